This design comes from an exercise in tuning for small area on the open sky130 flow, not from production work.
Where RTL was checked, it was by simulation tests only, not by an equivalence proof against the original.
Runs are listed by start time; runs that overlapped did not see each other's results, and the first one shown may already differ from the original design.
The series may have gaps, and a smaller design here may also do less where the tests do not look.
Only the layout flow was run in run 15; the RTL was not checked for function there.
The clock cells of runs 5 to 16 come from the design's own scripts or RTL, not from TritonCTS.
The flow treats the clock pin as an ideal source. Dropping or thinning the clock tree relies on that and would not hold on a real chip.

--- design.v ---
`timescale 1ns / 1ps
module UART(
    input clk,
    input rst,
    input start,
    input [7:0] tx_in,
    input rx,
    output reg tx,
    output [7:0] rx_output,
    output rx_done,
    output tx_done
);
    parameter baud_rate = 9600;  
    reg bit_done;  
    integer count;
    parameter clk_value = 100_000;  
    parameter wait_count = clk_value / (baud_rate);
    parameter idle = 2'b00;  
    parameter send = 2'b01;  
    parameter check = 2'b11;  
    reg [1:0] state;
    always @(posedge clk) begin
        if (rst) begin
            count <= 0;
            bit_done <= 1'b0;
        end else if (state == idle) begin
            count <= 0;
        end else begin
            if (count >= wait_count) begin
                bit_done <= 1'b1;
                count <= 0;
            end else begin
                count <= count + 1;
                bit_done <= 1'b0;
            end
        end
    end
    reg [9:0] tx_data;
    integer bit_index;
    reg [9:0] tx_shift;
    always @(posedge clk) begin
        if (rst) begin
            tx <= 1'b1;
            tx_data <= 0;
            bit_index <= 0;
            tx_shift <= 0;
            state <= idle;
        end else
        case (state)
            idle: begin
                tx <= 1'b1;
                bit_index <= 0;
                tx_shift <= 0;
                if (start) begin
                    tx_data <= {1'b1, tx_in, 1'b0};
                    state <= send;
                end else begin
                    tx_data <= 0;
                    state <= idle;
                end
            end
            send: begin
                tx <= (bit_index <= 9) ? tx_data[bit_index] : 1'b1;
                state <= check;
                tx_shift <= {(bit_index <= 9) ? tx_data[bit_index] : 1'b1, tx_shift[9:1]};
            end
            check: begin
                if (bit_index <= 9) begin
                    if (bit_done == 1'b1) begin
                        bit_index <= bit_index + 1;
                        state <= send;
                    end
                end else begin
                    state <= idle;
                    bit_index <= 0;
                end
            end
            default: state <= idle;
        endcase
    end
    assign tx_done = (bit_index == 9 && bit_done == 1) ? 1'b1 : 1'b0;
    integer rcount;
    integer rindex;
    parameter ridle = 2'b00, rcheck = 2'b01, recv = 2'b10, rwait = 2'b11;
    reg [1:0] rstate;
    reg [9:0] rxdata;
    reg rbit_done;
    integer rtick;
    always @(posedge clk) begin
        if (rst) begin
            rtick <= 0;
            rbit_done <= 1'b0;
        end else if (rstate == ridle) begin
            rtick <= 0;
        end else begin
            if (rtick >= wait_count) begin
                rbit_done <= 1'b1;
                rtick <= 0;
            end else begin
                rtick <= rtick + 1;
                rbit_done <= 1'b0;
            end
        end
    end
    always @(posedge clk) begin
        if (rst) begin
            rxdata <= 0;
            rindex <= 0;
            rcount <= 0;
            rstate <= ridle;
        end else
        case (rstate)
            ridle: begin
                rxdata <= 0;
                rindex <= 0;
                rcount <= 0;
                if (rx == 1'b0) begin
                    rstate <= rwait;
                end else begin
                    rstate <= ridle;
                end
            end
            rwait: begin
                if (rcount < wait_count / 2) begin
                    rcount <= rcount + 1;
                    rstate <= rwait;
                end else begin
                    rcount <= 0;
                    rstate <= recv;
                    rxdata <= {rx, rxdata[9:1]};
                end
            end
            recv: begin
                if (rindex <= 9) begin
                    if (rbit_done == 1'b1) begin
                        rindex <= rindex + 1;
                        rstate <= rwait;
                    end
                end else begin
                    rstate <= ridle;
                    rindex <= 0;
                end
            end
            default: rstate <= ridle;
        endcase
    end
assign rx_output = rxdata[8:1];
assign rx_done = (rindex == 9 && rbit_done == 1) ? 1'b1 : 1'b0;
endmodule
--- run.sh ---
#!/bin/bash
# synth_recipe.tcl (not shown) runs the flow's synth.tcl, then flattens the netlist and writes it again
# the make line also repeats each setting of config.mk as NAME=value (left out here)
make -C /OpenROAD-flow-scripts/flow DESIGN_CONFIG=/design/flow/config.mk WORK_HOME=/design/flow/orfs CLKGATE_MAP_FILE= SYNTH_SCRIPT=/design/flow/synth_recipe.tcl finish
--- config.mk ---
export PLATFORM = sky130hd
export DESIGN_NAME = UART
export DESIGN_NICKNAME = UART
export VERILOG_FILES = /design/flow/design.v
export SDC_FILE = /design/flow/constraint.sdc
export NUM_CORES = 4
export LEC_CHECK = 0
export CAP_MARGIN = 20
export CORE_MARGIN = 2
export CORE_UTILIZATION = 40
export SLEW_MARGIN = 20
--- constraint.sdc ---
create_clock -name core_clock -period 10.0 [get_ports {clk}]
set_input_delay 2.0000 -clock core_clock [delete_from_list [all_inputs] [get_ports {clk}]]
set_output_delay 2.0000 -clock core_clock [all_outputs]
set_load 0.01 [all_outputs]
==> metrics.yaml, run 1 <==
drt:
  route.vias.total: 7264
  first_pass_iters: 4
  drc: 0
  postRouteWirelength_mm: 19.3
  via_per_inst: 5.33
  drt-wirelength-per-cell_um: 14.1
  antenna_left: 0
  drt_iter0_markers: 413
place:
  placed_area_um2: 9380
  io_buffers: 22
  dp_slack_ps: 5760
  place.gp.congestion: 0.796
  hpwl_mm: 13.1
clock_network:
  worstSkewPairLatency_ps: 440
  cts_tree: "done"
  max-clock-path-buffers: 2
  cts_hold_buf: 0
  post_cts_buffers: 0
  cts.sinks: 185
  numCtsBuffers: 17
  h-tree-depth: 4
  cts-root-buf: "clkbuf_16"
  ctsResizeCount: 0
  path_clk_slew_ps: 70
worst_setup_path:
  crit_buf_inv: 1
  cp-startpoint: "bit_index[7]$_SDFFE_PP0P_"
  critPathTopFamily: "simple AND/OR/NAND/NOR gates"
  worst_setup_path_end_kind: "output pin"
  path_class: "reg2out"
  cpMaxStageDelayCell: "clkdlybuf4s50_1"
  slowest_delay_ps: 620
  startpoint_type: "flop"
  cp_max_fo: 4
  critical_path_depth: 4
  r2r-start: "rstate[0]$_SDFFE_PP0P_"
  required_ps: 8000
  worstPathArrival_ps: 2250
  path_cells: "nor4_1 > nand4_1 > nor3_1 > clkdlybuf4s50_1"
  r2r_cells: 8
synth:
  avgSynthCellArea_um2: 8.37
  syn-cell-area_um2: 9010
  synth_area_leaders: "dfxtp_1 (41%), nor2_1 (7.1%), xnor2_1 (7.0%)"
  synth.most_common_cell: "dfxtp_1"
  synthCells: 1077
  synth_fp_nets: 1105
  synth-main-ff-cell: "dfxtp_1"
  synth_top_cells_by_count: "dfxtp_1 (185), nor2_1 (171), nand2_1 (83)"
  ys_seq_area_share_pct: 41.1
  synth_area_leader_cell: "dfxtp_1"
  synth_edf_count: 0
  ys_ff_latch: 185
  async_flop_share_pct: 0
  ys_warn_count: 1
  synth_cell_types: 58
  synth_top_area_share_pct: 41.1
sta:
  finalClockSkew_ps: 8.43
  rsz0062_at_grt: "false"
  setup_slack_ps: 5750
  min_period_over_period_pct: 42.5
  finalSetupViolations: 0
  finalMaxSlewViolations: 0
  timing.fmax_mhz: 235
  slew-limit-headroom_pct: 31.6
  worst_pin_slew_ps: 1030
  tns_ps: 0
  final.min_clock_period_ps: 4250
  hold_slack_ps: 452
  finalHoldViolCount: 0
grt:
  antenna_found_initial: 0
  first_global_vias: 6803
  grt_first_pass_wirelength_mm: 33.0
  grt_overflow: 0
  grt_max_degree: 33
  grt.total_usage_pct: 16.8
die:
  boundaryPins: 23
  die_h_um: 154
  core-area_um2: 22000
  die_area_um2: 23800
  fp.dieW_um: 154
  fp-row-count: 54
  start_util_pct: 41.1
job:
  cap_viol_max_count: 0
cells_and_area:
  syn2layout_area_growth_pct: 10.9
  num_antenna_cells: 0
  nets: 1101
  drive_gt1_share_pct: 6.37
  fin_area_um2: 10000
worst_hold_path:
  hp-class: "reg2reg"
  min_path_cells: 2
  min_from: "tx_data[8]$_SDFFE_PP0P_"
status:
  status: "no timing/DRC/antenna violations"
-- state kept, by name, indices dropped and copies added, names as in the netlist --
signal	cells
count	32
bit_done	1
state	2
rtick	32
tx_data	9
rindex	32
rbit_done	1
rxdata	9
bit_index	32
rstate	2
rcount	32
tx	1
-- worst register-to-register path, delay by kind of cell, from the launching register on --
kind / cells / cell delay (ps)
AOI/OAI and AO/OA: 1 / 700
adders and majority gates: 1 / 280
buffers and inverters: 2 / 240
DFF: 1 / 360
muxes: 2 / 320
and+or+nand+nor: 2 / 1370
-- layout make-up --
class                           count  area, um2
Clock inverter                     10        166
Fill cell                        2171      12000
Tap cell                          280        350
Inverter                           31        116
Multi-Input combinational cell    809       4930
Clock buffer                       20        457
Sequential cell                   185       3700
Timing Repair Buffer               29        273
-- cells by family (layout without fill, tap and decap cells) --
logic type	after synthesis	in the layout	synth area share, %
xor gates and xnor gates	131	131	12.7
and+or+nand+nor	546	546	30.5
AOI/OAI and AO/OA	103	103	7.74
muxes	13	13	1.47
DFF	185	185	41.1
adders and majority gates	16	16	2.22
buffers and inverters	83	90	4.22
-- placed cells by master (no fill, tap or decap), drive strengths merged, types with 18 or more instances in the layout --
cell	synthesis	layout
clkdlybuf4s50	0	22
nand2	83	83
nor2	171	171
dfxtp	185	185
and3	25	25
inv	31	33
a21oi	43	43
o21ai	22	22
xor2	59	59
xnor2	72	72
clkbuf	30	20
nor4	42	42
nand3	71	71
nand4	61	61
or3	18	18
nor3	27	27
-- worst paths after layout --
kind,to,slack [ps]
worst max-delay path,tx_done,5750
worst min-delay path,tx_data[8]$_SDFFE_PP0P_,450
worst max register to register,rindex[16]$_SDFFE_PP0P_,6670
worst min register to register,tx_data[8]$_SDFFE_PP0P_,450
-- metal layers --
layer | part of all wire, % | vias up | track usage (%)
met4 | 0.86 | 0 | 4.01
met1 | 52 | 3415 | 23.4
met3 | 2.7 | 15 | 3.80
met2 | 45 | 79 | 26.4
li1 | - | 3755 | -
met5 | 0 | - | 0
-- stage by stage --
step | cells | utilization [%]
after floorplan | 1077 | -
after global placement | 1334 | 42.7
after detailed placement | 1334 | 42.7
after CTS | 1364 | 45.5
after global routing | 1364 | 45.5
final | 1364 | 45.5
Power of run 1 is not shown: the default activity estimate is doubtful for this run.
==> inputs of run 2 (changes only) <==
==> design.v (replaced) <==
`timescale 1ns / 1ps
module UART(
    input clk,
    input rst,
    input start,
    input [7:0] tx_in,
    input rx,
    output tx,
    output [7:0] rx_output,
    output rx_done,
    output tx_done
);
    reg [3:0] q;
    reg [3:0] j;
    reg [7:0] tdata;
    wire t_idle = j[3] & j[2] & ~j[0] & ~q[1] & ~q[0];
    wire t_end  = j[3] & ~j[2] & j[0];
    wire t_load = rst | t_end | (t_idle & ~start);
    wire q_wrap = q[3] & q[1];
    always @(posedge clk) begin
        if (t_load) begin
            q <= 4'd8;
            j <= 4'd14;
        end else begin
            q <= q_wrap ? 4'd0 : q + 4'd1;
            if (q_wrap) j <= j + 4'd1;
        end
        if (t_idle) tdata <= tx_in;
    end
    assign tx = (~j[3] & tdata[j[2:0]]) | (j[3] & ~j[2]) | (j[3] & ~j[0] & ~q[1]);
    assign tx_done = j[3] & ~j[2] & ~j[0] & q[3] & q[0];
    reg [3:0] p;
    reg [3:0] i;
    reg [7:0] rdata;
    wire r_idle = (i == 4'd0) & ~p[2] & p[1] & p[0];
    wire r_end  = i[3] & i[1] & i[0];
    wire r_load = rst | r_end | (r_idle & rx);
    wire p_wrap = p[3] & p[1];
    always @(posedge clk) begin
        if (r_load) begin
            p <= 4'd3;
            i <= 4'd0;
        end else begin
            p <= p_wrap ? 4'd0 : p + 4'd1;
            if (p_wrap) i <= i + 4'd1;
        end
        if (p_wrap & ~(i == 4'd9)) rdata <= {rx, rdata[7:1]};
    end
    assign rx_output = rdata;
    assign rx_done = (i == 4'd10) & ~p[3] & p[2] & ~p[1] & ~p[0];
endmodule
==> metrics.yaml, run 2 <==
cells_and_area:
  final_common_cell: "clkdlybuf4s50_1"
  mostFrequentLayoutCells: "clkdlybuf4s50_1 (22), dfxtp_1 (16), edfxtp_1 (16)"
  multiInputGateArea_um2: 553
  top_regs: "rdata: 8 flops, tdata: 8 flops"
  fin_util_pct: 51.2
  nets: 155
  num_antenna_cells: 0
  seqCellArea_um2: 801
  drive_gt1_share_pct: 12.4
  nFillCells: 301
  stdcell_count: 183
  fin_area_um2: 1710
  syn2layout_area_growth_pct: 23.1
synth:
  synth_area_leader_cell: "edfxtp_1"
  synth_area_leaders: "edfxtp_1 (35%), dfxtp_1 (23%), ha_1 (6.3%)"
  synthCells: 109
  async_flop_share_pct: 0
  synth_top_area_share_pct: 34.6
  synth_adder_area_share_pct: 6.31
  synth_top_family_by_area: "simple AND/OR/NAND/NOR gates"
  ys_ff_latch: 32
  synth-main-ff-cell: "edfxtp_1"
  synth_top_cells_by_count: "dfxtp_1 (16), edfxtp_1 (16), nand2_1 (9)"
  muxShareOfSynthArea_pct: 3.88
  avgSynthCellArea_um2: 12.7
  ys_warn_count: 1
  synth_fp_nets: 128
  synth_edf_count: 16
  ys_seq_area_share_pct: 57.7
  synth_xor_area_share_pct: 3.16
  syn-cell-area_um2: 1390
  synth_compound_area_share_pct: 7.30
  yosys.area_share.simple_pct: 19.2
  synth_cell_types: 38
die:
  start_util_pct: 41.6
  die_area_um2: 3960
  fp.dieW_um: 62.9
  fp-row-count: 21
  die_h_um: 62.9
  core-area_um2: 3340
  boundaryPins: 23
clock_network:
  cts_tree: "done"
  max-clock-path-buffers: 2
  post_cts_buffers: 0
  h-tree-depth: 2
  cts.sinks: 32
  cts-root-buf: "clkbuf_4"
  ctsResizeCount: 0
  cts_hold_buf: 0
  path_clk_slew_ps: 110
  numCtsBuffers: 5
  worstSkewPairLatency_ps: 340
sta:
  timing.fmax_mhz: 244
  min_period_over_period_pct: 41.0
  finalSetupViolations: 0
  slew-limit-headroom_pct: 43.6
  finalHoldViolCount: 0
  worst_pin_slew_ps: 841
  finalMaxSlewViolations: 0
  rsz0062_at_grt: "false"
  tns_ps: 0
  final.min_clock_period_ps: 4100
  finalClockSkew_ps: 14.8
drt:
  first_pass_iters: 4
  postRouteWirelength_mm: 2.48
  via_per_inst: 4.99
  drc: 0
  drt_iter0_markers: 39
  drt-wirelength-per-cell_um: 13.5
  route.vias.total: 914
  antenna_left: 0
place:
  placed_area_um2: 1650
  hpwl_mm: 1.68
  dp.cells: 175
  place.gp.congestion: 0.832
  io_buffers: 22
worst_setup_path:
  cpMaxStageDelayCell: "mux4_2"
  worstPathArrival_ps: 2100
  path_class: "reg2out"
  crit_buf_inv: 1
  worst_setup_path_end_kind: "output pin"
  critPathTopFamily: "multiplexers"
  slowest_delay_ps: 540
  path_cells: "mux4_2 > nor3_1 > a31oi_1 > clkdlybuf4s50_1"
  cp_max_fo: 9
  startpoint_type: "flop"
  required_ps: 8000
grt:
  first_global_vias: 830
  grt.total_usage_pct: 13.8
  grt_max_degree: 11
  grt_first_pass_wirelength_mm: 4.11
  antenna_found_initial: 0
  grt_overflow: 0
job:
  cap_viol_max_count: 0
status:
  status: "no timing/DRC/antenna violations"
worst_hold_path:
  hp-class: "reg2reg"
## run 2: cell types whose count changed after synthesis, sizes merged, moves of 56 or more
cell / previous run / this run
nor2: 171 / 1
dfxtp: 185 / 16
nand2: 83 / 10
xnor2: 72 / 2
nand3: 71 / 7
nand4: 61 / 0
xor2: 59 / 3
## run 2: worst paths after layout
kind	startpoint	endpoint	slack, ps	cells past startpoint
setup / recovery	j[0]$_SDFFE_PP0P_	tx	5900	4
hold / removal	rdata[2]$_DFFE_PP_	rdata[1]$_DFFE_PP_	460	0
setup reg to reg	i[1]$_SDFFE_PP0P_	rdata[5]$_DFFE_PP_	8220	3
hold reg to reg	rdata[2]$_DFFE_PP_	rdata[1]$_DFFE_PP_	460	0
## run 2: kinds of logic after synthesis
| logic type | after synthesis |
|---|---|
| DFF | 32 |
| buffers and inverters | 6 |
| adders and majority gates | 7 |
| and+or+nand+nor | 42 |
| xor gates and xnor gates | 5 |
| muxes | 4 |
| AOI/OAI and AO/OA | 13 |
## run 2: metal layers
metal,vias to the layer above,share of wire (%),global-route usage (%)
li1,458,-,-
met1,428,53,19.0
met2,23,40,17.8
met3,5,5.6,7.03
met4,0,1.4,5.83
met5,-,0,0
## run 2: through the flow
stage                     worst slack, ps  hold slack, ps
after floorplan                      6860             454
after global placement               6270             437
after detailed placement             6270             431
after CTS                            5880             464
after global routing                 5730             474
final                                5900             460
## run 2: worst register-to-register path, delay by kind of cell (launching register included)
family / cells / cell delay [ps]
AO/OA/AOI/OAI: 1 / 650
flip-flops: 1 / 450
adder cells (fa/ha/maj): 1 / 190
buffers and inverters: 1 / 100
## run 2: final cells by class
class                      count  share of cell area [%]
clock buffer                   6                    3.00
clock inverter                 2                   0.586
inverter                       4                   0.879
multi-input combinational     71                    32.4
sequential                    32                    46.9
tap                           46                    3.37
timing repair buffer          22                    12.9
Power of run 2 is not shown: the default activity estimate is doubtful for this run.
==> inputs of run 3 (changes only) <==
==> design.v (replaced) <==
`timescale 1ns / 1ps
module UART(
    input clk,
    input rst,
    input start,
    input [7:0] tx_in,
    input rx,
    output tx,
    output [7:0] rx_output,
    output rx_done,
    output tx_done
);
    reg [3:0] q;
    reg [3:0] j;
    reg [7:0] tdata;
    wire t_idle = j[3] & j[2] & ~j[0] & ~q[1] & ~q[0];
    wire t_end  = j[3] & ~j[2] & j[0];
    wire t_load = rst | t_end | (t_idle & ~start);
    wire q_wrap = q[3] & q[1];
    wire [3:0] q_inc = {(q[3] & ~q[1]) | (q[2] & q[1] & q[0]),
                        q[2] ^ (q[1] & q[0]),
                        ~q_wrap & (q[1] ^ q[0]),
                        ~q_wrap & ~q[0]};
    wire [3:0] j_inc = {j[3] ^ (q_wrap & j[2] & j[1] & j[0]),
                        j[2] ^ (q_wrap & j[1] & j[0]),
                        j[1] ^ (q_wrap & j[0]),
                        j[0] ^ q_wrap};
    always @(posedge clk) begin
        q <= t_load ? 4'd8 : q_inc;
        j <= t_load ? 4'd14 : j_inc;
        if (t_idle) tdata <= tx_in;
    end
    assign tx = (~j[3] & tdata[j[2:0]]) | (j[3] & ~j[2]) | (j[3] & ~j[0] & ~q[1]);
    assign tx_done = j[3] & ~j[2] & ~j[0] & q[3] & q[0];
    reg [3:0] p;
    reg [3:0] i;
    reg [7:0] rdata;
    wire r_idle = ~i[3] & ~i[2] & ~i[1] & ~i[0] & ~p[2] & p[1] & p[0];
    wire r_end  = i[3] & i[1] & i[0];
    wire r_load = rst | r_end | (r_idle & rx);
    wire p_wrap = p[3] & p[1];
    wire [3:0] p_inc = {(p[3] & ~p[1]) | (p[2] & p[1] & p[0]),
                        p[2] ^ (p[1] & p[0]),
                        ~p_wrap & (p[1] ^ p[0]),
                        ~p_wrap & ~p[0]};
    wire [3:0] i_inc = {i[3] ^ (p_wrap & i[2] & i[1] & i[0]),
                        i[2] ^ (p_wrap & i[1] & i[0]),
                        i[1] ^ (p_wrap & i[0]),
                        i[0] ^ p_wrap};
    always @(posedge clk) begin
        p <= r_load ? 4'd3 : p_inc;
        i <= r_load ? 4'd0 : i_inc;
        if (p_wrap & ~(i[3] & i[0])) rdata <= {rx, rdata[7:1]};
    end
    assign rx_output = rdata;
    assign rx_done = i[3] & i[1] & ~i[0] & p[2] & ~p[1] & ~p[0];
endmodule
==> metrics.yaml, run 3 <==
status:
  status: "no timing/DRC/antenna violations"
cells_and_area:
  nets: 139
  nFillCells: 280
  num_antenna_cells: 0
  final_common_cell: "clkdlybuf4s50_1"
  syn2layout_area_growth_pct: 26.9
  top_regs: "rdata: 8 flops, tdata: 8 flops"
  mostFrequentLayoutCells: "clkdlybuf4s50_1 (22), dfxtp_1 (16), edfxtp_1 (16)"
  drive_gt1_share_pct: 10.5
grt:
  first_global_vias: 805
  grt_first_pass_wirelength_mm: 3.46
  antenna_found_initial: 0
  grt_max_degree: 10
  grt_overflow: 0
  grt.total_usage_pct: 13.4
clock_network:
  ctsResizeCount: 0
  cts_tree: "done"
  max-clock-path-buffers: 2
  cts.sinks: 32
  h-tree-depth: 2
  numCtsBuffers: 5
  cts-root-buf: "clkbuf_4"
  post_cts_buffers: 0
  path_clk_slew_ps: 90
  worstSkewPairLatency_ps: 320
  cts_hold_buf: 0
sta:
  setup_slack_ps: 5950
  min_period_over_period_pct: 40.5
  tns_ps: 0
  finalMaxSlewViolations: 0
  timing.fmax_mhz: 247
  worst_pin_slew_ps: 797
  rsz0062_at_grt: "false"
  slew-limit-headroom_pct: 46.9
  finalSetupViolations: 0
  final.min_clock_period_ps: 4050
  finalHoldViolCount: 0
  finalClockSkew_ps: 10.2
worst_setup_path:
  critPathTopFamily: "multiplexers"
  reg2reg_to: "tdata[1]$_DFFE_PP_"
  cpMaxStageDelayCell: "mux4_2"
  critical_path_depth: 4
  r2r-start: "j[3]$_SDFF_PP1_"
  r2r_slack_ps: 8270
  cp_max_fo: 8
  crit_buf_inv: 1
  required_ps: 8000
  slowest_delay_ps: 550
  path_cells: "mux4_2 > nor3_1 > a31oi_1 > clkdlybuf4s50_1"
  r2r_cells: 2
  cp-startpoint: "j[0]$_SDFF_PP0_"
  worstSetupEndpoint: "tx"
  worstPathArrival_ps: 2050
  path_class: "reg2out"
  startpoint_type: "flop"
  worst_setup_path_end_kind: "output pin"
place:
  place.gp.congestion: 0.744
  dp_slack_ps: 6290
  hpwl_mm: 1.53
  io_buffers: 22
die:
  die_area_um2: 3610
  fp.dieW_um: 60.1
  fp-row-count: 20
  core-area_um2: 3030
  die_h_um: 60.1
  boundaryPins: 23
  start_util_pct: 41.6
drt:
  drc: 0
  postRouteWirelength_mm: 2.11
  via_per_inst: 4.93
  drt_iter0_markers: 20
  route.vias.total: 828
  drt-wirelength-per-cell_um: 12.6
  first_pass_iters: 4
  antenna_left: 0
worst_hold_path:
  hp-class: "reg2reg"
  min_path_cells: 0
  min_from: "rdata[2]$_DFFE_PP_"
synth:
  async_flop_share_pct: 0
  synth_fp_nets: 110
  synth_top_area_share_pct: 38.2
  synth_area_leaders: "edfxtp_1 (38%), dfxtp_1 (25%), ha_1 (4.0%)"
  synth_edf_count: 16
  avgSynthCellArea_um2: 13.4
  synth-main-ff-cell: "edfxtp_1"
  synth_top_cells_by_count: "dfxtp_1 (16), edfxtp_1 (16), nand2_1 (5), nor2_1 (5)"
  synth_area_leader_cell: "edfxtp_1"
  synthCells: 94
  syn-cell-area_um2: 1260
  ys_ff_latch: 32
  ys_warn_count: 1
  synth_cell_types: 31
  ys_seq_area_share_pct: 63.6
job:
  cap_viol_max_count: 0
[run 3: cell types whose count changed in the layout (fill, tap and decap cells not counted), moves of 2 or more]
cell      delta
nand4_1      +2
clkinv_2     -2
and3_1       -4
nor2_1       +4
xnor2_1      +2
clkbuf_1     +2
nor3b_1      +3
nand2_1      -4
nand3_1      -4
ha_1         -3
[run 3: stage by stage]
stage	utilization [%]	hold WS, ps	cell area (um2)	cells
after floorplan	-	458	1260	94
after global placement	50.7	433	1530	160
after detailed placement	50.7	440	1530	160
after CTS	52.6	469	1590	168
after global routing	52.8	478	1600	168
final	52.8	462	1600	168
[run 3: layer usage]
layer	part of all wire, %	global-route usage (%)	up-vias
li1	-	-	409
met5	0	0	-
met3	4.1	4.55	6
met4	1.8	7.62	0
met1	47	15.8	397
met2	47	21.1	16
[run 3: worst min path at each step]
stage / slack, ps / to
after floorplan: 460 / p[3]$_SDFF_PP0_
after global placement: 430 / rdata[6]$_DFFE_PP_
after detailed placement: 440 / rdata[4]$_DFFE_PP_
after CTS: 470 / rdata[3]$_DFFE_PP_
after global routing: 480 / rdata[3]$_DFFE_PP_
final: 460 / rdata[1]$_DFFE_PP_
[run 3: logic make-up after synthesis]
family	Yosys count	synth area share [%]
adder cells (fa/ha/maj)	4	3.98
flip-flops	32	63.6
XOR/XNOR	6	4.17
buffers and inverters	4	1.19
AO/OA/AOI/OAI	11	7.46
AND/OR/NAND/NOR	34	16.1
multiplexers	3	3.48
[run 3: area by class of cell]
class / instances / area [um2] / share of cell area (%)
Clock buffer: 8 / 58.8 / 3.68
Inverter: 4 / 15.0 / 0.940
Multi-Input combinational cell: 58 / 448 / 28.0
Tap cell: 44 / 55.1 / 3.45
Sequential cell: 32 / 801 / 50.1
Timing Repair Buffer: 22 / 220 / 13.8
Power of run 3 is not shown: the default activity estimate is doubtful for this run.
==> inputs of run 4 (changes only) <==
==> flow/run.sh (new file) <==
#!/bin/bash
# Own flow: the standard layout (standard.sh) with two changes:
#  - synthesis maps the logic with an area-oriented abc script (flow/area.abc);
#  - port buffers are sky130_fd_sc_hd__buf_1 instead of the default choice.
set -euo pipefail
export MY_WORK="$PWD"
export MY_ABC_SCRIPT="$PWD/flow/area.abc"
bash standard.sh SYNTH_SCRIPT="$PWD/flow/my_synth.tcl" \
  BUFFER_PORTS_ARGS="-buffer_cell sky130_fd_sc_hd__buf_1" finish > flow_make.log 2>&1
==> flow/area.abc (new file) <==
strash
&get -n
&st
&syn2
&dch -f
&nf -a -p -R 1000
&put
strash
&get -n
&dch -f
&nf -a -p -R 1000
&put
topo
==> flow/my_synth.tcl (new file) <==
# The standard synthesis (synth_recipe.tcl), with the final abc mapping run
# from an area-oriented script instead of ORFS's delay-oriented one.
proc abc {args} {
  set i [lsearch -exact $args -script]
  if { $i >= 0 } { set args [lreplace $args $i [expr {$i + 1}] -script $::env(MY_ABC_SCRIPT)] }
  yosys abc {*}$args
}
source $::env(MY_WORK)/synth_recipe.tcl
==> standard.sh (new file) <==
#!/bin/bash
# synth_recipe.tcl (not shown) runs the flow's synth.tcl, then flattens the netlist and writes it again
# the make line also repeats each setting of config.mk as NAME=value (left out here)
make -C /OpenROAD-flow-scripts/flow DESIGN_CONFIG=/design/flow/config.mk WORK_HOME=/design/flow/orfs CLKGATE_MAP_FILE= SYNTH_SCRIPT=/design/flow/synth_recipe.tcl "${@:-finish}"
--- a/config.mk
+++ b/config.mk
@@ -10,2 +10,5 @@
 export CORE_UTILIZATION = 40
+export CTS_BUF_LIST = sky130_fd_sc_hd__clkbuf_8
+export CTS_CLUSTER_DIAMETER = 200
+export CTS_CLUSTER_SIZE = 40
 export SLEW_MARGIN = 20
removed: run.sh
==> metrics.yaml, run 4 <==
status:
  status: "no timing/DRC/antenna violations"
drt:
  postRouteWirelength_mm: 1.81
  drc: 0
  drt-wirelength-per-cell_um: 11.6
  via_per_inst: 5.11
  first_pass_iters: 15
  route.vias.total: 797
  antenna_left: 0
  drt_iter0_markers: 22
synth:
  avgSynthCellArea_um2: 12.8
  ys_seq_area_share_pct: 66.3
  synth_area_leader_cell: "edfxtp_1"
  synth_area_leaders: "edfxtp_1 (40%), dfxtp_1 (27%), ha_1 (4.1%)"
  synth_top_cells_by_count: "dfxtp_1 (16), edfxtp_1 (16), nand2_1 (12)"
  async_flop_share_pct: 0
  synth_cell_types: 27
  synth-main-ff-cell: "edfxtp_1"
  synth_edf_count: 16
  synth_top_area_share_pct: 39.8
  ys_warn_count: 1
  ys_ff_latch: 32
  synth_fp_nets: 110
  synthCells: 94
  syn-cell-area_um2: 1210
die:
  core-area_um2: 2810
  die_area_um2: 3470
  fp-row-count: 19
  fp.dieW_um: 58.9
  die_h_um: 58.9
  start_util_pct: 43.0
  boundaryPins: 23
job:
  cap_viol_max_count: 0
sta:
  final.min_clock_period_ps: 3690
  finalHoldViolCount: 0
  slew-limit-headroom_pct: 41.0
  min_period_over_period_pct: 36.9
  worst_pin_slew_ps: 878
  rsz0062_at_grt: "false"
  timing.fmax_mhz: 271
  finalMaxSlewViolations: 0
  setup_slack_ps: 6310
  finalSetupViolations: 0
  finalClockSkew_ps: 5.07
  tns_ps: 0
grt:
  grt.total_usage_pct: 12.8
  grt_first_pass_wirelength_mm: 3.16
  grt_max_degree: 11
  antenna_found_initial: 0
  first_global_vias: 740
  grt_overflow: 0
worst_setup_path:
  path_class: "reg2out"
  required_ps: 8000
  cp_max_fo: 7
  startpoint_type: "flop"
  worstPathArrival_ps: 1690
  reg2reg_to: "q[1]$_SDFF_PP0_"
  r2r_cells: 6
  worstSetupEndpoint: "tx"
  cp-startpoint: "j[0]$_SDFF_PP0_"
  r2r-start: "j[0]$_SDFF_PP0_"
  worst_setup_path_end_kind: "output pin"
  r2r_slack_ps: 8030
cells_and_area:
  drive_gt1_share_pct: 7.20
  fin_util_pct: 50.6
  top_regs: "rdata: 8 flops, tdata: 8 flops"
  nets: 140
  stdcell_count: 156
  mostFrequentLayoutCells: "buf_1 (22), dfxtp_1 (16), edfxtp_1 (16)"
  nFillCells: 259
  final_common_cell: "buf_1"
  syn2layout_area_growth_pct: 17.6
  num_antenna_cells: 0
place:
  dp_slack_ps: 6600
  hpwl_mm: 1.30
  place.gp.congestion: 0.768
  dp.cells: 148
  io_buffers: 22
clock_network:
  max-clock-path-buffers: 2
  numCtsBuffers: 5
  cts_hold_buf: 0
  post_cts_buffers: 0
  h-tree-depth: 2
  cts.sinks: 32
  worstSkewPairLatency_ps: 280
  ctsResizeCount: 0
  cts-root-buf: "clkbuf_8"
  cts_tree: "done"
  path_clk_slew_ps: 60
worst_hold_path:
  hp-class: "reg2reg"
[run 4: changes by cell type after synthesis, moves of 2 or more]
cell / previous run / this run
inv_1: 4 / 0
nor2_1: 5 / 7
and3b_1: 2 / 0
nor2b_1: 0 / 3
nand2_1: 5 / 12
nor3_1: 3 / 5
nor3b_1: 4 / 0
clkinv_1: 0 / 2
and2_1: 3 / 0
[run 4: per-layer routing]
metal	track usage [%]	vias to the layer above	wire [um]
li1	-	403	-
met1	15.6	369	859
met2	18.3	21	813
met3	6.59	4	102
met4	6.82	0	29
met5	0	-	0
[run 4: cell type report]
cell class                 instances  area [um2]  area share (%)
sequential                        32         801            56.4
clock inverter                     3        15.0            1.06
timing repair buffer              23        90.1            6.34
clock buffer                       5        68.8            4.85
tap                               31        38.8            2.73
multi-input combinational         60         399            28.1
inverter                           2        7.51           0.529
[run 4: kinds of logic after synthesis]
kind of cell	count (synthesis)	share of synthesized area [%]
compound gates	11	6.11
xor+xnor	5	3.63
simple gates	38	15.4
flops	32	66.3
mux	2	3.73
buf+inv	2	0.622
fa+ha+maj	4	4.15
[run 4: worst max-delay path: stages (launching register included)]
cell and delay, ps:
dfxtp_1 470, mux4_2 530, o32a_1 290, buf_1 130
[run 4: metrics by stage]
step	cell area, um2	hold WS, ps
after global routing	1420	466
after CTS	1420	458
after floorplan	1210	441
after detailed placement	1340	441
after global placement	1340	429
final	1420	454
[run 4: worst min path at each step]
stage / start / endpoint / slack (ps) / depth (start not counted)
global route: rdata[1]$_DFFE_PP_ / rdata[0]$_DFFE_PP_ / 470 / 0
finish: rdata[1]$_DFFE_PP_ / rdata[0]$_DFFE_PP_ / 450 / 0
floorplan: q[0]$_SDFF_PP0_ / q[0]$_SDFF_PP0_ / 440 / 1
global placement: rdata[7]$_DFFE_PP_ / rdata[6]$_DFFE_PP_ / 430 / 0
detailed placement: rdata[7]$_DFFE_PP_ / rdata[6]$_DFFE_PP_ / 440 / 0
CTS: rdata[7]$_DFFE_PP_ / rdata[6]$_DFFE_PP_ / 460 / 0
Power of run 4 is not shown: the default activity estimate is doubtful for this run.
==> inputs of run 5 (changes only) <==
==> flow/run.sh (replaced) <==
#!/bin/bash
# Own flow: the standard layout (standard.sh), with three changes:
#  - synthesis maps the logic with an area-oriented abc script (flow/area.abc);
#  - port buffers are sky130_fd_sc_hd__buf_1 instead of the default choice;
#  - the clock is buffered by flow/my_cts.tcl (a few clock buffers, each
#    driving one cluster of flip-flops) in place of TritonCTS.
# Each tool's output goes to a log file of its own in this folder.
set -euo pipefail
export MY_WORK="$PWD"
export MY_ABC_SCRIPT="$PWD/flow/area.abc"
ARGS=(SYNTH_SCRIPT="$PWD/flow/my_synth.tcl" BUFFER_PORTS_ARGS="-buffer_cell sky130_fd_sc_hd__buf_1")
bash standard.sh "${ARGS[@]}" place > flow_place.log 2>&1
RES="$PWD/orfs/results/sky130hd/UART/base"
MY_RESULTS="$RES" PLATFORM_DIR="$FLOW_HOME/platforms/sky130hd" CLK_K=2 CLK_BUF=sky130_fd_sc_hd__clkbuf_8 \
  openroad -no_init -exit flow/my_cts.tcl > flow_cts.log 2>&1
bash standard.sh "${ARGS[@]}" finish > flow_finish.log 2>&1
==> flow/my_cts.tcl (new file) <==
# Clock buffering in place of TritonCTS: the clock port drives CLK_K buffers
# (CLK_BUF cells), each driving one cluster of the flip-flops (k-means on
# their placed locations). Then legalise, and write the CTS step's results.
set P $::env(PLATFORM_DIR)
read_lef $P/lef/sky130_fd_sc_hd.tlef
read_lef $P/lef/sky130_fd_sc_hd_merged.lef
read_liberty $P/lib/sky130_fd_sc_hd__tt_025C_1v80.lib
read_db $::env(MY_RESULTS)/3_place.odb
read_sdc $::env(MY_RESULTS)/3_place.sdc
source $P/setRC.tcl

set block [ord::get_db_block]
set db [ord::get_db]
set K $::env(CLK_K)
set master [$db findMaster $::env(CLK_BUF)]
set clkport [$block findBTerm clk]
set clknet [$clkport getNet]
set sinks {}
foreach it [$clknet getITerms] { lappend sinks $it }
puts "clock sinks: [llength $sinks]"

# k-means on sink locations
set pts {}
foreach it $sinks {
  set b [[$it getInst] getBBox]
  lappend pts [list [expr {([$b xMin] + [$b xMax]) / 2.0}] [expr {([$b yMin] + [$b yMax]) / 2.0}]]
}
set n [llength $pts]
set sorted [lsort -real -index 0 $pts]
set cents {}
for {set k 0} {$k < $K} {incr k} {
  lappend cents [lindex $sorted [expr {int(($k + 0.5) * $n / $K)}]]
}
for {set iter 0} {$iter < 50} {incr iter} {
  set assign {}
  foreach p $pts {
    set best 0; set bd 1e30
    for {set k 0} {$k < $K} {incr k} {
      set c [lindex $cents $k]
      set d [expr {abs([lindex $p 0] - [lindex $c 0]) + abs([lindex $p 1] - [lindex $c 1])}]
      if {$d < $bd} { set bd $d; set best $k }
    }
    lappend assign $best
  }
  set new {}
  for {set k 0} {$k < $K} {incr k} {
    set sx 0.0; set sy 0.0; set c 0
    foreach p $pts a $assign { if {$a == $k} { set sx [expr {$sx + [lindex $p 0]}]; set sy [expr {$sy + [lindex $p 1]}]; incr c } }
    if {$c > 0} { lappend new [list [expr {$sx / $c}] [expr {$sy / $c}]] } else { lappend new [lindex $cents $k] }
  }
  set cents $new
}
for {set k 0} {$k < $K} {incr k} {
  set inst [odb::dbInst_create $block $master clkbuf_my_$k]
  set net [odb::dbNet_create $block clknet_my_$k]
  $net setSigType CLOCK
  [$inst findITerm A] connect $clknet
  [$inst findITerm X] connect $net
  set c [lindex $cents $k]
  $inst setLocation [expr {int([lindex $c 0])}] [expr {int([lindex $c 1])}]
  $inst setPlacementStatus PLACED
  set cnt 0
  foreach it $sinks a $assign { if {$a == $k} { $it disconnect; $it connect $net; incr cnt } }
  puts "buffer $k at $c drives $cnt sinks"
}
set_placement_padding -global -left 0 -right 0
detailed_placement
check_placement -verbose
set_propagated_clock [all_clocks]
estimate_parasitics -placement
set sl {}
foreach p [get_pins -hierarchical */CLK] { lappend sl [get_property $p slew_max] }
puts "max clock pin slew (placement estimate): [lindex [lsort -real $sl] end]"
report_clock_skew
report_worst_slack -min
report_worst_slack -max
write_db $::env(MY_RESULTS)/4_1_cts.odb
write_sdc $::env(MY_RESULTS)/4_cts.sdc
==> config.mk (replaced) <==
export PLATFORM = sky130hd
export DESIGN_NAME = UART
export DESIGN_NICKNAME = UART
export VERILOG_FILES = /design/flow/design.v
export SDC_FILE = /design/flow/constraint.sdc
export NUM_CORES = 4
export LEC_CHECK = 0
export CAP_MARGIN = 20
export CORE_AREA = 3 3 63 63
export DIE_AREA = 0 0 66 66
export SLEW_MARGIN = 20
==> metrics.yaml, run 5 <==
cells_and_area:
  nets: 137
  drive_gt1_share_pct: 4.20
  num_antenna_cells: 0
  mostFrequentLayoutCells: "buf_1 (22), dfxtp_1 (16), edfxtp_1 (16)"
  syn2layout_area_growth_pct: 14.5
  fin_area_um2: 1380
  top_regs: "rdata: 8 flops, tdata: 8 flops"
  final_common_cell: "buf_1"
sta:
  setup_slack_ps: 6390
  finalSetupViolations: 0
  finalClockSkew_ps: 2.83
  slew-limit-headroom_pct: 37.0
  finalHoldViolCount: 0
  worst_pin_slew_ps: 936
  hold_slack_ps: 459
  final.min_clock_period_ps: 3610
  tns_ps: 0
  rsz0062_at_grt: "false"
  min_period_over_period_pct: 36.1
  finalMaxSlewViolations: 0
  timing.fmax_mhz: 277
worst_setup_path:
  worst_setup_path_end_kind: "output pin"
  path_class: "reg2out"
  cpMaxStageDelayCell: "mux4_2"
  crit_buf_inv: 1
  critical_path_depth: 3
  startpoint_type: "flop"
  path_cells: "mux4_2 > o32a_1 > buf_1"
  required_ps: 8000
  cp-startpoint: "j[0]$_SDFF_PP0_"
  r2r-start: "j[0]$_SDFF_PP0_"
  cp_max_fo: 7
  r2r_cells: 6
  slowest_delay_ps: 550
  worstPathArrival_ps: 1610
  critPathTopFamily: "multiplexers"
synth:
  synth_area_leaders: "edfxtp_1 (40%), dfxtp_1 (27%), ha_1 (4.1%)"
  synth_top_area_share_pct: 39.8
  ys_warn_count: 1
  synth_top_cells_by_count: "dfxtp_1 (16), edfxtp_1 (16), nand2_1 (12)"
  async_flop_share_pct: 0
  synth_cell_types: 27
  ys_ff_latch: 32
  synth-main-ff-cell: "edfxtp_1"
  synth_edf_count: 16
  synth_fp_nets: 110
  synth_area_leader_cell: "edfxtp_1"
  avgSynthCellArea_um2: 12.8
  synthCells: 94
  ys_seq_area_share_pct: 66.3
  syn-cell-area_um2: 1210
grt:
  grt_first_pass_wirelength_mm: 3.18
  grt_overflow: 0
  antenna_found_initial: 0
  first_global_vias: 754
  grt_max_degree: 17
  grt.total_usage_pct: 8.71
die:
  boundaryPins: 23
  core-area_um2: 3390
  die_h_um: 66
  start_util_pct: 35.6
  fp-row-count: 21
  die_area_um2: 4360
  fp.dieW_um: 66
place:
  place.gp.congestion: 0.804
  dp_slack_ps: 6570
  hpwl_mm: 1.46
  placed_area_um2: 1360
  io_buffers: 22
worst_hold_path:
  min_path_cells: 0
  hp-class: "reg2reg"
  min_from: "rdata[6]$_DFFE_PP_"
drt:
  drc: 0
  first_pass_iters: 4
  postRouteWirelength_mm: 1.92
  via_per_inst: 4.73
  route.vias.total: 781
  drt-wirelength-per-cell_um: 11.6
  drt_iter0_markers: 28
  antenna_left: 0
clock_network:
  worstSkewPairLatency_ps: 150
  path_clk_slew_ps: 90
status:
  status: "no timing/DRC/antenna violations"
job:
  cap_viol_max_count: 0
==> run 5: layer usage <==
metal	up-vias	part of all wire, %	GRT usage [%]
li1	395	-	-
met1	364	44	10.2
met2	20	50	17.0
met3	2	4.5	0.850
met4	0	1.5	1.52
met5	-	0	0
==> run 5: worst reg2reg max path, delay by kind of cell (launching register included) <==
| kind | cells | cell delay (ps) |
|---|---|---|
| AND/OR/NAND/NOR | 5 | 1230 |
| flip-flops | 1 | 490 |
| buffers and inverters | 1 | 180 |
==> run 5: layout make-up <==
cell class / count / area [um2]
multi-input cells: 60 / 399
well taps: 46 / 57.6
plain buffers: 2 / 27.5
flip-flops and latches: 32 / 801
fillers: 318 / 2010
repair buffers: 23 / 90.1
inverters: 2 / 7.51
==> run 5: through the flow <==
step | util [%] | std cells
final | 40.8 | 165
after global routing | 40.8 | 165
after detailed placement | 40.0 | 163
after global placement | 40.0 | 163
after floorplan | - | 94
==> run 5: path summary, 6_finish.rpt <==
kind | slack (ps) | to
setup reg to reg | 8060 | q[1]$_SDFF_PP0_
setup / recovery | 6390 | tx
hold reg to reg | 460 | rdata[5]$_DFFE_PP_
hold / removal | 460 | rdata[5]$_DFFE_PP_
==> run 5: cell families (layout without fill, tap and decap cells) <==
group	count (synthesis)	count (layout)	share of synthesized area [%]
AO/OA/AOI/OAI	11	11	6.11
XOR/XNOR	5	5	3.63
adder cells (fa/ha/maj)	4	4	4.15
buffers and inverters	2	27	0.622
flip-flops	32	32	66.3
multiplexers	2	2	3.73
AND/OR/NAND/NOR	38	38	15.4
Power of run 5 is not shown: the default activity estimate is doubtful for this run.
==> inputs of run 6 (changes only) <==
==> design.v (replaced) <==
`timescale 1ns / 1ps
module UART(
    input clk,
    input rst,
    input start,
    input [7:0] tx_in,
    input rx,
    output tx,
    output [7:0] rx_output,
    output rx_done,
    output tx_done
);
    reg [3:0] q;
    reg [3:0] j;
    reg [7:0] tdata;
    reg tmux;
    wire t_idle = (q[3] & ~j[1] & ~j[2] & ~j[3]);
    wire t_end = (j[2] & j[3]);
    wire t_load = rst | t_end | (t_idle & ~start);
    wire q_wrap = (q[1] & q[2]);
    wire [3:0] q_nx = {((q[2])), ((q[1])), ((q[0])), ((q[0] & q[3]) | (~q[0] & ~q[2] & ~q[3]) | (~q[0] & ~q[1] & ~q[3]))};
    wire [3:0] j_tg = {((j[0] & j[1] & j[2])), ((j[0] & j[1])), ((j[0])), (1'b1)};
    always @(*) begin
        case ({j[2], j[1], j[0]})
            3'd0: tmux = tdata[5];
            3'd1: tmux = tdata[6];
            3'd2: tmux = tdata[7];
            3'd3: tmux = tdata[0];
            3'd4: tmux = tdata[1];
            3'd5: tmux = tdata[2];
            3'd6: tmux = tdata[3];
            3'd7: tmux = tdata[4];
            default: tmux = 1'b1;
        endcase
    end
    always @(posedge clk) begin
        q <= t_load ? 4'd9 : q_nx;
        j <= t_load ? 4'd1 : (j ^ ({4{q_wrap}} & j_tg));
        if (t_idle) tdata <= tx_in;
    end
    assign tx = (((j[0] & j[1]) | (j[3]) | (j[2])) & tmux) | (j[0] & j[1] & j[3]) | (j[2] & j[3]) | (q[0] & ~j[1] & ~j[2] & ~j[3]);
    assign tx_done = (q[0] & q[1] & j[0] & j[1] & j[3]);
    reg [3:0] p;
    reg [3:0] i;
    reg [7:0] rdata;
    wire r_idle = (p[2] & p[3] & ~i[0] & ~i[1] & ~i[2] & ~i[3]);
    wire r_end = (i[0] & i[1] & i[3]);
    wire r_load = rst | r_end | (r_idle & rx);
    wire p_wrap = (~p[0] & ~p[1] & ~p[2] & ~p[3]);
    wire [3:0] p_nx = {((p[2])), ((p[1])), ((p[0])), ((~p[1] & ~p[2] & ~p[3]) | (~p[0] & ~p[2] & ~p[3]) | (p[2] & p[3]))};
    wire [3:0] i_tg = {((i[0] & i[1] & i[2])), ((i[0] & i[1])), ((i[0])), (1'b1)};
    always @(posedge clk) begin
        p <= r_load ? 4'd12 : p_nx;
        i <= r_load ? 4'd0 : (i ^ ({4{p_wrap}} & i_tg));
        if (p_wrap & ((~i[3]) | (~i[0]))) rdata <= {rx, rdata[7:1]};
    end
    assign rx_output = rdata;
    assign rx_done = (p[0] & p[3] & i[1] & i[3]);
endmodule
==> metrics.yaml, run 6 <==
place:
  dp.cells: 156
  io_buffers: 22
  place.gp.congestion: 0.759
  hpwl_mm: 1.38
worst_setup_path:
  required_ps: 8000
  path_cells: "mux4_2 > nor2_1 > a21oi_1 > buf_1"
  path_class: "reg2out"
  worstPathArrival_ps: 1470
  slowest_delay_ps: 540
  r2r_slack_ps: 7970
  startpoint_type: "flop"
  worst_setup_path_end_kind: "output pin"
  cpMaxStageDelayCell: "mux4_2"
  cp_max_fo: 7
synth:
  async_flop_share_pct: 0
  synth_area_leader_cell: "edfxtp_1"
  ys_seq_area_share_pct: 69.3
  muxShareOfSynthArea_pct: 2.82
  synth_cell_types: 28
  yosys.area_share.simple_pct: 15.9
  synth_xor_area_share_pct: 1.52
  synth_top_family_by_area: "simple AND/OR/NAND/NOR gates"
  ys_ff_latch: 32
  synth_top_cells_by_count: "dfxtp_1 (16), edfxtp_1 (16), nor2_1 (13)"
  synth_edf_count: 16
  synth_adder_area_share_pct: 2.17
  synth_top_area_share_pct: 41.6
  synth_compound_area_share_pct: 7.91
  synth_area_leaders: "edfxtp_1 (42%), dfxtp_1 (28%), nor2_1 (4.2%)"
  synth-main-ff-cell: "edfxtp_1"
  synth_fp_nets: 101
  avgSynthCellArea_um2: 13.3
  ys_warn_count: 1
  syn-cell-area_um2: 1150
  synthCells: 87
grt:
  grt_max_degree: 18
  antenna_found_initial: 0
  grt_first_pass_wirelength_mm: 3.23
  first_global_vias: 699
  grt.total_usage_pct: 8.96
  grt_overflow: 0
drt:
  postRouteWirelength_mm: 1.87
  via_per_inst: 4.80
  first_pass_iters: 4
  drt_iter0_markers: 14
  antenna_left: 0
  drc: 0
  drt-wirelength-per-cell_um: 11.9
  route.vias.total: 759
sta:
  min_period_over_period_pct: 34.7
  timing.fmax_mhz: 288
  finalMaxSlewViolations: 0
  finalHoldViolCount: 0
  tns_ps: 0
  finalSetupViolations: 0
  rsz0062_at_grt: "false"
  slew-limit-headroom_pct: 51.0
  final.min_clock_period_ps: 3470
  worst_pin_slew_ps: 734
  finalClockSkew_ps: 5.31
die:
  start_util_pct: 34.1
  fp.dieW_um: 66
  boundaryPins: 23
  die_h_um: 66
  die_area_um2: 4360
  fp-row-count: 21
  core-area_um2: 3390
worst_hold_path:
  hp-class: "reg2reg"
cells_and_area:
  stdcell_count: 158
  multiInputGateArea_um2: 350
  syn2layout_area_growth_pct: 15.2
  mostFrequentLayoutCells: "buf_1 (22), dfxtp_1 (16), edfxtp_1 (16)"
  nets: 128
  seqCellArea_um2: 801
  num_antenna_cells: 0
  fin_util_pct: 39.2
  top_regs: "rdata: 8 flops, tdata: 8 flops"
  drive_gt1_share_pct: 3.57
  final_common_cell: "buf_1"
  nFillCells: 339
clock_network:
  worstSkewPairLatency_ps: 160
  path_clk_slew_ps: 100
status:
  status: "no timing/DRC/antenna violations"
job:
  cap_viol_max_count: 0
## run 6: changes by cell type in the layout (fill, tap and decap cells not counted), sizes merged, moves of 2 or more
| cell | delta |
|---|---|
| nor2 | +6 |
| nand4 | -2 |
| and4 | +2 |
| ha | -2 |
| and2 | +2 |
| or2 | +2 |
| nor3 | -2 |
| xnor2 | -2 |
| nand2 | -9 |
## run 6: routing by layer
layer	share of wire [%]	vias to the layer above	GRT usage (%)	wire length, um
met2	47	20	14.5	875
met1	47	357	13.3	874
li1	-	378	-	-
met5	0	-	0	0
met4	1.1	0	1.02	21
met3	5.4	4	1.02	101
## run 6: through the flow
stage / worst slack (ps) / instance area [um2] / hold slack, ps
after global routing: 6330 / 1330 / 475
final: 6530 / 1330 / 458
after global placement: 6750 / 1300 / 428
after detailed placement: 6710 / 1300 / 440
after floorplan: 6880 / 1150 / 411
## run 6: path summary, 6_finish.rpt
kind / startpoint / to / cells after the start
worst max-delay path: j[0]$_SDFF_PP1_ / tx / 4
worst min-delay path: q[2]$_SDFF_PP0_ / q[3]$_SDFF_PP1_ / 1
worst max register to register: p[3]$_SDFF_PP1_ / rdata[1]$_DFFE_PP_ / 2
worst min register to register: q[2]$_SDFF_PP0_ / q[3]$_SDFF_PP1_ / 1
## run 6: cell families (layout without fill, tap and decap cells)
group	after synthesis	count (layout)
AOI/OAI and AO/OA	13	13
muxes	2	2
DFF	32	32
adders and majority gates	2	2
and+or+nand+nor	35	35
buffers and inverters	1	26
xor gates and xnor gates	2	2
## run 6: critical path, delay by kind of cell, from the launching register on
kind	cells	cell delay, ps
buffers and inverters	1	130
and+or+nand+nor	1	100
muxes	1	540
AOI/OAI and AO/OA	1	70
DFF	1	490
## run 6: cell type report
cell class              instances  area share (%)
flip-flops and latches         32            60.2
multi-input cells              54            26.3
repair buffers                 23            6.77
well taps                      46            4.33
plain buffers                   2            2.07
inverters                       1           0.282
Power of run 6 is not shown: the default activity estimate is doubtful for this run.
==> inputs of run 7 (changes only) <==
--- a/config.mk
+++ b/config.mk
@@ -10,2 +10,3 @@
 export DIE_AREA = 0 0 66 66
+export GPL_TIMING_DRIVEN = 0
 export SLEW_MARGIN = 20
==> metrics.yaml, run 7 <==
status:
  status: "no timing/DRC/antenna violations"
worst_setup_path:
  slowest_delay_ps: 530
  worstPathArrival_ps: 1470
  cp_max_fo: 7
  path_cells: "mux4_2 > nor2_1 > a21oi_1 > buf_1"
  crit_buf_inv: 1
  required_ps: 8000
  cpMaxStageDelayCell: "mux4_2"
  path_class: "reg2out"
  startpoint_type: "flop"
  critPathTopFamily: "multiplexers"
  worst_setup_path_end_kind: "output pin"
synth:
  synthCells: 87
  muxShareOfSynthArea_pct: 2.82
  ys_ff_latch: 32
  ys_warn_count: 1
  synth_top_area_share_pct: 41.6
  synth_fp_nets: 101
  synth-main-ff-cell: "edfxtp_1"
  synth_top_cells_by_count: "dfxtp_1 (16), edfxtp_1 (16), nor2_1 (13)"
  synth_area_leader_cell: "edfxtp_1"
  yosys.area_share.simple_pct: 15.9
  syn-cell-area_um2: 1150
  synth_adder_area_share_pct: 2.17
  avgSynthCellArea_um2: 13.3
  ys_seq_area_share_pct: 69.3
  synth_cell_types: 28
  synth_area_leaders: "edfxtp_1 (42%), dfxtp_1 (28%), nor2_1 (4.2%)"
  synth_compound_area_share_pct: 7.91
  synth_xor_area_share_pct: 1.52
  async_flop_share_pct: 0
  synth_edf_count: 16
  synth_top_family_by_area: "simple AND/OR/NAND/NOR gates"
drt:
  routedLengthMet1_um: 835
  first_pass_iters: 4
  wl_met3_um: 118
  route.vias.total: 743
  drt-wirelength-per-cell_um: 12.1
  top_layer: "met4"
  via_per_inst: 4.70
  antenna_left: 0
  drt_iter0_markers: 21
  met2_length_um: 928
  postRouteWirelength_mm: 1.92
  drc: 0
die:
  die_area_um2: 4360
  fp-row-count: 21
  boundaryPins: 23
  die_h_um: 66
  fp.dieW_um: 66
  start_util_pct: 34.1
  core-area_um2: 3390
place:
  place.gp.congestion: 0.778
  io_buffers: 22
  hpwl_mm: 1.46
sta:
  slew-limit-headroom_pct: 51.6
  finalSetupViolations: 0
  finalClockSkew_ps: 6.85
  finalMaxSlewViolations: 0
  min_period_over_period_pct: 34.7
  timing.fmax_mhz: 288
  final.min_clock_period_ps: 3470
  rsz0062_at_grt: "false"
  worst_pin_slew_ps: 725
  finalHoldViolCount: 0
  tns_ps: 0
cells_and_area:
  top_regs: "rdata: 8 flops, tdata: 8 flops"
  nets: 128
  drive_gt1_share_pct: 4.46
  syn2layout_area_growth_pct: 15.5
  nFillCells: 342
  num_antenna_cells: 0
  final_common_cell: "buf_1"
  mostFrequentLayoutCells: "buf_1 (22), dfxtp_1 (16), edfxtp_1 (16)"
grt:
  first_global_vias: 731
  grt.total_usage_pct: 9.34
  grt_first_pass_wirelength_mm: 3.34
  antenna_found_initial: 0
  grt_overflow: 0
  grt_max_degree: 18
worst_hold_path:
  hp-class: "reg2reg"
job:
  cap_viol_max_count: 0
clock_network:
  path_clk_slew_ps: 90
  worstSkewPairLatency_ps: 150
[run 7: changes by cell type in the layout (fill, tap and decap cells not counted)]
| cell | change |
|---|---|
| nor4b_1 | -1 |
| nor4b_2 | +1 |
| buf_4 | -1 |
| buf_2 | +1 |
[run 7: logic make-up after synthesis]
family          Yosys count
fa+ha+maj                 2
xor+xnor                  2
mux                       2
flops                    32
buf+inv                   1
compound gates           13
simple gates             35
[run 7: cell type report]
class / instances / area [um2] / area share (%)
sequential: 32 / 801 / 60.0
inverter: 1 / 3.75 / 0.281
timing repair buffer: 23 / 87.6 / 6.57
multi-input combinational: 54 / 357 / 26.7
buffer: 2 / 27.5 / 2.06
tap: 46 / 57.6 / 4.32
[run 7: metal layers]
metal  vias up  GRT usage, %
met5         -             0
met4         0          1.52
met3         4          1.19
met2        25          16.0
met1       339          12.8
li1        375             -
[run 7: per-stage QoR]
stage	area, um2	hold WS, ps	worst slack [ps]	instances	util, %
finish	1330	454	6530	158	39.4
global placement	1290	426	6710	155	38.2
floorplan	1150	411	6880	87	-
detailed placement	1310	435	6690	156	38.5
global route	1330	475	6330	158	39.4
[run 7: worst paths after layout]
check | start | endpoint | slack, ps | cells after the start
worst max-delay path | j[0]$_SDFF_PP1_ | tx | 6530 | 4
worst max register to register | p[3]$_SDFF_PP1_ | rdata[1]$_DFFE_PP_ | 8010 | 2
worst min-delay path | rdata[4]$_DFFE_PP_ | rdata[3]$_DFFE_PP_ | 450 | 0
worst min register to register | rdata[4]$_DFFE_PP_ | rdata[3]$_DFFE_PP_ | 450 | 0
[run 7: worst reg2reg max path: cells and delay by family, from the launching register on]
| family | cells | cell delay [ps] |
|---|---|---|
| and+or+nand+nor | 1 | 580 |
| DFF | 1 | 360 |
| AOI/OAI and AO/OA | 1 | 690 |
Power of run 7 is not shown: the default activity estimate is doubtful for this run.
==> inputs of run 8 (changes only) <==
--- a/config.mk
+++ b/config.mk
@@ -7,3 +7,3 @@
 export LEC_CHECK = 0
-export CAP_MARGIN = 20
+export CAP_MARGIN = 0
 export CORE_AREA = 3 3 63 63
@@ -11,2 +11,2 @@
 export GPL_TIMING_DRIVEN = 0
-export SLEW_MARGIN = 20
+export SLEW_MARGIN = 0
==> metrics.yaml, run 8 <==
die:
  fp-row-count: 21
  fp.dieW_um: 66
  die_h_um: 66
  boundaryPins: 23
  die_area_um2: 4360
  core-area_um2: 3390
  start_util_pct: 34.1
synth:
  async_flop_share_pct: 0
  synth_area_leader_cell: "edfxtp_1"
  syn-cell-area_um2: 1150
  ys_ff_latch: 32
  synth_area_leaders: "edfxtp_1 (42%), dfxtp_1 (28%), nor2_1 (4.2%)"
  synth_fp_nets: 101
  synth_compound_area_share_pct: 7.91
  yosys.area_share.simple_pct: 15.9
  synth_xor_area_share_pct: 1.52
  synth_cell_types: 28
  synth_top_family_by_area: "simple AND/OR/NAND/NOR gates"
  synth_edf_count: 16
  ys_seq_area_share_pct: 69.3
  synth_top_area_share_pct: 41.6
  synth_adder_area_share_pct: 2.17
  ys_warn_count: 1
  synth_top_cells_by_count: "dfxtp_1 (16), edfxtp_1 (16), nor2_1 (13)"
  synthCells: 87
  muxShareOfSynthArea_pct: 2.82
  synth-main-ff-cell: "edfxtp_1"
  avgSynthCellArea_um2: 13.3
drt:
  drt_iter0_markers: 23
  antenna_left: 0
  postRouteWirelength_mm: 1.90
  drt-wirelength-per-cell_um: 12.1
  route.vias.total: 763
  via_per_inst: 4.86
  drc: 0
  first_pass_iters: 4
sta:
  finalSetupViolations: 0
  min_period_over_period_pct: 34.8
  rsz0062_at_grt: "false"
  finalMaxSlewViolations: 0
  tns_ps: 0
  timing.fmax_mhz: 288
  final.min_clock_period_ps: 3480
  finalHoldViolCount: 0
  finalClockSkew_ps: 8.43
  slew-limit-headroom_pct: 25.5
  worst_pin_slew_ps: 1110
cells_and_area:
  fin_util_pct: 39.2
  fin_area_um2: 1330
  final_common_cell: "buf_1"
  syn2layout_area_growth_pct: 15.1
  mostFrequentLayoutCells: "buf_1 (22), dfxtp_1 (16), edfxtp_1 (16)"
  nets: 127
  top_regs: "rdata: 8 flops, tdata: 8 flops"
  num_antenna_cells: 0
  drive_gt1_share_pct: 3.60
  nFillCells: 336
clock_network:
  worstSkewPairLatency_ps: 150
  path_clk_slew_ps: 100
place:
  place.gp.congestion: 0.778
  placed_area_um2: 1300
  io_buffers: 22
  hpwl_mm: 1.40
grt:
  first_global_vias: 713
  grt_overflow: 0
  grt_first_pass_wirelength_mm: 3.28
  grt_max_degree: 18
  grt.total_usage_pct: 9.15
  antenna_found_initial: 0
worst_setup_path:
  worst_setup_path_end_kind: "output pin"
  critPathTopFamily: "multiplexers"
  cp_max_fo: 7
  worstPathArrival_ps: 1480
  path_cells: "mux4_2 > nor2_1 > a21oi_1 > buf_1"
  path_class: "reg2out"
  startpoint_type: "flop"
  slowest_delay_ps: 530
  required_ps: 8000
  cpMaxStageDelayCell: "mux4_2"
  crit_buf_inv: 1
job:
  cap_viol_max_count: 0
status:
  status: "no timing/DRC/antenna violations"
worst_hold_path:
  hp-class: "reg2reg"
-- run 8: cell families after synthesis --
group           Yosys count
simple gates             35
fa+ha+maj                 2
compound gates           13
buf+inv                   1
flops                    32
xor+xnor                  2
mux                       2
-- run 8: area by class of cell --
class,count,area [um2],area share (%)
Tap cell,46,57.6,4.33
Multi-Input combinational cell,54,357,26.8
Buffer,2,27.5,2.07
Sequential cell,32,801,60.3
Inverter,1,3.75,0.282
Timing Repair Buffer,22,82.6,6.21
-- run 8: stage by stage --
| step | worst slack [ps] | hold slack [ps] | cells |
|---|---|---|---|
| finish | 6520 | 456 | 157 |
| global route | 6350 | 474 | 157 |
| detailed placement | 6700 | 439 | 155 |
| global placement | 6710 | 426 | 155 |
| floorplan | 6880 | 411 | 87 |
-- run 8: worst reg2reg max path, stage by stage (launching register included) --
cell      delay, ps
dfxtp_1         360
nor4_1          590
a21boi_0        940
-- run 8: worst paths after layout --
kind,from,end,slack [ps],depth (start not counted)
max,j[0]$_SDFF_PP1_,tx,6520,4
min,rdata[4]$_DFFE_PP_,rdata[3]$_DFFE_PP_,460,0
min reg2reg,rdata[4]$_DFFE_PP_,rdata[3]$_DFFE_PP_,460,0
max reg2reg,p[3]$_SDFF_PP1_,rdata[1]$_DFFE_PP_,7730,2
-- run 8: layer usage --
metal | vias up | global-route usage, % | wire length, um
met3 | 4 | 1.02 | 132
met5 | - | 0 | 0
met2 | 32 | 15.9 | 890
met1 | 355 | 12.4 | 837
li1 | 372 | - | -
met4 | 0 | 1.52 | 36
Power of run 8 is not shown: the default activity estimate is doubtful for this run.
==> inputs of run 9 (changes only) <==
--- a/design.v
+++ b/design.v
@@ -45,15 +45,13 @@
     reg [7:0] rdata;
-    wire r_idle = (p[2] & p[3] & ~i[0] & ~i[1] & ~i[2] & ~i[3]);
-    wire r_end = (i[0] & i[1] & i[3]);
-    wire r_load = rst | r_end | (r_idle & rx);
-    wire p_wrap = (~p[0] & ~p[1] & ~p[2] & ~p[3]);
-    wire [3:0] p_nx = {((p[2])), ((p[1])), ((p[0])), ((~p[1] & ~p[2] & ~p[3]) | (~p[0] & ~p[2] & ~p[3]) | (p[2] & p[3]))};
-    wire [3:0] i_tg = {((i[0] & i[1] & i[2])), ((i[0] & i[1])), ((i[0])), (1'b1)};
+    wire r_idle = (~i[0] & ~i[1] & ~i[2] & ~i[3]);
+    wire i_step = (r_idle & ~rx) | ((~p[1] & ~p[3]));
+    wire [3:0] p_nx = {((p[2])), ((p[1])), ((p[0])), ((p[0] & ~p[3]) | (~p[1] & ~p[2]) | (~p[0] & p[3]))};
+    wire [3:0] i_tg = {((i[0] & i[1] & i[3]) | (i[0] & i[1] & i[2])), ((i[0] & i[1] & ~i[3])), ((i[0])), (1'b1)};
     always @(posedge clk) begin
-        p <= r_load ? 4'd12 : p_nx;
-        i <= r_load ? 4'd0 : (i ^ ({4{p_wrap}} & i_tg));
-        if (p_wrap & ((~i[3]) | (~i[0]))) rdata <= {rx, rdata[7:1]};
+        p <= (rst | r_idle) ? 4'd9 : p_nx;
+        i <= rst ? 4'd0 : (i ^ ({4{i_step}} & i_tg));
+        if (((~p[0] & ~p[2])) & ((~i[3]) | (~i[1]))) rdata <= {rx, rdata[7:1]};
     end
     assign rx_output = rdata;
-    assign rx_done = (p[0] & p[3] & i[1] & i[3]);
+    assign rx_done = (~p[1] & ~p[2] & i[0] & i[1] & i[3]);
 endmodule
==> metrics.yaml, run 9 <==
worst_setup_path:
  r2r_slack_ps: 8120
  r2r_cells: 3
  required_ps: 8000
  worstPathArrival_ps: 1490
  worstSetupEndpoint: "tx"
  startpoint_type: "flop"
  path_class: "reg2out"
  worst_setup_path_end_kind: "output pin"
  reg2reg_to: "j[2]$_SDFF_PP0_"
  cp-startpoint: "j[0]$_SDFF_PP1_"
  cp_max_fo: 7
  r2r-start: "j[1]$_SDFF_PP0_"
drt:
  postRouteWirelength_mm: 1.77
  antenna_left: 0
  first_pass_iters: 4
  drt_iter0_markers: 18
  drc: 0
  route.vias.total: 712
  via_per_inst: 4.51
  drt-wirelength-per-cell_um: 11.2
synth:
  synth-main-ff-cell: "edfxtp_1"
  ys_seq_area_share_pct: 70.1
  synth_top_cells_by_count: "dfxtp_1 (16), edfxtp_1 (16), nor2_1 (13)"
  synth_edf_count: 16
  synth_top_area_share_pct: 42.1
  ys_warn_count: 1
  synth_area_leaders: "edfxtp_1 (42%), dfxtp_1 (28%), nor2_1 (4.3%)"
  syn-cell-area_um2: 1140
  synth_fp_nets: 102
  synth_cell_types: 26
  async_flop_share_pct: 0
  synthCells: 88
  ys_ff_latch: 32
  avgSynthCellArea_um2: 13.0
  synth_area_leader_cell: "edfxtp_1"
place:
  hpwl_mm: 1.33
  io_buffers: 22
  placed_area_um2: 1290
  place.gp.congestion: 0.794
cells_and_area:
  fin_area_um2: 1320
  final_common_cell: "buf_1"
  nets: 128
  syn2layout_area_growth_pct: 15.2
  num_antenna_cells: 0
  nFillCells: 335
  mostFrequentLayoutCells: "buf_1 (22), dfxtp_1 (16), edfxtp_1 (16)"
  drive_gt1_share_pct: 3.57
  top_regs: "rdata: 8 flops, tdata: 8 flops"
  fin_util_pct: 38.8
die:
  start_util_pct: 33.7
  die_area_um2: 4360
  fp.dieW_um: 66
  die_h_um: 66
  fp-row-count: 21
  boundaryPins: 23
  core-area_um2: 3390
grt:
  grt.total_usage_pct: 8.31
  first_global_vias: 684
  grt_first_pass_wirelength_mm: 3.02
  antenna_found_initial: 0
  grt_overflow: 0
  grt_max_degree: 18
sta:
  finalHoldViolCount: 0
  tns_ps: 0
  final.min_clock_period_ps: 3490
  min_period_over_period_pct: 34.9
  hold_slack_ps: 456
  worst_pin_slew_ps: 1130
  finalMaxSlewViolations: 0
  finalClockSkew_ps: 8.72
  timing.fmax_mhz: 287
  rsz0062_at_grt: "false"
  finalSetupViolations: 0
  slew-limit-headroom_pct: 24.2
clock_network:
  path_clk_slew_ps: 100
  worstSkewPairLatency_ps: 150
worst_hold_path:
  hp-class: "reg2reg"
status:
  status: "no timing/DRC/antenna violations"
job:
  cap_viol_max_count: 0
[run 9: logic make-up (layout without fill, tap and decap cells)]
group                    count (synthesis)  in the layout  synth area share, %
adder cells (fa/ha/maj)                  2              2                 2.19
XOR/XNOR                                 3              3                 2.30
multiplexers                             2              2                 2.85
AO/OA/AOI/OAI                           11             11                 6.24
buffers and inverters                    1             25                0.328
AND/OR/NAND/NOR                         37             37                 16.0
flip-flops                              32             32                 70.1
[run 9: critical path: stages, from the launching register on]
cell and delay (ps):
dfxtp_1 490, mux4_2 540, nor2_1 100, a21oi_1 70, buf_1 130
[run 9: through the flow]
stage / worst slack (ps) / cells
3_3_place_gp: 6690 / 156
2_1_floorplan: 6880 / 88
6_report: 6510 / 158
3_5_place_dp: 6680 / 156
5_1_grt: 6320 / 158
[run 9: how the worst min path moves through the flow]
| stage | from | endpoint | slack, ps | cells after the start |
|---|---|---|---|---|
| after floorplan | q[2]$_SDFF_PP0_ | q[3]$_SDFF_PP1_ | 410 | 1 |
| after detailed placement | rdata[6]$_DFFE_PP_ | rdata[5]$_DFFE_PP_ | 440 | 0 |
| after global placement | q[2]$_SDFF_PP0_ | q[3]$_SDFF_PP1_ | 430 | 1 |
| after global routing | rdata[2]$_DFFE_PP_ | rdata[1]$_DFFE_PP_ | 470 | 0 |
| final | q[2]$_SDFF_PP0_ | q[3]$_SDFF_PP1_ | 460 | 1 |
[run 9: layout make-up]
class	count	area (um2)	area share, %
timing repair buffer	22	82.6	6.27
multi-input combinational	55	344	26.1
tap	46	57.6	4.37
inverter	1	3.75	0.285
sequential	32	801	60.8
buffer	2	27.5	2.09
[run 9: per-layer routing]
| metal | wire, um | global-route usage, % | up-vias |
|---|---|---|---|
| met5 | 0 | 0 | - |
| li1 | - | - | 367 |
| met2 | 809 | 13.8 | 19 |
| met3 | 83 | 0.680 | 5 |
| met1 | 819 | 11.7 | 321 |
| met4 | 55 | 2.28 | 0 |
Power of run 9 is not shown: the default activity estimate is doubtful for this run.
==> inputs of run 10 (changes only) <==
--- a/flow/run.sh
+++ b/flow/run.sh
@@ -13,3 +13,3 @@
 RES="$PWD/orfs/results/sky130hd/UART/base"
-MY_RESULTS="$RES" PLATFORM_DIR="$FLOW_HOME/platforms/sky130hd" CLK_K=2 CLK_BUF=sky130_fd_sc_hd__clkbuf_8 \
+MY_RESULTS="$RES" PLATFORM_DIR="$FLOW_HOME/platforms/sky130hd" CLK_K=1 CLK_BUF=sky130_fd_sc_hd__clkbuf_16 \
   openroad -no_init -exit flow/my_cts.tcl > flow_cts.log 2>&1
==> metrics.yaml, run 10 <==
status:
  status: "no timing/DRC/antenna violations"
drt:
  route.vias.total: 705
  top_layer: "met4"
  drt_iter0_markers: 27
  postRouteWirelength_mm: 1.72
  routedLengthMet1_um: 802
  via_per_inst: 4.49
  drt-wirelength-per-cell_um: 11.0
  wl_met3_um: 69
  antenna_left: 0
  met2_length_um: 791
  drc: 0
  first_pass_iters: 4
synth:
  synth_top_cells_by_count: "dfxtp_1 (16), edfxtp_1 (16), nor2_1 (13)"
  synth_compound_area_share_pct: 6.24
  synth_adder_area_share_pct: 2.19
  synth-main-ff-cell: "edfxtp_1"
  ys_seq_area_share_pct: 70.1
  muxShareOfSynthArea_pct: 2.85
  avgSynthCellArea_um2: 13.0
  synth_top_family_by_area: "simple AND/OR/NAND/NOR gates"
  async_flop_share_pct: 0
  yosys.area_share.simple_pct: 16.0
  synth_area_leaders: "edfxtp_1 (42%), dfxtp_1 (28%), nor2_1 (4.3%)"
  synth_area_leader_cell: "edfxtp_1"
  synth_top_area_share_pct: 42.1
  synth_edf_count: 16
  ys_warn_count: 1
  synth_xor_area_share_pct: 2.30
  synthCells: 88
  synth_fp_nets: 102
  synth_cell_types: 26
  ys_ff_latch: 32
  syn-cell-area_um2: 1140
grt:
  grt_overflow: 0
  grt_first_pass_wirelength_mm: 2.97
  antenna_found_initial: 0
  grt.total_usage_pct: 8.35
  grt_max_degree: 33
  first_global_vias: 670
sta:
  min_period_over_period_pct: 35.1
  worst_pin_slew_ps: 1100
  finalClockSkew_ps: 2.65
  finalMaxSlewViolations: 0
  finalHoldViolCount: 0
  slew-limit-headroom_pct: 26.3
  rsz0062_at_grt: "false"
  finalSetupViolations: 0
  timing.fmax_mhz: 285
  final.min_clock_period_ps: 3510
  tns_ps: 0
worst_setup_path:
  slowest_delay_ps: 540
  startpoint_type: "flop"
  worst_setup_path_end_kind: "output pin"
  cpMaxStageDelayCell: "mux4_2"
  critPathTopFamily: "multiplexers"
  path_class: "reg2out"
  required_ps: 8000
  crit_buf_inv: 1
  cp_max_fo: 7
  path_cells: "mux4_2 > nor2_1 > a21oi_1 > buf_1"
  worstPathArrival_ps: 1510
die:
  start_util_pct: 33.7
  die_h_um: 66
  fp.dieW_um: 66
  core-area_um2: 3390
  fp-row-count: 21
  boundaryPins: 23
  die_area_um2: 4360
cells_and_area:
  final_common_cell: "buf_1"
  syn2layout_area_growth_pct: 15.0
  top_regs: "rdata: 8 flops, tdata: 8 flops"
  mostFrequentLayoutCells: "buf_1 (22), dfxtp_1 (16), edfxtp_1 (16)"
  num_antenna_cells: 0
  drive_gt1_share_pct: 2.70
  nets: 127
clock_network:
  path_clk_slew_ps: 110
  worstSkewPairLatency_ps: 170
place:
  place.gp.congestion: 0.794
  io_buffers: 22
  hpwl_mm: 1.33
job:
  cap_viol_max_count: 0
worst_hold_path:
  hp-class: "reg2reg"
[run 10: changes by cell type in the layout (fill, tap and decap cells not counted), sizes merged]
cell	previous run	this run
clkbuf	2	1
[run 10: area by class of cell]
class | instances | area, um2
Sequential cell | 32 | 801
Timing Repair Buffer | 22 | 82.6
Buffer | 1 | 25.0
Inverter | 1 | 3.75
Fill cell | 333 | 2080
Multi-Input combinational cell | 55 | 344
Tap cell | 46 | 57.6
[run 10: cell families after synthesis]
family	after synthesis
AND/OR/NAND/NOR	37
flip-flops	32
AO/OA/AOI/OAI	11
XOR/XNOR	3
multiplexers	2
adder cells (fa/ha/maj)	2
buffers and inverters	1
[run 10: through the flow]
stage | instances | hold slack, ps | area, um2 | util (%) | setup slack (ps)
floorplan | 88 | 411 | 1140 | - | 6880
global placement | 156 | 427 | 1280 | 37.8 | 6690
detailed placement | 156 | 441 | 1290 | 38.0 | 6680
global route | 157 | 482 | 1310 | 38.8 | 6300
finish | 157 | 463 | 1310 | 38.8 | 6490
[run 10: metal layers]
metal / up-vias / global-route usage, %
met4: 0 / 2.28
li1: 363 / -
met1: 320 / 11.5
met3: 4 / 0.510
met2: 18 / 14.1
met5: - / 0
[run 10: final timing paths]
check | from | to | slack (ps) | cells past startpoint
hold / removal | rdata[6]$_DFFE_PP_ | rdata[5]$_DFFE_PP_ | 460 | 0
setup reg to reg | j[1]$_SDFF_PP0_ | j[2]$_SDFF_PP0_ | 8130 | 3
hold reg to reg | rdata[6]$_DFFE_PP_ | rdata[5]$_DFFE_PP_ | 460 | 0
setup / recovery | j[0]$_SDFF_PP1_ | tx | 6490 | 4
Power of run 10 is not shown: the default activity estimate is doubtful for this run.
==> inputs of run 11 (changes only) <==
--- a/design.v
+++ b/design.v
@@ -16,7 +16,7 @@
     reg tmux;
-    wire t_idle = (q[3] & ~j[1] & ~j[2] & ~j[3]);
-    wire t_end = (j[2] & j[3]);
+    wire t_idle = (~q[3] & ~j[0] & ~j[2] & ~j[3]);
+    wire t_end = (j[0] & j[2] & j[3]);
     wire t_load = rst | t_end | (t_idle & ~start);
-    wire q_wrap = (q[1] & q[2]);
-    wire [3:0] q_nx = {((q[2])), ((q[1])), ((q[0])), ((q[0] & q[3]) | (~q[0] & ~q[2] & ~q[3]) | (~q[0] & ~q[1] & ~q[3]))};
+    wire q_wrap = (~q[1] & ~q[2]);
+    wire [3:0] q_nx = {((q[2])), ((q[1])), ((q[0])), ((q[0] & ~q[3]) | (~q[1] & ~q[2]) | (~q[0] & q[3]))};
     wire [3:0] j_tg = {((j[0] & j[1] & j[2])), ((j[0] & j[1])), ((j[0])), (1'b1)};
@@ -24,10 +24,10 @@
         case ({j[2], j[1], j[0]})
-            3'd0: tmux = tdata[5];
-            3'd1: tmux = tdata[6];
-            3'd2: tmux = tdata[7];
-            3'd3: tmux = tdata[0];
-            3'd4: tmux = tdata[1];
-            3'd5: tmux = tdata[2];
-            3'd6: tmux = tdata[3];
-            3'd7: tmux = tdata[4];
+            3'd0: tmux = tdata[4];
+            3'd1: tmux = tdata[5];
+            3'd2: tmux = tdata[6];
+            3'd3: tmux = tdata[7];
+            3'd4: tmux = tdata[0];
+            3'd5: tmux = tdata[1];
+            3'd6: tmux = tdata[2];
+            3'd7: tmux = tdata[3];
             default: tmux = 1'b1;
@@ -36,8 +36,8 @@
     always @(posedge clk) begin
-        q <= t_load ? 4'd9 : q_nx;
-        j <= t_load ? 4'd1 : (j ^ ({4{q_wrap}} & j_tg));
+        q <= t_load ? 4'd6 : q_nx;
+        j <= t_load ? 4'd2 : (j ^ ({4{q_wrap}} & j_tg));
         if (t_idle) tdata <= tx_in;
     end
-    assign tx = (((j[0] & j[1]) | (j[3]) | (j[2])) & tmux) | (j[0] & j[1] & j[3]) | (j[2] & j[3]) | (q[0] & ~j[1] & ~j[2] & ~j[3]);
-    assign tx_done = (q[0] & q[1] & j[0] & j[1] & j[3]);
+    assign tx = (((j[2]) | (j[3])) & tmux) | (j[2] & j[3]) | (~q[0] & ~j[0] & ~j[2] & ~j[3]);
+    assign tx_done = (~q[0] & ~q[1] & j[2] & j[3]);
     reg [3:0] p;
==> metrics.yaml, run 11 <==
die:
  start_util_pct: 33.5
  fp.dieW_um: 66
  fp-row-count: 21
  boundaryPins: 23
  die_area_um2: 4360
  die_h_um: 66
  core-area_um2: 3390
drt:
  via_per_inst: 4.56
  drc: 0
  first_pass_iters: 4
  route.vias.total: 698
  antenna_left: 0
  drt_iter0_markers: 9
  drt-wirelength-per-cell_um: 11.6
  postRouteWirelength_mm: 1.78
synth:
  avgSynthCellArea_um2: 13.5
  synth_top_cells_by_count: "dfxtp_1 (16), edfxtp_1 (16), nor2_1 (9)"
  syn-cell-area_um2: 1130
  synthCells: 84
  ys_seq_area_share_pct: 70.6
  ys_warn_count: 1
  synth-main-ff-cell: "edfxtp_1"
  synth_fp_nets: 98
  synth_edf_count: 16
  synth_cell_types: 25
  synth_top_area_share_pct: 42.3
  async_flop_share_pct: 0
  synth_area_leader_cell: "edfxtp_1"
  synth_area_leaders: "edfxtp_1 (42%), dfxtp_1 (28%), mux4_2 (4.0%)"
  ys_ff_latch: 32
sta:
  min_period_over_period_pct: 36.0
  rsz0062_at_grt: "false"
  finalHoldViolCount: 0
  timing.fmax_mhz: 277
  finalMaxSlewViolations: 0
  finalSetupViolations: 0
  tns_ps: 0
  worst_pin_slew_ps: 1110
  slew-limit-headroom_pct: 25.8
  finalClockSkew_ps: 3.27
  final.min_clock_period_ps: 3600
grt:
  grt_first_pass_wirelength_mm: 3.09
  grt.total_usage_pct: 8.70
  first_global_vias: 673
  grt_max_degree: 33
  antenna_found_initial: 0
  grt_overflow: 0
worst_setup_path:
  r2r_cells: 4
  path_class: "reg2out"
  worstSetupEndpoint: "tx"
  r2r-start: "j[0]$_SDFF_PP0_"
  slowest_delay_ps: 550
  required_ps: 8000
  r2r_slack_ps: 8060
  startpoint_type: "flop"
  worst_setup_path_end_kind: "output pin"
  worstPathArrival_ps: 1600
  path_cells: "mux4_2 > o21ai_0 > nand2_1 > buf_1"
  reg2reg_to: "j[2]$_SDFF_PP0_"
  cpMaxStageDelayCell: "mux4_2"
  cp_max_fo: 8
  cp-startpoint: "j[0]$_SDFF_PP0_"
cells_and_area:
  seqCellArea_um2: 801
  drive_gt1_share_pct: 3.74
  multiInputGateArea_um2: 337
  nets: 123
  syn2layout_area_growth_pct: 15.1
  nFillCells: 320
  mostFrequentLayoutCells: "buf_1 (22), dfxtp_1 (16), edfxtp_1 (16)"
  top_regs: "rdata: 8 flops, tdata: 8 flops"
  final_common_cell: "buf_1"
  num_antenna_cells: 0
place:
  place.gp.congestion: 0.726
  io_buffers: 22
  hpwl_mm: 1.38
status:
  status: "no timing/DRC/antenna violations"
worst_hold_path:
  hp-class: "reg2reg"
clock_network:
  path_clk_slew_ps: 110
  worstSkewPairLatency_ps: 170
job:
  cap_viol_max_count: 0
## run 11: worst min-delay path by stage
stage / cells after the start / to / from
floorplan: 1 / q[2]$_SDFF_PP1_ / q[1]$_SDFF_PP1_
global placement: 0 / rdata[5]$_DFFE_PP_ / rdata[6]$_DFFE_PP_
detailed placement: 0 / rdata[1]$_DFFE_PP_ / rdata[2]$_DFFE_PP_
global route: 0 / rdata[1]$_DFFE_PP_ / rdata[2]$_DFFE_PP_
finish: 0 / rdata[5]$_DFFE_PP_ / rdata[6]$_DFFE_PP_
## run 11: kinds of logic (layout without fill, tap and decap cells)
family / Yosys count / count (layout) / share of synthesized area [%]
flops: 32 / 32 / 70.6
xor+xnor: 4 / 4 / 3.09
compound gates: 8 / 8 / 4.08
fa+ha+maj: 2 / 2 / 2.20
buf+inv: 1 / 24 / 0.330
mux: 2 / 2 / 3.97
simple gates: 35 / 35 / 15.8
## run 11: cell type report
cell class                 instances  share of cell area, %
timing repair buffer              22                   6.32
sequential                        32                   61.3
inverter                           1                  0.287
tap                               46                   4.41
buffer                             1                   1.92
multi-input combinational         51                   25.8
## run 11: per-stage QoR
stage                     cell area (um2)  util, %  setup slack, ps  hold WS [ps]  cells
after floorplan                      1130        -             6800           443     84
after global placement               1270     37.6             6610           436    152
after detailed placement             1280     37.8             6570           440    152
after global routing                 1310     38.5             6260           480    153
final                                1310     38.5             6400           462    153
## run 11: per-layer routing
| layer | up-vias | track usage, % | wire (um) |
|---|---|---|---|
| li1 | 353 | - | - |
| met1 | 327 | 12.5 | 865 |
| met2 | 16 | 14.4 | 795 |
| met3 | 2 | 1.19 | 99 |
| met4 | 0 | 1.02 | 21 |
| met5 | - | 0 | 0 |
## run 11: critical path: cells and delay by family (launching register included)
family	cells	cell delay [ps]
flip-flops	1	530
AND/OR/NAND/NOR	1	70
AO/OA/AOI/OAI	1	170
buffers and inverters	1	120
multiplexers	1	550
Power of run 11 is not shown: the default activity estimate is doubtful for this run.
==> inputs of run 12 (changes only) <==
--- a/flow/run.sh
+++ b/flow/run.sh
@@ -13,3 +13,3 @@
 RES="$PWD/orfs/results/sky130hd/UART/base"
-MY_RESULTS="$RES" PLATFORM_DIR="$FLOW_HOME/platforms/sky130hd" CLK_K=1 CLK_BUF=sky130_fd_sc_hd__clkbuf_16 \
+MY_RESULTS="$RES" PLATFORM_DIR="$FLOW_HOME/platforms/sky130hd" CLK_K=1 CLK_BUF=sky130_fd_sc_hd__buf_12 \
   openroad -no_init -exit flow/my_cts.tcl > flow_cts.log 2>&1
==> metrics.yaml, run 12 <==
status:
  status: "no timing/DRC/antenna violations"
worst_setup_path:
  crit_buf_inv: 1
  slowest_delay_ps: 550
  startpoint_type: "flop"
  r2r_slack_ps: 8060
  cp-startpoint: "j[0]$_SDFF_PP0_"
  r2r-start: "j[0]$_SDFF_PP0_"
  required_ps: 8000
  worstSetupEndpoint: "tx"
  worst_setup_path_end_kind: "output pin"
  critPathTopFamily: "multiplexers"
  r2r_cells: 4
  path_cells: "mux4_2 > o21ai_0 > nand2_1 > buf_1"
  cpMaxStageDelayCell: "mux4_2"
  critical_path_depth: 4
  path_class: "reg2out"
  cp_max_fo: 8
  worstPathArrival_ps: 1580
  reg2reg_to: "j[2]$_SDFF_PP0_"
place:
  place.gp.congestion: 0.726
  io_buffers: 22
  dp.cells: 152
  hpwl_mm: 1.38
  dp_slack_ps: 6570
clock_network:
  worstSkewPairLatency_ps: 140
  path_clk_slew_ps: 110
synth:
  synth_top_cells_by_count: "dfxtp_1 (16), edfxtp_1 (16), nor2_1 (9)"
  avgSynthCellArea_um2: 13.5
  synth_cell_types: 25
  synth_adder_area_share_pct: 2.21
  async_flop_share_pct: 0
  synth_area_leaders: "edfxtp_1 (42%), dfxtp_1 (28%), mux4_2 (4.0%)"
  syn-cell-area_um2: 1130
  synth_top_family_by_area: "simple AND/OR/NAND/NOR gates"
  ys_warn_count: 1
  synthCells: 84
  synth_top_area_share_pct: 42.3
  synth_compound_area_share_pct: 4.08
  ys_seq_area_share_pct: 70.6
  ys_ff_latch: 32
  synth_area_leader_cell: "edfxtp_1"
  synth-main-ff-cell: "edfxtp_1"
  yosys.area_share.simple_pct: 15.8
  synth_xor_area_share_pct: 3.09
  synth_edf_count: 16
  synth_fp_nets: 98
  muxShareOfSynthArea_pct: 3.97
sta:
  tns_ps: 0
  finalMaxSlewViolations: 0
  timing.fmax_mhz: 279
  slew-limit-headroom_pct: 25.8
  finalSetupViolations: 0
  rsz0062_at_grt: "false"
  min_period_over_period_pct: 35.8
  finalClockSkew_ps: 2.23
  worst_pin_slew_ps: 1110
  final.min_clock_period_ps: 3580
  setup_slack_ps: 6420
  finalHoldViolCount: 0
die:
  start_util_pct: 33.5
  boundaryPins: 23
  fp.dieW_um: 66
  core-area_um2: 3390
  fp-row-count: 21
  die_h_um: 66
  die_area_um2: 4360
job:
  cap_viol_max_count: 0
drt:
  drt-wirelength-per-cell_um: 11.6
  drt_iter0_markers: 13
  postRouteWirelength_mm: 1.78
  first_pass_iters: 4
  antenna_left: 0
  met2_length_um: 801
  via_per_inst: 4.57
  route.vias.total: 699
  wl_met3_um: 99
  drc: 0
  top_layer: "met4"
  routedLengthMet1_um: 858
grt:
  antenna_found_initial: 0
  grt_overflow: 0
  grt.total_usage_pct: 8.70
  first_global_vias: 673
  grt_first_pass_wirelength_mm: 3.09
  grt_max_degree: 33
cells_and_area:
  syn2layout_area_growth_pct: 14.7
  mostFrequentLayoutCells: "buf_1 (22), dfxtp_1 (16), edfxtp_1 (16)"
  num_antenna_cells: 0
  top_regs: "rdata: 8 flops, tdata: 8 flops"
  fin_util_pct: 38.4
  stdcell_count: 153
  multiInputGateArea_um2: 337
  seqCellArea_um2: 801
  nFillCells: 321
  nets: 123
  final_common_cell: "buf_1"
  drive_gt1_share_pct: 3.74
worst_hold_path:
  hp-class: "reg2reg"
run 12: cell counts after synthesis:
No cell type changed its count.
run 12: metal layers:
| layer | vias to the layer above | global-route usage, % |
|---|---|---|
| li1 | 353 | - |
| met1 | 328 | 12.5 |
| met2 | 16 | 14.4 |
| met3 | 2 | 1.19 |
| met4 | 0 | 1.02 |
| met5 | - | 0 |
run 12: stage by stage:
stage                     hold slack, ps  instance area, um2
after floorplan                      443                1130
after global routing                 482                1300
final                                463                1300
after detailed placement             440                1280
after global placement               436                1270
run 12: how the worst min path moves through the flow:
| stage | start | endpoint | slack [ps] | depth (start not counted) |
|---|---|---|---|---|
| final | rdata[6]$_DFFE_PP_ | rdata[5]$_DFFE_PP_ | 460 | 0 |
| after global routing | rdata[2]$_DFFE_PP_ | rdata[1]$_DFFE_PP_ | 480 | 0 |
| after detailed placement | rdata[2]$_DFFE_PP_ | rdata[1]$_DFFE_PP_ | 440 | 0 |
| after global placement | rdata[6]$_DFFE_PP_ | rdata[5]$_DFFE_PP_ | 440 | 0 |
| after floorplan | q[1]$_SDFF_PP1_ | q[2]$_SDFF_PP1_ | 440 | 1 |
run 12: area by class of cell:
cell class,count,area share [%]
Timing Repair Buffer,22,6.35
Tap cell,46,4.42
Buffer,1,1.54
Sequential cell,32,61.5
Inverter,1,0.288
Multi-Input combinational cell,51,25.9
run 12: cell families (layout without fill, tap and decap cells):
group	Yosys count	after routing
compound gates	8	8
xor+xnor	4	4
fa+ha+maj	2	2
buf+inv	1	24
flops	32	32
mux	2	2
simple gates	35	35
Power of run 12 is not shown: the default activity estimate is doubtful for this run.
==> inputs of run 13 (changes only) <==
==> design.v (replaced) <==
`timescale 1ns / 1ps
module UART(
    input clk,
    input rst,
    input start,
    input [7:0] tx_in,
    input rx,
    output tx,
    output [7:0] rx_output,
    output rx_done,
    output tx_done
);
    reg [3:0] q;
    reg [3:0] j;
    reg [7:0] tdata;
    reg tmux;
    wire t_idle = (j[1] & ~j[2] & j[3]);
    wire t_den = (j[1] & j[3]);
    wire j_step = (t_idle & start) | ((q[0] & q[2] & q[3])) | ((~j[0] & j[2] & j[3]));
    wire [3:0] q_nx = {((q[2])), ((q[1])), ((q[0])), ((~q[1] & ~q[3]) | (~q[0] & ~q[3]) | (~q[2] & q[3]))};
    wire [3:0] j_tg = {((~j[0] & ~j[1] & ~j[2])), ((~j[0] & ~j[1]) | (~j[0] & j[2] & j[3])), ((~j[0] & ~j[3]) | (~j[0] & ~j[2])), ((~j[3]) | (~j[2]) | (j[0]))};
    always @(*) begin
        case ({j[2], j[1], j[0]})
            3'd0: tmux = tdata[7];
            3'd1: tmux = tdata[6];
            3'd2: tmux = tdata[5];
            3'd3: tmux = tdata[4];
            3'd4: tmux = tdata[3];
            3'd5: tmux = tdata[2];
            3'd6: tmux = tdata[1];
            3'd7: tmux = tdata[0];
            default: tmux = 1'b1;
        endcase
    end
    always @(posedge clk) begin
        q <= (rst | t_idle) ? 4'd6 : q_nx;
        j <= rst ? 4'd10 : (j ^ ({4{j_step}} & j_tg));
        if (t_den) tdata <= tx_in;
    end
    assign tx = (((~j[3])) & tmux) | (j[1] & j[3]) | (~q[0] & j[0] & j[3]);
    assign tx_done = (~q[0] & ~q[3] & j[2] & j[3]);
    reg [3:0] p;
    reg [3:0] i;
    reg [7:0] rdata;
    wire r_idle = (~i[0] & ~i[1] & ~i[2] & ~i[3]);
    wire i_step = (r_idle & ~rx) | ((~p[1] & ~p[3]));
    wire [3:0] p_nx = {((p[2])), ((p[1])), ((p[0])), ((p[0] & ~p[3]) | (~p[1] & ~p[2]) | (~p[0] & p[3]))};
    wire [3:0] i_tg = {((i[0] & i[1] & i[3]) | (i[0] & i[1] & i[2])), ((i[0] & i[1] & ~i[3])), ((i[0])), (1'b1)};
    always @(posedge clk) begin
        p <= (rst | r_idle) ? 4'd9 : p_nx;
        i <= rst ? 4'd0 : (i ^ ({4{i_step}} & i_tg));
        if (((~p[0] & ~p[2])) & ((~i[3]) | (~i[1]))) rdata <= {rx, rdata[7:1]};
    end
    assign rx_output = rdata;
    assign rx_done = (~p[1] & ~p[2] & i[0] & i[1] & i[3]);
endmodule
==> metrics.yaml, run 13 <==
sta:
  finalClockSkew_ps: 2.42
  slew-limit-headroom_pct: 23.8
  tns_ps: 0
  finalHoldViolCount: 0
  setup_slack_ps: 6430
  timing.fmax_mhz: 280
  min_period_over_period_pct: 35.7
  worst_pin_slew_ps: 1140
  finalMaxSlewViolations: 0
  finalSetupViolations: 0
  rsz0062_at_grt: "false"
  final.min_clock_period_ps: 3570
worst_setup_path:
  cp_max_fo: 6
  reg2reg_to: "j[3]$_SDFF_PP1_"
  worst_setup_path_end_kind: "output pin"
  worstPathArrival_ps: 1570
  required_ps: 8000
  r2r_slack_ps: 8290
  r2r_cells: 6
  r2r-start: "j[3]$_SDFF_PP1_"
  path_class: "reg2out"
  startpoint_type: "flop"
worst_hold_path:
  min_from: "q[2]$_SDFF_PP1_"
  hold_end: "q[0]$_SDFF_PP0_"
  hp-class: "reg2reg"
  min_path_cells: 1
job:
  cap_viol_max_count: 0
place:
  io_buffers: 22
  hpwl_mm: 1.43
  place.gp.congestion: 0.754
  dp_slack_ps: 6580
grt:
  first_global_vias: 714
  grt_max_degree: 33
  grt_first_pass_wirelength_mm: 3.11
  grt_overflow: 0
  antenna_found_initial: 0
  grt.total_usage_pct: 8.66
cells_and_area:
  num_antenna_cells: 0
  fin_util_pct: 38.2
  mostFrequentLayoutCells: "buf_1 (22), dfxtp_1 (16), edfxtp_1 (16)"
  nFillCells: 330
  syn2layout_area_growth_pct: 14.1
  top_regs: "rdata: 8 flops, tdata: 8 flops"
  nets: 126
  drive_gt1_share_pct: 2.70
  final_common_cell: "buf_1"
synth:
  synthCells: 88
  ys_ff_latch: 32
  synth_edf_count: 16
  synth_area_leaders: "edfxtp_1 (42%), dfxtp_1 (28%), mux4_2 (4.0%)"
  synth_top_area_share_pct: 42.3
  synth_cell_types: 21
  async_flop_share_pct: 0
  synth_fp_nets: 101
  synth_area_leader_cell: "edfxtp_1"
  ys_warn_count: 1
  syn-cell-area_um2: 1140
  avgSynthCellArea_um2: 12.9
  synth_top_cells_by_count: "dfxtp_1 (16), edfxtp_1 (16), nor2_1 (9)"
  ys_seq_area_share_pct: 70.5
  synth-main-ff-cell: "edfxtp_1"
die:
  die_area_um2: 4360
  start_util_pct: 33.5
  fp.dieW_um: 66
  die_h_um: 66
  core-area_um2: 3390
  fp-row-count: 21
  boundaryPins: 23
drt:
  via_per_inst: 4.73
  antenna_left: 0
  drt_iter0_markers: 38
  postRouteWirelength_mm: 1.86
  drc: 0
  drt-wirelength-per-cell_um: 11.8
  first_pass_iters: 4
  route.vias.total: 742
status:
  status: "no timing/DRC/antenna violations"
clock_network:
  worstSkewPairLatency_ps: 140
  path_clk_slew_ps: 110
==> run 13: worst max-delay path, cell delays in order (launching register included) <==
cell and delay (ps):
dfxtp_1 480, mux4_2 530, a22oi_1 170, o21ai_0 100, buf_1 140
==> run 13: worst max-delay path by stage <==
| stage | to | startpoint | cells past startpoint |
|---|---|---|---|
| global placement | tx | j[0]$_SDFF_PP0_ | 4 |
| floorplan | tx | j[0]$_SDFF_PP0_ | 3 |
| global route | tx | j[0]$_SDFF_PP0_ | 4 |
| detailed placement | tx | j[0]$_SDFF_PP0_ | 4 |
| finish | tx | j[0]$_SDFF_PP0_ | 4 |
==> run 13: cells by family (layout without fill, tap and decap cells) <==
family                     Yosys count  after routing  share of synthesized area [%]
DFF                                 32             32                           70.5
and+or+nand+nor                     30             30                           13.0
AOI/OAI and AO/OA                   18             18                           8.92
buffers and inverters                3             26                          0.991
xor gates and xnor gates             2              2                           1.54
muxes                                2              2                           3.96
adders and majority gates            1              1                           1.10
==> run 13: routing by layer <==
metal  share of wire [%]  wire length [um]  global-route usage [%]
met5                   0                 0                       0
met4                 1.6                30                    1.02
met3                 3.3                62                   0.510
met2                  50               919                    16.4
met1                  45               843                    11.1
==> run 13: per-stage QoR <==
stage               instance area (um2)  cells  hold slack (ps)
floorplan                          1140     88              416
global placement                   1280    156              422
detailed placement                 1280    156              436
global route                       1300    157              474
finish                             1300    157              461
==> run 13: cell type report <==
class | count | area, um2 | share of cell area [%]
plain buffers | 1 | 20.0 | 1.54
flip-flops and latches | 32 | 801 | 61.8
repair buffers | 22 | 82.6 | 6.37
inverters | 3 | 11.3 | 0.869
multi-input cells | 53 | 324 | 25.0
well taps | 46 | 57.6 | 4.44
Power of run 13 is not shown: the default activity estimate is doubtful for this run.
==> inputs of run 14 (changes only) <==
--- a/config.mk
+++ b/config.mk
@@ -11,2 +11,3 @@
 export GPL_TIMING_DRIVEN = 0
+export PLACE_DENSITY = 0.9
 export SLEW_MARGIN = 0
==> metrics.yaml, run 14 <==
drt:
  drt-wirelength-per-cell_um: 10.5
  route.vias.total: 715
  via_per_inst: 4.55
  first_pass_iters: 4
  drt_iter0_markers: 33
  antenna_left: 0
  drc: 0
  postRouteWirelength_mm: 1.64
synth:
  async_flop_share_pct: 0
  synth_area_leader_cell: "edfxtp_1"
  synth_edf_count: 16
  synth_top_area_share_pct: 42.3
  ys_seq_area_share_pct: 70.5
  synth_area_leaders: "edfxtp_1 (42%), dfxtp_1 (28%), mux4_2 (4.0%)"
  syn-cell-area_um2: 1140
  synth_cell_types: 21
  synth-main-ff-cell: "edfxtp_1"
  ys_ff_latch: 32
  synth_top_cells_by_count: "dfxtp_1 (16), edfxtp_1 (16), nor2_1 (9)"
  ys_warn_count: 1
  synth_fp_nets: 101
  synthCells: 88
  avgSynthCellArea_um2: 12.9
sta:
  finalMaxSlewViolations: 0
  final.min_clock_period_ps: 3570
  min_period_over_period_pct: 35.7
  finalHoldViolCount: 0
  worst_pin_slew_ps: 1060
  hold_slack_ps: 458
  tns_ps: 0
  slew-limit-headroom_pct: 28.6
  timing.fmax_mhz: 280
  rsz0062_at_grt: "false"
  finalSetupViolations: 0
  finalClockSkew_ps: 1.38
place:
  place.gp.congestion: 0.763
  io_buffers: 22
  hpwl_mm: 1.28
worst_setup_path:
  startpoint_type: "flop"
  cpMaxStageDelayCell: "mux4_2"
  r2r_cells: 7
  worstPathArrival_ps: 1570
  path_class: "reg2out"
  reg2reg_to: "j[1]$_SDFF_PP1_"
  r2r-start: "j[3]$_SDFF_PP1_"
  required_ps: 8000
  slowest_delay_ps: 530
  cp_max_fo: 6
  critPathTopFamily: "multiplexers"
  path_cells: "mux4_2 > a22oi_1 > o21ai_0 > buf_1"
  cp-startpoint: "j[0]$_SDFF_PP0_"
  crit_buf_inv: 1
  r2r_slack_ps: 8280
  worst_setup_path_end_kind: "output pin"
die:
  die_h_um: 66
  fp-row-count: 21
  start_util_pct: 33.5
  fp.dieW_um: 66
  die_area_um2: 4360
  core-area_um2: 3390
  boundaryPins: 23
grt:
  grt_overflow: 0
  grt_max_degree: 33
  first_global_vias: 659
  grt_first_pass_wirelength_mm: 2.84
  grt.total_usage_pct: 7.85
  antenna_found_initial: 0
worst_hold_path:
  hp-class: "reg2reg"
  hold_end: "q[0]$_SDFF_PP0_"
  min_from: "q[2]$_SDFF_PP1_"
  min_path_cells: 1
clock_network:
  path_clk_slew_ps: 110
  worstSkewPairLatency_ps: 140
cells_and_area:
  syn2layout_area_growth_pct: 14.1
  fin_util_pct: 38.2
  drive_gt1_share_pct: 2.70
  multiInputGateArea_um2: 324
  nets: 126
  seqCellArea_um2: 801
  mostFrequentLayoutCells: "buf_1 (22), dfxtp_1 (16), edfxtp_1 (16)"
  num_antenna_cells: 0
  nFillCells: 337
  final_common_cell: "buf_1"
  top_regs: "rdata: 8 flops, tdata: 8 flops"
status:
  status: "no timing/DRC/antenna violations"
job:
  cap_viol_max_count: 0
-- run 14: cell counts in the layout (fill, tap and decap cells not counted) --
No cell type changed its count.
-- run 14: area by class of cell --
| type | instances | area share [%] |
|---|---|---|
| flip-flops and latches | 32 | 61.8 |
| repair buffers | 22 | 6.37 |
| plain buffers | 1 | 1.54 |
| multi-input cells | 53 | 25.0 |
| inverters | 3 | 0.869 |
| well taps | 46 | 4.44 |
-- run 14: per-layer routing --
| layer | global-route usage, % | share of wire (%) | up-vias |
|---|---|---|---|
| li1 | - | - | 368 |
| met1 | 11.1 | 46 | 331 |
| met2 | 13.3 | 48 | 14 |
| met3 | 1.02 | 5.2 | 2 |
| met4 | 0.761 | 1.4 | 0 |
| met5 | 0 | 0 | - |
-- run 14: through the flow --
| stage | area [um2] | setup slack, ps | instances |
|---|---|---|---|
| final | 1300 | 6430 | 157 |
| after detailed placement | 1280 | 6590 | 156 |
| after floorplan | 1140 | 6740 | 88 |
| after global placement | 1280 | 6560 | 156 |
| after global routing | 1300 | 6280 | 157 |
-- run 14: worst reg2reg max path, stage by stage (launching register included) --
cell and delay [ps]:
dfxtp_1 390, clkinv_1 140, nor3_1 360, a32oi_1 160, a21oi_1 200, nand2_1 110, a21oi_1 150, o21ai_0 90
-- run 14: logic make-up after synthesis --
family / after synthesis / synth area share (%)
xor+xnor: 2 / 1.54
compound gates: 18 / 8.92
mux: 2 / 3.96
simple gates: 30 / 13.0
fa+ha+maj: 1 / 1.10
flops: 32 / 70.5
buf+inv: 3 / 0.991
-- run 14: how the worst max path moves through the flow --
stage               cells after the start  end  slack (ps)
floorplan                               3   tx        6740
global placement                        4   tx        6560
detailed placement                      4   tx        6590
global route                            4   tx        6280
finish                                  4   tx        6430
Power of run 14 is not shown: the default activity estimate is doubtful for this run.
==> inputs of run 15 (changes only) <==
--- a/design.v
+++ b/design.v
@@ -44,6 +44,6 @@
     reg [7:0] rdata;
-    wire r_idle = (~i[0] & ~i[1] & ~i[2] & ~i[3]);
+    wire r_idle = (~i[0] & ~i[1] & ~i[2]);
     wire i_step = (r_idle & ~rx) | ((~p[1] & ~p[3]));
     wire [3:0] p_nx = {((p[2])), ((p[1])), ((p[0])), ((p[0] & ~p[3]) | (~p[1] & ~p[2]) | (~p[0] & p[3]))};
-    wire [3:0] i_tg = {((i[0] & i[1] & i[3]) | (i[0] & i[1] & i[2])), ((i[0] & i[1] & ~i[3])), ((i[0])), (1'b1)};
+    wire [3:0] i_tg = {((i[0] & i[1] & i[2]) | (i[0] & i[1] & i[3])), ((i[0] & i[1] & ~i[2] & ~i[3]) | (i[0] & i[2] & i[3])), ((i[0])), (1'b1)};
     always @(posedge clk) begin
@@ -54,3 +54,3 @@
     assign rx_output = rdata;
-    assign rx_done = (~p[1] & ~p[2] & i[0] & i[1] & i[3]);
+    assign rx_done = (~p[1] & ~p[2] & i[0] & ~i[2] & i[3]);
 endmodule
--- a/config.mk
+++ b/config.mk
@@ -11,3 +11,2 @@
 export GPL_TIMING_DRIVEN = 0
-export PLACE_DENSITY = 0.9
 export SLEW_MARGIN = 0
==> metrics.yaml, run 15 <==
die:
  core-area_um2: 3390
  fp-row-count: 21
  start_util_pct: 33.5
  fp.dieW_um: 66
  die_area_um2: 4360
  die_h_um: 66
  boundaryPins: 23
worst_setup_path:
  r2r-start: "j[1]$_SDFF_PP1_"
  critPathTopFamily: "multiplexers"
  r2r_cells: 7
  r2r_slack_ps: 8290
  worstPathArrival_ps: 1560
  worst_setup_path_end_kind: "output pin"
  cpMaxStageDelayCell: "mux4_2"
  required_ps: 8000
  cp_max_fo: 6
  crit_buf_inv: 1
  startpoint_type: "flop"
  path_cells: "mux4_2 > a21oi_1 > a22oi_1 > buf_1"
  slowest_delay_ps: 530
  path_class: "reg2out"
  reg2reg_to: "j[1]$_SDFF_PP1_"
grt:
  grt_first_pass_wirelength_mm: 3.12
  first_global_vias: 707
  grt_overflow: 0
  antenna_found_initial: 0
  grt.total_usage_pct: 8.77
  grt_max_degree: 33
cells_and_area:
  syn2layout_area_growth_pct: 14.1
  mostFrequentLayoutCells: "buf_1 (22), dfxtp_1 (16), edfxtp_1 (16)"
  fin_area_um2: 1300
  nFillCells: 333
  nets: 125
  final_common_cell: "buf_1"
  drive_gt1_share_pct: 2.73
  top_regs: "rdata: 8 flops, tdata: 8 flops"
  num_antenna_cells: 0
  fin_util_pct: 38.2
sta:
  timing.fmax_mhz: 281
  final.min_clock_period_ps: 3560
  slew-limit-headroom_pct: 25.4
  finalHoldViolCount: 0
  rsz0062_at_grt: "false"
  tns_ps: 0
  worst_pin_slew_ps: 1110
  finalMaxSlewViolations: 0
  finalSetupViolations: 0
  setup_slack_ps: 6440
  min_period_over_period_pct: 35.6
  finalClockSkew_ps: 2.21
clock_network:
  path_clk_slew_ps: 120
  worstSkewPairLatency_ps: 150
synth:
  ys_warn_count: 1
  async_flop_share_pct: 0
  avgSynthCellArea_um2: 13.1
  synth_adder_area_share_pct: 1.10
  synth_xor_area_share_pct: 1.54
  ys_ff_latch: 32
  synth_cell_types: 21
  synth_compound_area_share_pct: 9.58
  synth_top_area_share_pct: 42.3
  synth_area_leader_cell: "edfxtp_1"
  synth_top_cells_by_count: "dfxtp_1 (16), edfxtp_1 (16), a21oi_1 (9)"
  synth-main-ff-cell: "edfxtp_1"
  synth_top_family_by_area: "simple AND/OR/NAND/NOR gates"
  muxShareOfSynthArea_pct: 3.96
  synth_fp_nets: 100
  ys_seq_area_share_pct: 70.5
  synthCells: 87
  syn-cell-area_um2: 1140
  synth_area_leaders: "edfxtp_1 (42%), dfxtp_1 (28%), a21oi_1 (4.0%)"
  synth_edf_count: 16
  yosys.area_share.simple_pct: 12.3
place:
  io_buffers: 22
  placed_area_um2: 1280
  hpwl_mm: 1.45
  dp_slack_ps: 6620
  place.gp.congestion: 0.741
worst_hold_path:
  hold_end: "q[2]$_SDFF_PP1_"
  min_from: "q[1]$_SDFF_PP1_"
  hp-class: "reg2reg"
  min_path_cells: 1
drt:
  first_pass_iters: 4
  top_layer: "met4"
  wl_met3_um: 93
  drc: 0
  via_per_inst: 4.78
  drt_iter0_markers: 39
  postRouteWirelength_mm: 1.85
  routedLengthMet1_um: 828
  route.vias.total: 746
  antenna_left: 0
  drt-wirelength-per-cell_um: 11.9
  met2_length_um: 883
job:
  cap_viol_max_count: 0
status:
  status: "no timing/DRC/antenna violations"
run 15: routing by layer:
| metal | global-route usage, % | vias to the layer above |
|---|---|---|
| li1 | - | 367 |
| met1 | 11.2 | 357 |
| met2 | 16.1 | 18 |
| met3 | 0.680 | 4 |
| met4 | 1.78 | 0 |
| met5 | 0 | - |
run 15: final cells by class:
cell class | count | area [um2] | area share [%]
Multi-Input combinational cell | 52 | 324 | 25.0
Buffer | 1 | 20.0 | 1.54
Sequential cell | 32 | 801 | 61.8
Inverter | 3 | 11.3 | 0.869
Timing Repair Buffer | 22 | 82.6 | 6.37
Tap cell | 46 | 57.6 | 4.44
run 15: metrics by stage:
stage / cells / hold WS, ps
after floorplan: 87 / 416
after global placement: 155 / 424
after detailed placement: 155 / 435
after global routing: 156 / 471
final: 156 / 462
run 15: logic make-up (layout without fill, tap and decap cells):
group	count (synthesis)	count (layout)
buffers and inverters	3	26
AND/OR/NAND/NOR	28	28
XOR/XNOR	2	2
multiplexers	2	2
AO/OA/AOI/OAI	19	19
flip-flops	32	32
adder cells (fa/ha/maj)	1	1
run 15: how the worst max path moves through the flow:
stage                               start  to  slack, ps  cells past startpoint
after global placement    j[0]$_SDFF_PP0_  tx       6640                      4
final                     j[0]$_SDFF_PP0_  tx       6440                      4
after global routing      j[0]$_SDFF_PP0_  tx       6290                      4
after detailed placement  j[0]$_SDFF_PP0_  tx       6620                      4
after floorplan           j[0]$_SDFF_PP0_  tx       6810                      3
run 15: worst reg2reg max path, stage by stage, from the launching register on:
cell and delay (ps):
dfxtp_1 480, clkinv_1 150, nor3_1 290, a32oi_1 160, a21oi_1 200, nand2_1 100
a21oi_1 130, o21ai_0 100
Power of run 15 is not shown: the default activity estimate is doubtful for this run.
==> inputs of run 16 (changes only) <==
--- a/design.v
+++ b/design.v
@@ -44,6 +44,6 @@
     reg [7:0] rdata;
-    wire r_idle = (~i[0] & ~i[1] & ~i[2]);
+    wire r_idle = (~i[0] & ~i[1] & ~i[2] & ~i[3]);
     wire i_step = (r_idle & ~rx) | ((~p[1] & ~p[3]));
     wire [3:0] p_nx = {((p[2])), ((p[1])), ((p[0])), ((p[0] & ~p[3]) | (~p[1] & ~p[2]) | (~p[0] & p[3]))};
-    wire [3:0] i_tg = {((i[0] & i[1] & i[2]) | (i[0] & i[1] & i[3])), ((i[0] & i[1] & ~i[2] & ~i[3]) | (i[0] & i[2] & i[3])), ((i[0])), (1'b1)};
+    wire [3:0] i_tg = {((i[0] & i[1] & i[3]) | (i[0] & i[1] & i[2])), ((i[0] & i[1] & ~i[3])), ((i[0])), (1'b1)};
     always @(posedge clk) begin
@@ -54,3 +54,3 @@
     assign rx_output = rdata;
-    assign rx_done = (~p[1] & ~p[2] & i[0] & ~i[2] & i[3]);
+    assign rx_done = (~p[1] & ~p[2] & i[0] & i[1] & i[3]);
 endmodule
--- a/flow/run.sh
+++ b/flow/run.sh
@@ -4,4 +4,5 @@
 #  - port buffers are sky130_fd_sc_hd__buf_1 instead of the default choice;
-#  - the clock is buffered by flow/my_cts.tcl (a few clock buffers, each
-#    driving one cluster of flip-flops) in place of TritonCTS.
+#  - the clock is buffered by flow/my_cts.tcl in place of TritonCTS: here one
+#    sky130_fd_sc_hd__buf_12, placed at the flip-flops' centroid, drives all
+#    32 flip-flop clock pins (largest clock-pin slew about 116 ps).
 # Each tool's output goes to a log file of its own in this folder.
==> metrics.yaml, run 16 <==
sta:
  worst_pin_slew_ps: 1140
  slew-limit-headroom_pct: 23.8
  finalClockSkew_ps: 2.42
  final.min_clock_period_ps: 3570
  rsz0062_at_grt: "false"
  finalMaxSlewViolations: 0
  min_period_over_period_pct: 35.7
  tns_ps: 0
  timing.fmax_mhz: 280
  finalHoldViolCount: 0
  finalSetupViolations: 0
synth:
  synth_top_area_share_pct: 42.3
  ys_ff_latch: 32
  synth_fp_nets: 101
  async_flop_share_pct: 0
  avgSynthCellArea_um2: 12.9
  synth-main-ff-cell: "edfxtp_1"
  synthCells: 88
  syn-cell-area_um2: 1140
  synth_cell_types: 21
  synth_edf_count: 16
  synth_area_leader_cell: "edfxtp_1"
  ys_warn_count: 1
  synth_area_leaders: "edfxtp_1 (42%), dfxtp_1 (28%), mux4_2 (4.0%)"
  synth_top_cells_by_count: "dfxtp_1 (16), edfxtp_1 (16), nor2_1 (9)"
  ys_seq_area_share_pct: 70.5
die:
  fp.dieW_um: 66
  start_util_pct: 33.5
  die_h_um: 66
  core-area_um2: 3390
  boundaryPins: 23
  die_area_um2: 4360
  fp-row-count: 21
place:
  place.gp.congestion: 0.754
  io_buffers: 22
  hpwl_mm: 1.43
  placed_area_um2: 1280
worst_setup_path:
  path_class: "reg2out"
  required_ps: 8000
  worstPathArrival_ps: 1570
  cpMaxStageDelayCell: "mux4_2"
  critPathTopFamily: "multiplexers"
  path_cells: "mux4_2 > a22oi_1 > o21ai_0 > buf_1"
  slowest_delay_ps: 530
  startpoint_type: "flop"
  worst_setup_path_end_kind: "output pin"
  cp_max_fo: 6
  crit_buf_inv: 1
grt:
  grt.total_usage_pct: 8.66
  grt_max_degree: 33
  antenna_found_initial: 0
  grt_first_pass_wirelength_mm: 3.11
  first_global_vias: 714
  grt_overflow: 0
drt:
  postRouteWirelength_mm: 1.86
  first_pass_iters: 4
  drt_iter0_markers: 38
  drc: 0
  via_per_inst: 4.73
  route.vias.total: 742
  antenna_left: 0
  drt-wirelength-per-cell_um: 11.8
cells_and_area:
  top_regs: "rdata: 8 flops, tdata: 8 flops"
  drive_gt1_share_pct: 2.70
  fin_area_um2: 1300
  mostFrequentLayoutCells: "buf_1 (22), dfxtp_1 (16), edfxtp_1 (16)"
  final_common_cell: "buf_1"
  nFillCells: 330
  num_antenna_cells: 0
  syn2layout_area_growth_pct: 14.1
  nets: 126
clock_network:
  path_clk_slew_ps: 110
  worstSkewPairLatency_ps: 140
worst_hold_path:
  hp-class: "reg2reg"
status:
  status: "no timing/DRC/antenna violations"
job:
  cap_viol_max_count: 0
-- run 16: cell count changes after synthesis, sizes merged --
cell,change
nor2,+3
nand2,-2
nand3,+2
a211oi,-1
a21oi,-1
and2,+1
and3,-1
nand2b,-1
nor2b,-1
o21ai,+1
or3,+1
-- run 16: final timing paths --
| kind | startpoint | cells past startpoint | end | slack (ps) |
|---|---|---|---|---|
| setup / recovery | j[0]$_SDFF_PP0_ | 4 | tx | 6430 |
| hold / removal | q[2]$_SDFF_PP1_ | 1 | q[0]$_SDFF_PP0_ | 460 |
| setup reg to reg | j[3]$_SDFF_PP1_ | 6 | j[3]$_SDFF_PP1_ | 8290 |
| hold reg to reg | q[2]$_SDFF_PP1_ | 1 | q[0]$_SDFF_PP0_ | 460 |
-- run 16: final cells by class --
class / count / area [um2] / area share (%)
Tap cell: 46 / 57.6 / 4.44
Buffer: 1 / 20.0 / 1.54
Sequential cell: 32 / 801 / 61.8
Timing Repair Buffer: 22 / 82.6 / 6.37
Multi-Input combinational cell: 53 / 324 / 25.0
Inverter: 3 / 11.3 / 0.869
-- run 16: stage by stage --
step | std cells | utilization, % | hold slack (ps) | worst slack (ps)
floorplan | 88 | - | 416 | 6740
global route | 157 | 38.2 | 474 | 6300
finish | 157 | 38.2 | 461 | 6430
detailed placement | 156 | 37.7 | 436 | 6580
global placement | 156 | 37.7 | 422 | 6580
-- run 16: layer usage --
layer / wire length (um) / GRT usage (%) / part of all wire (%)
met1: 843 / 11.1 / 45
met2: 919 / 16.4 / 50
met3: 62 / 0.510 / 3.3
met4: 30 / 1.02 / 1.6
met5: 0 / 0 / 0
-- run 16: worst register-to-register path: stages (launching register included) --
cell and delay (ps):
dfxtp_1 390, clkinv_1 140, nor3_1 350, a32oi_1 160, nor4_1 380, a21oi_1 120
o21ai_0 100
-- run 16: cells by family (layout without fill, tap and decap cells) --
family | Yosys count | count (layout) | synth area share, %
adder cells (fa/ha/maj) | 1 | 1 | 1.10
buffers and inverters | 3 | 26 | 0.991
AO/OA/AOI/OAI | 18 | 18 | 8.92
flip-flops | 32 | 32 | 70.5
XOR/XNOR | 2 | 2 | 1.54
AND/OR/NAND/NOR | 30 | 30 | 13.0
multiplexers | 2 | 2 | 3.96
Power of run 16 is not shown: the default activity estimate is doubtful for this run.
==> inputs of run 17 (changes only) <==
==> run.sh (new file) <==
#!/bin/bash
# synth_recipe.tcl (not shown) runs the flow's synth.tcl, then flattens the netlist and writes it again
# the make line also repeats each setting of config.mk as NAME=value (left out here)
make -C /OpenROAD-flow-scripts/flow DESIGN_CONFIG=/design/flow/config.mk WORK_HOME=/design/flow/orfs CLKGATE_MAP_FILE= SYNTH_SCRIPT=/design/flow/synth_recipe.tcl finish
removed: flow/run.sh
removed: flow/area.abc
removed: flow/my_cts.tcl
removed: flow/my_synth.tcl
removed: standard.sh
==> metrics.yaml, run 17 <==
status:
  status: "no timing/DRC/antenna violations"
worst_setup_path:
  r2r-start: "i[1]$_SDFF_PP0_"
  critPathTopFamily: "buffers and inverters"
  cp-startpoint: "j[2]$_SDFF_PP0_"
  crit_buf_inv: 2
  r2r_cells: 1
  r2r_slack_ps: 8260
  reg2reg_to: "rdata[0]$_DFFE_PP_"
  required_ps: 8000
  worstPathArrival_ps: 2020
  worst_setup_path_end_kind: "output pin"
  cpMaxStageDelayCell: "clkdlybuf4s50_1"
  critical_path_depth: 4
  path_class: "reg2out"
  path_cells: "inv_2 > or4_1 > nand4_1 > clkdlybuf4s50_1"
  startpoint_type: "flop"
  worstSetupEndpoint: "tx"
  slowest_delay_ps: 540
  cp_max_fo: 7
synth:
  synth_edf_count: 16
  ys_warn_count: 1
  ys_seq_area_share_pct: 64.7
  synth-main-ff-cell: "edfxtp_1"
  avgSynthCellArea_um2: 12.8
  synth_top_cells_by_count: "dfxtp_1 (16), edfxtp_1 (16), nor2_1 (8)"
  synth_area_leader_cell: "edfxtp_1"
  synthCells: 97
  synth_area_leaders: "edfxtp_1 (39%), dfxtp_1 (26%), mux2i_1 (2.4%)"
  synth_cell_types: 36
  syn-cell-area_um2: 1240
  ys_ff_latch: 32
  async_flop_share_pct: 0
  synth_fp_nets: 110
  synth_top_area_share_pct: 38.8
place:
  place.gp.congestion: 0.846
  io_buffers: 22
  hpwl_mm: 1.51
die:
  boundaryPins: 23
  die_area_um2: 4360
  fp.dieW_um: 66
  start_util_pct: 36.5
  core-area_um2: 3390
  die_h_um: 66
  fp-row-count: 21
drt:
  via_per_inst: 4.77
  route.vias.total: 826
  first_pass_iters: 4
  postRouteWirelength_mm: 2.12
  drt_iter0_markers: 22
  drt-wirelength-per-cell_um: 12.3
  antenna_left: 0
  drc: 0
cells_and_area:
  top_regs: "rdata: 8 flops, tdata: 8 flops"
  mostFrequentLayoutCells: "clkdlybuf4s50_1 (22), dfxtp_1 (16), edfxtp_1 (16)"
  nets: 139
  drive_gt1_share_pct: 12.6
  num_antenna_cells: 0
  final_common_cell: "clkdlybuf4s50_1"
  syn2layout_area_growth_pct: 27.4
clock_network:
  cts-root-buf: "clkbuf_4"
  path_clk_slew_ps: 100
  max-clock-path-buffers: 2
  cts_tree: "done"
  cts_hold_buf: 0
  worstSkewPairLatency_ps: 330
  cts.sinks: 32
  post_cts_buffers: 0
  h-tree-depth: 2
  ctsResizeCount: 0
  numCtsBuffers: 5
worst_hold_path:
  min_from: "q[1]$_SDFF_PP1_"
  min_path_cells: 1
  hp-class: "reg2reg"
grt:
  grt_first_pass_wirelength_mm: 3.56
  grt_max_degree: 11
  grt_overflow: 0
  antenna_found_initial: 0
  first_global_vias: 809
  grt.total_usage_pct: 11.3
sta:
  finalClockSkew_ps: 13.6
  min_period_over_period_pct: 40.2
  finalHoldViolCount: 0
  tns_ps: 0
  final.min_clock_period_ps: 4020
  rsz0062_at_grt: "false"
  worst_pin_slew_ps: 1180
  finalSetupViolations: 0
  finalMaxSlewViolations: 0
  timing.fmax_mhz: 248
  slew-limit-headroom_pct: 21.0
job:
  cap_viol_max_count: 0
==> run 17: stage by stage <==
| stage | util, % | worst slack (ps) | instance area (um2) | hold slack (ps) | instances |
|---|---|---|---|---|---|
| final | 46.5 | 5980 | 1580 | 453 | 173 |
| after CTS | 46.5 | 5950 | 1580 | 455 | 173 |
| after detailed placement | 44.7 | 6340 | 1520 | 431 | 165 |
| after floorplan | - | 6860 | 1240 | 411 | 97 |
| after global placement | 44.7 | 6330 | 1520 | 415 | 165 |
| after global routing | 46.5 | 5870 | 1580 | 473 | 173 |
==> run 17: routing by layer <==
metal	up-vias	track usage, %	part of all wire, %	routed length, um
met5	-	0	0	0
met4	0	6.85	2.0	42
met3	4	5.78	4.6	97
met2	13	17.9	50	1060
met1	396	11.9	43	918
li1	413	-	-	-
==> run 17: cell type report <==
cell class	count	area, um2
repair buffers	22	220
clock inverters	2	10.0
inverters	1	3.75
fillers	306	1810
clock buffers	6	51.3
multi-input cells	60	409
flip-flops and latches	32	801
well taps	46	57.6
plain buffers	4	23.8
==> run 17: cell families after synthesis <==
family                     after synthesis  share of synthesized area [%]
AOI/OAI and AO/OA                       12                           6.88
xor gates and xnor gates                 2                           1.42
adders and majority gates                1                           1.01
buffers and inverters                    5                           2.22
DFF                                     32                           64.7
muxes                                    5                           5.16
and+or+nand+nor                         40                           18.6
==> run 17: worst min path at each step <==
stage,end,slack [ps]
floorplan,q[2]$_SDFF_PP1_,410
global placement,q[2]$_SDFF_PP1_,420
detailed placement,q[2]$_SDFF_PP1_,430
CTS,q[2]$_SDFF_PP1_,460
global route,rdata[1]$_DFFE_PP_,470
finish,q[2]$_SDFF_PP1_,450
Power of run 17 is not shown: the default activity estimate is doubtful for this run.

afterwards: timing with drivers on the ports:
How much do the figures lean on ideal ports? The routed layouts below were timed once more, with nothing changed but the port constraints.
Step 1 (the two cells are an assumption about what drives the block):
set clk [get_ports {clk}]
set_driving_cell -lib_cell sky130_fd_sc_hd__clkbuf_16 $clk
set_driving_cell -lib_cell sky130_fd_sc_hd__buf_2 [delete_from_list [all_inputs] $clk]
Step 2 moves the port delays by t, midway between the first and last clock arrival at a register: inputs arrive t later, outputs are due t later. That takes back most of the time a late clock gives input paths.
Three values: ideal ports, drivers, drivers and shift; two values: the first two.
run | t, ns | setup WS [ns] | cell pins on the clock port's net
run 1 | 0.482 | 5.747 / 5.700 / 5.798 | 1
run 2 | 0.359 | 5.900 / 5.876 / 6.235 | 1
run 3 | 0.338 | 5.950 / 5.929 / 6.267 | 1
run 4 | 0.303 | 6.306 / 6.284 / 6.587 | 1
run 5 | 0.184 | 6.389 / 6.357 / 6.541 | 2
run 6 | 0.186 | 6.527 / 6.493 / 6.679 | 2
run 7 | 0.184 | 6.526 / 6.491 / 6.675 | 2
run 8 | 0.183 | 6.523 / 6.488 / 6.671 | 2
run 9 | 0.183 | 6.510 / 6.477 / 6.660 | 2
run 10 | 0.196 | 6.494 / 6.466 / 6.662 | 1
run 11 | 0.196 | 6.395 / 6.367 / 6.562 | 1
run 12 | 0.172 | 6.419 / 6.389 / 6.561 | 1
run 13 | 0.170 | 6.433 / 6.404 / 6.574 | 1
run 14 | 0.169 | 6.426 / 6.396 / 6.565 | 1
run 15 | 0.174 | 6.444 / 6.414 / 6.588 | 1
run 16 | 0.170 | 6.433 / 6.404 / 6.574 | 1
run 17 | 0.345 | 5.975 / 5.953 / 6.298 | 1
After both steps setup and hold are still met in every run listed.
